This design comes from an exercise in tuning for small area on the open sky130 flow, not from production work. The RTL was checked by simulation tests, not by an equivalence proof against the original design. Runs are listed by start time; runs that overlapped did not see each other's results, and the first one shown may already differ from the original design. Some runs may be left out. An edit can pass the tests and still lose a function that they never use. In runs 9 to 12 the design's own scripts or RTL, not TritonCTS, make the clock network. No driver is modelled on the clock port, so clock power and skew are understated where the tree is cut down; a real chip needs a root buffer or a tree.

### run.sh
#!/bin/bash
# synth_recipe.tcl (not shown) runs the flow's synth.tcl, then flattens the netlist and writes it again
# the make line also repeats each setting of config.mk as NAME=value (left out here)
make -C /OpenROAD-flow-scripts/flow DESIGN_CONFIG=/design/flow/config.mk WORK_HOME=/design/flow/orfs CLKGATE_MAP_FILE= SYNTH_SCRIPT=/design/flow/synth_recipe.tcl finish
### config.mk
export PLATFORM = sky130hd
export DESIGN_NAME = Oven
export DESIGN_NICKNAME = Oven
export VERILOG_FILES = /design/flow/design.v
export SDC_FILE = /design/flow/constraint.sdc
export NUM_CORES = 4
export LEC_CHECK = 0
export CAP_MARGIN = 20
export CORE_MARGIN = 2
export CORE_UTILIZATION = 40
export SLEW_MARGIN = 20
### constraint.sdc
create_clock -name core_clock -period 150.0 [get_ports {clk}]
set_input_delay 30.0000 -clock core_clock [delete_from_list [all_inputs] [get_ports {clk}]]
set_output_delay 30.0000 -clock core_clock [all_outputs]
set_load 0.01 [all_outputs]
### design.v
module Oven (input ON_OFF_INPUT,
			 input UP,
			 input DOWN,
			 input SW9,
			 input SW8,
			 input clk, 
			 input rst,					 
			 output reg ON_OFF_OUTPUT,	 
			 output reg READY,			 
			 output reg DONE,				 
			 output reg [7:0] HEX0,
			 output reg [7:0] HEX1,
			 output reg [7:0] HEX2,
			 output reg [7:0] HEX3
			);
	reg [11:0] kitchen_clock;			 
	reg [11:0] kitchen_timer;			 
	parameter ROOM_TEMP = 65;
	parameter DEFAULT_TEMP = 300;
	parameter MAX_TEMP = 500;
	reg [8:0] oven_temp;			 
	reg [8:0] preheat_temp;	 
	reg decrease_temp;
	reg one_sec_clk;
	parameter ONE_SEC = 48;
	reg [$clog2(ONE_SEC+2)-1:0] one_sec_count;
	wire one_sec_tick = (one_sec_count > ONE_SEC) && (one_sec_clk == 0);
	always @ (posedge clk) begin
		if (rst) begin
			one_sec_count <= 0;
			one_sec_clk <= 0;
		end
		else if (one_sec_count <= ONE_SEC) one_sec_count <= one_sec_count + 1;
		else begin
			one_sec_count <= 0;
			one_sec_clk <= ~one_sec_clk;
		end
	end
	reg new_clk;
	parameter MAX_COUNT = 10;
	reg [$clog2(MAX_COUNT+2)-1:0] count;
	wire new_tick = (count > MAX_COUNT) && (new_clk == 0);
	always @ (posedge clk) begin
		if (rst) begin
			count <= 0;
			new_clk <= 0;
		end
		else if (count <= MAX_COUNT) count <= count + 1;
		else begin
			count <= 0;
			new_clk <= ~new_clk;
		end
	end
	localparam OFF = 0, PREHEAT = 1, MAINTAIN = 2;
	reg [1:0] current_oven_state, next_oven_state;
	localparam SHOW_CLOCK = 0, SHOW_TEMP = 1, SET_TIMER = 2, SET_TEMP = 3;
	reg [1:0] current_display_state, next_display_state;
	localparam NONE = 0, INCREASE_TIMER = 1, DECREASE_TIMER = 2, INCREASE_TEMP = 3, DECREASE_TEMP = 4;
	reg [2:0] current_increase_decrease_state, next_increase_decrease_state;
	always @ (*) begin
		next_display_state = current_display_state;
		next_increase_decrease_state = NONE;
		next_oven_state = current_oven_state;
		case (current_oven_state)
			OFF: if (ON_OFF_INPUT == 1) next_oven_state = PREHEAT;
			PREHEAT: begin
				if (ON_OFF_INPUT == 0) next_oven_state = OFF;
				else if (oven_temp < preheat_temp + 1 && oven_temp > preheat_temp - 1) next_oven_state = MAINTAIN;
			end
			MAINTAIN: begin
				if (ON_OFF_INPUT == 0) next_oven_state = OFF;
				else if (oven_temp > preheat_temp + 1 || oven_temp < preheat_temp - 1) next_oven_state = PREHEAT;
			end
		endcase
		if (SW9 == 0 && SW8 == 0) next_display_state = SHOW_CLOCK;
		if (SW9 == 0 && SW8 == 1) next_display_state = SHOW_TEMP;
		if (SW9 == 1 && SW8 == 0) next_display_state = SET_TIMER;
		if (SW9 == 1 && SW8 == 1) next_display_state = SET_TEMP;
		if (SW9 == 1 && SW8 == 0) begin
			if (~UP) next_increase_decrease_state = INCREASE_TIMER;
			else if (~DOWN) next_increase_decrease_state = DECREASE_TIMER;
			else next_increase_decrease_state = NONE;
		end
		if (SW9 == 1 && SW8 == 1) begin
			if (~UP) next_increase_decrease_state = INCREASE_TEMP;
			else if (~DOWN) next_increase_decrease_state = DECREASE_TEMP;
			else next_increase_decrease_state = NONE;
		end
		if (SW9 == 0) next_increase_decrease_state = NONE;
	end
	always @ (posedge clk) begin
		if (rst) begin
			current_oven_state <= OFF;
			current_display_state <= SHOW_CLOCK;
			current_increase_decrease_state <= NONE;
		end
		else if (new_tick) begin
			current_oven_state <= next_oven_state;
			current_display_state <= next_display_state;
			current_increase_decrease_state <= next_increase_decrease_state;
		end
	end
	always @ (posedge clk) begin
		if (rst) begin
			kitchen_clock <= 0;
			kitchen_timer <= 0;
			oven_temp <= ROOM_TEMP;
			preheat_temp <= DEFAULT_TEMP;
			decrease_temp <= 0;
			ON_OFF_OUTPUT <= 0;
			READY <= 0;
			DONE <= 0;
		end
		else if (one_sec_tick) begin
		kitchen_clock <= kitchen_clock + 1;
		if (kitchen_timer > 0 && READY == 1) kitchen_timer <= kitchen_timer - 1;
		case (current_increase_decrease_state)
			INCREASE_TIMER: if (kitchen_timer <= 3570) kitchen_timer <= kitchen_timer + 30;
			DECREASE_TIMER: if (kitchen_timer >= 30) kitchen_timer <= kitchen_timer - 30;
			INCREASE_TEMP: if (preheat_temp <= 450) preheat_temp <= preheat_temp + 50;
			DECREASE_TEMP: if (preheat_temp >= 150) preheat_temp <= preheat_temp - 50;
		endcase
		case (current_oven_state)
			PREHEAT: begin
				ON_OFF_OUTPUT <= 1;
				READY <= 0;
				if (oven_temp < preheat_temp - 1) oven_temp <= oven_temp + 2;
				else begin
					if (decrease_temp == 0) decrease_temp <= 1;
					else begin
						oven_temp <= oven_temp - 1;
						decrease_temp <= 0;
					end
				end
			end
			MAINTAIN: begin
				ON_OFF_OUTPUT <= 1;
				READY <= 1;
				if (kitchen_timer == 0) DONE <= 1;
				else DONE <= 0;
				if (oven_temp == preheat_temp - 1) oven_temp <= oven_temp + 2;
				else begin
					if (decrease_temp == 0) decrease_temp <= 1;
					else begin
						oven_temp <= oven_temp - 1;
						decrease_temp <= 0;
					end
				end
			end
			OFF: begin
				ON_OFF_OUTPUT <= 0;
				READY <= 0;
				if (oven_temp > ROOM_TEMP) begin
					if (decrease_temp == 0) decrease_temp <= 1;
					else begin
						oven_temp <= oven_temp - 1;
						decrease_temp <= 0;
					end
				end
			end
		endcase			
		end
	end
	reg [1:0] display_setting;
	reg [3:0] H3;
	reg [3:0] H2;
	reg [3:0] H1;
	reg [3:0] H0;
	always @ (*) begin
		case (current_display_state)
			SHOW_CLOCK: display_setting = 0;
			SHOW_TEMP: display_setting = 1;
			SET_TIMER: display_setting = 2;
			SET_TEMP: display_setting = 3;
		endcase
	end
	always @ (*) begin
		H3 = 0;
		H2 = 0;
		H1 = 0;
		H0 = 0;
		HEX3 = 0;
		HEX2 = 0;
		HEX1 = 0;
		HEX0 = 0;
		if (display_setting == 0 || display_setting == 2) begin
			if (display_setting  == 0) begin
				H3 = (kitchen_clock / 60) / 10;
				H2 = (kitchen_clock / 60) - (H3 * 10);
				H1 = (kitchen_clock % 60) / 10;
				H0 = (kitchen_clock % 60) - (H1 * 10);
			end
			if (display_setting == 2) begin
				H3 = (kitchen_timer / 60) / 10;
				H2 = (kitchen_timer / 60) - (H3 * 10);
				H1 = (kitchen_timer % 60) / 10;
				H0 = (kitchen_timer % 60) - (H1 * 10);
			end
			case (H3)
				0: HEX3 = 8'b11000000;			 
				1: HEX3 = 8'b11111001;			 
				2: HEX3 = 8'b10100100;			 
				3: HEX3 = 8'b10110000;			 
				4: HEX3 = 8'b10011001;			 
				5: HEX3 = 8'b10010010;			 
				6: HEX3 = 8'b10000010;			 
				7: HEX3 = 8'b11111000;			 
				8: HEX3 = 8'b10000000;			 
				9: HEX3 = 8'b10010000;			 
				default: HEX3 = 8'b10111111;	 
			endcase
			case (H2)
				0: HEX2 = 8'b01000000;			 
				1: HEX2 = 8'b01111001;			 
				2: HEX2 = 8'b00100100;			 
				3: HEX2 = 8'b00110000;			 
				4: HEX2 = 8'b00011001;			 
				5: HEX2 = 8'b00010010;			 
				6: HEX2 = 8'b00000010;			 
				7: HEX2 = 8'b01111000;			 
				8: HEX2 = 8'b00000000;			 
				9: HEX2 = 8'b00010000;			 
				default: HEX2 = 8'b00111111;	 
			endcase
			case (H1)
				0: HEX1 = 8'b11000000;			 
				1: HEX1 = 8'b11111001;			 
				2: HEX1 = 8'b10100100;			 
				3: HEX1 = 8'b10110000;			 
				4: HEX1 = 8'b10011001;			 
				5: HEX1 = 8'b10010010;			 
				6: HEX1 = 8'b10000010;			 
				7: HEX1 = 8'b11111000;			 
				8: HEX1 = 8'b10000000;			 
				9: HEX1 = 8'b10010000;			 
				default: HEX1 = 8'b10111111;	 
			endcase
			case (H0)
				0: HEX0 = 8'b11000000;			 
				1: HEX0 = 8'b11111001;			 
				2: HEX0 = 8'b10100100;			 
				3: HEX0 = 8'b10110000;			 
				4: HEX0 = 8'b10011001;			 
				5: HEX0 = 8'b10010010;			 
				6: HEX0 = 8'b10000010;			 
				7: HEX0 = 8'b11111000;			 
				8: HEX0 = 8'b10000000;			 
				9: HEX0 = 8'b10010000;			 
				default: HEX0 = 8'b10111111;	 
			endcase
		end
		if (display_setting == 1 || display_setting == 3) begin
			if (display_setting == 1) begin
				H1 = oven_temp % 10;
				H2 = ((oven_temp - H1) % 100) / 10;
				H3 = ((oven_temp - H1) - H2 * 10) / 100;
			end
			if (display_setting == 3) begin
				H1 = preheat_temp % 10;
				H2 = ((preheat_temp - H1) % 100) / 10;
				H3 = ((preheat_temp - H1) - H2 * 10) / 100;
			end
			case (H3)
				0: HEX3 = 8'b11000000;			 
				1: HEX3 = 8'b11111001;			 
				2: HEX3 = 8'b10100100;			 
				3: HEX3 = 8'b10110000;			 
				4: HEX3 = 8'b10011001;			 
				5: HEX3 = 8'b10010010;			 
				6: HEX3 = 8'b10000010;			 
				7: HEX3 = 8'b11111000;			 
				8: HEX3 = 8'b10000000;			 
				9: HEX3 = 8'b10010000;			 
				default: HEX3 = 8'b10111111;	 
			endcase
			case (H2)
				0: HEX2 = 8'b11000000;			 
				1: HEX2 = 8'b11111001;			 
				2: HEX2 = 8'b10100100;			 
				3: HEX2 = 8'b10110000;			 
				4: HEX2 = 8'b10011001;			 
				5: HEX2 = 8'b10010010;			 
				6: HEX2 = 8'b10000010;			 
				7: HEX2 = 8'b11111000;			 
				8: HEX2 = 8'b10000000;			 
				9: HEX2 = 8'b10010000;			 
				default: HEX2 = 8'b10111111;	 
			endcase
			case (H1)
				0: HEX1 = 8'b11000000;			 
				1: HEX1 = 8'b11111001;			 
				2: HEX1 = 8'b10100100;			 
				3: HEX1 = 8'b10110000;			 
				4: HEX1 = 8'b10011001;			 
				5: HEX1 = 8'b10010010;			 
				6: HEX1 = 8'b10000010;			 
				7: HEX1 = 8'b11111000;			 
				8: HEX1 = 8'b10000000;			 
				9: HEX1 = 8'b10010000;			 
				default: HEX1 = 8'b10111111;	 
			endcase
			HEX0 = 8'b10001110;
		end
	end
endmodule
==> results of run 1 <==
[routing by layer]
layer / vias to the layer above / share of wire (%)
met1: 9188 / 45
met3: 84 / 5.2
met5: - / 0
met2: 656 / 48
met4: 0 / 2.1
li1: 9393 / -
[logic make-up (layout without fill, tap and decap cells)]
group / count (synthesis) / count (layout)
AO/OA/AOI/OAI: 881 / 881
XOR/XNOR: 125 / 125
adder cells (fa/ha/maj): 158 / 158
buffers and inverters: 283 / 219
flip-flops: 64 / 64
multiplexers: 57 / 57
other: 1 / 3
AND/OR/NAND/NOR: 986 / 986
[worst reg2reg max path: stages, from the launching register on]
cell and delay, ns:
dfxtp_1 0.56, inv_1 0.31, ha_1 0.37, nand2_1 0.10, xnor2_1 0.12, ha_1 0.27
a21o_1 0.18, a21o_1 0.17, a21oi_1 0.13, o21ai_0 0.10, a21o_1 0.21, nand2_1 0.13
nand2b_1 0.09, a21oi_1 0.63, inv_1 0.17, o2bb2ai_1 0.17, a221o_1 0.31
[state kept, by name, indices dropped and copies added (netlist names)]
signal / cells
DONE: 1
ON_OFF_OUTPUT: 1
READY: 1
count: 4
current_display_state: 2
current_increase_decrease_state: 3
current_oven_state: 2
decrease_temp: 1
kitchen_clock: 12
kitchen_timer: 12
new_clk: 1
one_sec_clk: 1
one_sec_count: 6
oven_temp: 9
preheat_temp: 8
[area by class of cell]
type / instances / area, um2 / area share [%]
clock inverter: 7 / 104 / 0.565
multi-input combinational: 2210 / 15000 / 81.5
tap: 585 / 732 / 3.98
sequential: 64 / 1280 / 6.98
inverter: 149 / 562 / 3.06
clock buffer: 9 / 225 / 1.23
timing repair buffer: 54 / 498 / 2.71
[worst paths after layout]
| kind | startpoint | endpoint | slack [ns] |
|---|---|---|---|
| max | oven_temp[2] | HEX3[4] | 101.38 |
| min | new_clk | new_clk | 0.45 |
| max reg2reg | preheat_temp[1] | oven_temp[6] | 145.86 |
| min reg2reg | new_clk | new_clk | 0.45 |
[cells in the mapped netlist (49+ instances only)]
master,instances,area (um2)
nor2_1,270,1010
nand2_1,231,867
a21oi_1,195,976
o21ai_0,165,826
ha_1,143,1790
inv_1,136,510
xnor2_1,99,867
clkbuf_1,87,327
nand3_1,76,380
nor3_1,73,365
dfxtp_1,64,1280
a211oi_1,49,368
[cells in the final DEF (no fill, tap or decap), types with 49 or more instances in the layout]
cell type / n
dfxtp_1: 62
xnor2_1: 99
a21oi_1: 195
a211oi_1: 49
nor3_1: 73
nand2_1: 231
ha_1: 143
o21ai_0: 165
nor2_1: 270
nand3_1: 76
inv_1: 136
[through the flow]
stage                     util (%)  worst slack (ns)
after floorplan                  -            105.71
after global placement        42.0            102.85
after detailed placement      42.0            102.19
after CTS                     42.7            101.74
after global routing          42.8             99.59
final                         42.8            101.38
==> results.py, run 1 <==
metrics = {
    "outcome": {
        "outcome": "timing/DRC/antenna clean",
    },
    "synth": {
        "syn_inst": 2555,
        "synth_compound_area_share_pct": 36.0,
        "synth_seq_area_share_pct": 7.37,
        "synth_area_um2": 17400,
        "synth_edf_count": 0,
        "synth.distinct_cells": 128,
        "synth_simple_gate_area_share_pct": 28.4,
        "async_reset_ff_share_pct": 0,
        "ys_ff_latch": 64,
        "synth_top_family_by_area": "compound AO/OA/AOI/OAI gates",
        "synth_area_per_cell_um2": 6.81,
        "synthAdderAreaFrac_pct": 11.7,
        "synth_mux_area_share_pct": 3.54,
        "synth_flop_cell": "dfxtp_1",
        "synth-warning-count": 1,
        "synth_xor_area_share_pct": 6.34,
    },
    "timing": {
        "final_hold_viol_count": 0,
        "min_period_over_period_pct": 32.4,
        "max_slew_margin_pct": 21.5,
        "skew_ns": 0.00676,
        "finalSetupViolations": 0,
        "rsz0062_at_grt": "no",
        "maxSlewViolCount": 0,
        "worst_pin_slew_ns": 1.17,
        "period_minus_slack_ns": 48.62,
        "worst_hold_slack_ns": 0.454,
        "tns_ns": 0,
        "fmax_mhz": 20.6,
    },
    "route": {
        "drt_iter0_markers": 1925,
        "wire_per_inst_um": 17.4,
        "via_per_inst": 6.28,
        "route.detailed.drc": 0,
        "routed_wirelength_mm": 53.5,
        "firstDrtPassIters": 6,
        "vias": 19300,
        "detail-route-antenna-nets": 0,
    },
    "clocking": {
        "cts_buffers": 9,
        "ctsResizeCount": 0,
        "clock_latency_ns": 0.35,
        "clkSinkCount": 64,
        "cts.clk_slew.worst_paths_ns": 0.06,
        "clk_path_buf_depth": 2,
        "cts_tree": "built",
        "h-tree-depth": 3,
        "ctsHoldBuffers": 0,
        "cts_setup_buffers": 0,
        "ctsRootBufferMaster": "clkbuf_16",
    },
    "global_routing": {
        "grt_pass1_vias": 17500,
        "gr-usage-met1_pct": 30.9,
        "grt_max_degree": 57,
        "grt-ovfl-total": 0,
        "grt_busiest_layer": "met2",
        "grt_first_pass_wirelength_mm": 88.1,
        "grtUsageMet3_pct": 1.74,
        "grt.total_usage_pct": 23.2,
        "grtUsageMet2_pct": 40.3,
        "antenna_found_initial": 0,
    },
    "floorplan": {
        "placementRows": 76,
        "dieArea_um2": 45200,
        "core-area_um2": 43000,
        "fp.dieH_um": 213,
        "start_util_pct": 40.5,
        "die_x_um": 213,
        "ios": 42,
    },
    "final_layout": {
        "drive_gt1_share_pct": 6.42,
        "final_area_um2": 18400,
        "final_cell_count_no_fill": 3078,
        "antenna_cells": 0,
        "final.fill_count": 4472,
        "syn2layout_area_growth_pct": 5.68,
        "layout.nets": 2647,
    },
    "setup_path": {
        "start_kind": "flop",
        "slowest_delay_ns": 0.79,
        "crit_family": "compound AO/OA/AOI/OAI gates",
        "crit_required_ns": 120.00,
        "crit_top_cell": "ha_1",
        "critPathMaxFanout": 16,
        "crit_buf_inv": 5,
        "cpMaxStageDelayCell": "nor2b_1",
        "critPathKind": "flop to output pin",
        "path_depth": 61,
        "end_kind": "output pin",
        "arrival_ns": 18.62,
        "ff2ff_path_depth": 16,
    },
    "placement": {
        "gp_congestion": 0.936,
        "dpl.hpwl_mm": 40.9,
        "dp_cells": 3062,
        "io_buffers": 38,
        "placed_cell_area_um2": 18000,
    },
    "min_path": {
        "whs_path_depth": 2,
        "hold_path_class": "flop to flop",
    },
    "flow_run": {
        "drv_cap": 0,
    },
}
Power of run 1 is not shown: the default activity estimate is doubtful for this run.
==> inputs of run 2 (changes only) <==
==> design.v (replaced) <==
module Oven (input ON_OFF_INPUT,
			 input UP,
			 input DOWN,
			 input SW9,
			 input SW8,
			 input clk,
			 input rst,					 
			 output reg ON_OFF_OUTPUT,	 
			 output reg READY,			 
			 output reg DONE,				 
			 output reg [7:0] HEX0,
			 output reg [7:0] HEX1,
			 output reg [7:0] HEX2,
			 output reg [7:0] HEX3
			);
	reg [2:0] c8;
	reg [1:0] c3;		 
	reg [4:0] c25;
	wire sec_tick  = ~c8[1] & c8[0] & c25[4] & c25[3];
	wire samp_tick = c8[1] & c8[0] & ~c8[2] & c3[1];
	always @ (posedge clk) begin
		if (rst) begin
			c8 <= 0;
			c3 <= 0;
			c25 <= 0;
		end
		else begin
			c8 <= c8 + 1;
			c3 <= {c3[0], ~(c3[0] | c3[1])};
			c25 <= (c25[4] & c25[3]) ? 5'd0 : c25 + 1;
		end
	end
	reg [2:0] m;
	reg st_on, st_mt;
	reg [3:0] ks0; reg [2:0] ks1; reg [3:0] km0; reg [2:0] km1;
	reg [3:0] ts0; reg [2:0] ts1; reg [3:0] tm0; reg [2:0] tm1;
	reg [2:0] oh; reg [3:0] ot; reg [3:0] ou;
	reg [2:0] ph; reg pf;
	reg decrease_temp;
	wire ot_is_pt = pf ? (ot == 4'd5) : (ot == 4'd0);
	wire eq   = (oh == ph) & ot_is_pt & (ou == 4'd0);
	wire eqp1 = (oh == ph) & ot_is_pt & (ou == 4'd1);
	wire eqm1 = pf ? ((oh == ph) & (ot == 4'd4) & (ou == 4'd9))
	               : ((oh == ph - 3'd1) & (ot == 4'd9) & (ou == 4'd9));
	wire lt_p = (oh < ph) | ((oh == ph) & pf & (ot < 4'd5));
	wire near = eq | eqm1 | eqp1;
	wire above_room = (oh != 0) | (ot > 4'd6) | ((ot == 4'd6) & (ou > 4'd5));
	always @ (posedge clk) begin
		if (rst) begin
			m <= 0;
			st_on <= 0;
			st_mt <= 0;
		end
		else if (samp_tick) begin
			m <= {SW9 & ~(UP & DOWN), SW9 & UP, SW8};
			st_on <= ON_OFF_INPUT;
			st_mt <= ON_OFF_INPUT & st_on & (st_mt ? near : eq);
		end
	end
	wire act_inc = m[2] & ~m[1];
	wire act_dec = m[2] & m[1];
	wire t_zero = (ts0 == 0) & (ts1 == 0) & (tm0 == 0) & (tm1 == 0);
	wire t_le_3570 = ~((tm1 == 3'd6) | ((tm1 == 3'd5) & (tm0 == 4'd9) & ((ts1 > 3'd3) | ((ts1 == 3'd3) & (ts0 != 0)))));
	wire t_ge_30 = (tm1 != 0) | (tm0 != 0) | (ts1 >= 3'd3);
	wire heat = st_on & (st_mt ? eqm1 : (lt_p & ~eqm1));
	wire cool = ~heat & (st_on | above_room);
	always @ (posedge clk) begin
		if (rst) begin
			ks0 <= 0; ks1 <= 0; km0 <= 0; km1 <= 0;
			ts0 <= 0; ts1 <= 0; tm0 <= 0; tm1 <= 0;
			oh <= 3'd0; ot <= 4'd6; ou <= 4'd5;
			ph <= 3'd3; pf <= 0;
			decrease_temp <= 0;
			ON_OFF_OUTPUT <= 0;
			READY <= 0;
			DONE <= 0;
		end
		else if (sec_tick) begin
			if (km1 == 3'd6 && km0 == 4'd8 && ks1 == 3'd1 && ks0 == 4'd5) begin
				ks0 <= 0; ks1 <= 0; km0 <= 0; km1 <= 0;
			end
			else if (ks0 != 4'd9) ks0 <= ks0 + 1;
			else begin
				ks0 <= 0;
				if (ks1 != 3'd5) ks1 <= ks1 + 1;
				else begin
					ks1 <= 0;
					if (km0 != 4'd9) km0 <= km0 + 1;
					else begin
						km0 <= 0;
						km1 <= km1 + 1;
					end
				end
			end
			if (~m[0] & act_inc & t_le_3570) begin
				if (ts1 < 3'd3) ts1 <= ts1 + 3'd3;
				else begin
					ts1 <= ts1 - 3'd3;
					if (tm0 != 4'd9) tm0 <= tm0 + 1;
					else begin
						tm0 <= 0;
						tm1 <= tm1 + 1;
					end
				end
			end
			else if (~m[0] & act_dec & t_ge_30) begin
				if (ts1 >= 3'd3) ts1 <= ts1 - 3'd3;
				else begin
					ts1 <= ts1 + 3'd3;
					if (tm0 != 0) tm0 <= tm0 - 1;
					else begin
						tm0 <= 4'd9;
						tm1 <= tm1 - 1;
					end
				end
			end
			else if (READY & ~t_zero) begin
				if (ts0 != 0) ts0 <= ts0 - 1;
				else begin
					ts0 <= 4'd9;
					if (ts1 != 0) ts1 <= ts1 - 1;
					else begin
						ts1 <= 3'd5;
						if (tm0 != 0) tm0 <= tm0 - 1;
						else begin
							tm0 <= 4'd9;
							tm1 <= tm1 - 1;
						end
					end
				end
			end
			if (m[0] & act_inc & ~(ph == 3'd5)) begin
				if (pf) begin ph <= ph + 1; pf <= 0; end
				else pf <= 1;
			end
			else if (m[0] & act_dec & ~(ph == 3'd1 & ~pf)) begin
				if (pf) pf <= 0;
				else begin ph <= ph - 1; pf <= 1; end
			end
			if (heat) begin
				if (ou < 4'd8) ou <= ou + 4'd2;
				else begin
					ou <= ou - 4'd8;
					if (ot != 4'd9) ot <= ot + 1;
					else begin
						ot <= 0;
						oh <= oh + 1;
					end
				end
			end
			else if (cool) begin
				decrease_temp <= ~decrease_temp;
				if (decrease_temp) begin
					if (ou != 0) ou <= ou - 1;
					else begin
						ou <= 4'd9;
						if (ot != 0) ot <= ot - 1;
						else begin
							ot <= 4'd9;
							oh <= oh - 1;
						end
					end
				end
			end
			ON_OFF_OUTPUT <= st_on;
			READY <= st_mt;
			if (st_mt) DONE <= t_zero;
		end
	end
	function [6:0] seg;
		input [3:0] d;
		case (d)
			4'd0: seg = 7'b1000000;
			4'd1: seg = 7'b1111001;
			4'd2: seg = 7'b0100100;
			4'd3: seg = 7'b0110000;
			4'd4: seg = 7'b0011001;
			4'd5: seg = 7'b0010010;
			4'd6: seg = 7'b0000010;
			4'd7: seg = 7'b1111000;
			4'd8: seg = 7'b0000000;
			4'd9: seg = 7'b0010000;
			default: seg = 7'b0111111;
		endcase
	endfunction
	wire is_temp = m[0];
	wire is_set = m[1] | m[2];
	reg [3:0] d3, d2, d1, d0;
	always @ (*) begin
		case ({is_temp, is_set})
			2'b00: begin d3 = {1'b0, km1}; d2 = km0; d1 = {1'b0, ks1}; d0 = ks0; end
			2'b01: begin d3 = {1'b0, tm1}; d2 = tm0; d1 = {1'b0, ts1}; d0 = ts0; end
			2'b10: begin d3 = {1'b0, oh}; d2 = ot; d1 = ou; d0 = 4'd0; end
			default: begin d3 = {1'b0, ph}; d2 = pf ? 4'd5 : 4'd0; d1 = 4'd0; d0 = 4'd0; end
		endcase
		HEX3 = {1'b1, seg(d3)};
		HEX2 = {is_temp, seg(d2)};
		HEX1 = {1'b1, seg(d1)};
		HEX0 = is_temp ? 8'b10001110 : {1'b1, seg(d0)};
	end
endmodule
--- a/config.mk
+++ b/config.mk
@@ -5,6 +5,7 @@
 export SDC_FILE = /design/flow/constraint.sdc
 export NUM_CORES = 4
 export LEC_CHECK = 0
+export ABC_AREA = 1
 export CAP_MARGIN = 20
 export CORE_MARGIN = 2
 export CORE_UTILIZATION = 40
==> results.py, run 2 <==
metrics = {
    "outcome": {
        "outcome": "timing/DRC/antenna clean",
    },
    "route": {
        "firstDrtPassIters": 5,
        "via_per_inst": 5.18,
        "vias": 4691,
        "route.detailed.drc": 0,
        "detail-route-antenna-nets": 0,
        "drt_iter0_markers": 265,
        "routed_wirelength_mm": 12.6,
        "wire_per_inst_um": 13.9,
    },
    "setup_path": {
        "arrival_ns": 3.16,
        "slowest_delay_ns": 0.56,
        "cpMaxStageDelayCell": "clkdlybuf4s50_1",
        "crit_start": "m[0]",
        "crit_family": "buffers and inverters",
        "critPathKind": "flop to output pin",
        "start_kind": "flop",
        "path_depth": 11,
        "crit_buf_inv": 3,
        "ff2ff_path_depth": 17,
        "critPathMaxFanout": 11,
        "path_cells": "inv_1, nor2_2, nand2_1, o221ai_1, o21bai_1, inv_1, ha_1, o21ai_0, nand2_1, o21ai_0, clkdlybuf4s50_1",
        "end_kind": "output pin",
        "rr_startpoint": "ph[2]",
        "crit_required_ns": 120.00,
    },
    "timing": {
        "skew_ns": 0.00617,
        "min_period_over_period_pct": 22.1,
        "fmax_mhz": 30.2,
        "worst_pin_slew_ns": 0.646,
        "max_slew_margin_pct": 56.5,
        "final_hold_viol_count": 0,
        "tns_ns": 0,
        "finalSetupViolations": 0,
        "maxSlewViolCount": 0,
        "period_minus_slack_ns": 33.16,
        "rsz0062_at_grt": "no",
    },
    "clocking": {
        "cts_tree": "built",
        "ctsResizeCount": 0,
        "clock_latency_ns": 0.33,
        "ctsHoldBuffers": 0,
        "clkSinkCount": 62,
        "cts_setup_buffers": 0,
        "h-tree-depth": 3,
        "cts_buffers": 9,
        "ctsRootBufferMaster": "clkbuf_16",
        "cts.clk_slew.worst_paths_ns": 0.06,
        "clk_path_buf_depth": 2,
    },
    "final_layout": {
        "layout.nets": 805,
        "regMostFlops": "c25",
        "layout_common_cells": "133 x nand2_1, 104 x inv_1, 71 x nor2_1, 62 x dfxtp_1, 61 x o21ai_0",
        "drive_gt1_share_pct": 10.2,
        "antenna_cells": 0,
        "final_common_cell": "nand2_1",
        "largest_register_ff_count": 5,
        "syn2layout_area_growth_pct": 17.5,
    },
    "placement": {
        "io_buffers": 38,
        "gp_congestion": 0.899,
        "dpl.hpwl_mm": 9.73,
    },
    "synth": {
        "synth_edf_count": 0,
        "synth_seq_area_share_pct": 25.7,
        "synthTopCellsByArea": "dfxtp_1 26%, ha_1 11%, nand2_1 10%, inv_1 8.1%, o21ai_0 6.3%",
        "synth_common_cells": "133 x nand2_1, 104 x inv_1, 71 x nor2_1, 62 x dfxtp_1, 61 x o21ai_0",
        "synth.distinct_cells": 57,
        "synth-warning-count": 1,
        "yosysTopAreaCell": "dfxtp_1",
        "synth_area_per_cell_um2": 6.76,
        "ys_ff_latch": 62,
        "synth_flop_cell": "dfxtp_1",
        "synth_area_um2": 4830,
        "synth_top_area_share_pct": 25.7,
        "synth.most_common_cell": "nand2_1",
        "syn_inst": 715,
        "async_reset_ff_share_pct": 0,
    },
    "floorplan": {
        "core-area_um2": 11900,
        "dieArea_um2": 13000,
        "ios": 42,
        "start_util_pct": 40.6,
        "placementRows": 40,
        "fp.dieH_um": 114,
        "die_x_um": 114,
    },
    "global_routing": {
        "grt_max_degree": 30,
        "grt_pass1_vias": 4391,
        "antenna_found_initial": 0,
        "grt-ovfl-total": 0,
        "grt.total_usage_pct": 20.0,
        "grt_first_pass_wirelength_mm": 20.8,
    },
    "min_path": {
        "whs_path_depth": 1,
        "hold_path_class": "flop to flop",
        "holdCritStartpoint": "c3[1]",
    },
    "flow_run": {
        "drv_cap": 0,
    },
}
run 2: kinds of logic after synthesis:
logic type	synth area share (%)
AOI/OAI and AO/OA	19.3
xor gates and xnor gates	2.64
adders and majority gates	12.0
buffers and inverters	11.0
DFF	25.7
other	0.0776
and+or+nand+nor	29.4
run 2: worst reg2reg max path: stages (launching register included):
cell and delay, ns:
dfxtp_1 0.47, inv_2 0.13, ha_1 0.33, nand3_1 0.12, nor2_1 0.14, nand2_1 0.08
nand2_2 0.09, nand2_1 0.05, nand2_1 0.08, nand2_2 0.07, nand2_4 0.18, inv_4 0.11
fa_1 0.38, xor2_1 0.16, xor2_1 0.17, inv_1 0.06, nand2_1 0.05, a21oi_1 0.13
run 2: final timing paths:
path	to	slack, ns
max	HEX2[4]	116.84
max reg2reg	oh[2]	147.15
min	c3[0]	0.42
min reg2reg	c3[0]	0.42
run 2: routing by layer:
metal  vias to the layer above  global-route usage, %  share of wire, %
met2                        92                   31.8                45
met1                      2160                   26.2                48
met5                         -                      0                 0
met4                         0                   8.62               2.8
met3                        28                   4.41               3.8
li1                       2411                      -                 -
run 2: layout make-up:
cell class	count	area (um2)
clock buffers	10	239
clock inverters	6	115
fillers	1222	6230
inverters	118	445
multi-input cells	523	3070
flip-flops and latches	62	1240
well taps	147	184
repair buffers	39	388
run 2: stage by stage:
| step | hold slack, ns | cells | instance area [um2] | setup slack (ns) | utilization [%] |
|---|---|---|---|---|---|
| 2_1_floorplan | 0.391 | 717 | 4840 | 117.90 | - |
| 3_3_place_gp | 0.403 | 889 | 5330 | 117.28 | 44.7 |
| 3_5_place_dp | 0.413 | 889 | 5330 | 117.20 | 44.7 |
| 4_1_cts | 0.426 | 905 | 5680 | 116.83 | 47.7 |
| 5_1_grt | 0.453 | 905 | 5680 | 116.56 | 47.7 |
| 6_report | 0.419 | 905 | 5680 | 116.84 | 47.7 |
Power of run 2 is not shown: the default activity estimate is doubtful for this run.
==> inputs of run 3 (changes only) <==
==> design.v (replaced) <==
module Oven (input ON_OFF_INPUT,
			 input UP,
			 input DOWN,
			 input SW9,
			 input SW8,
			 input clk,
			 input rst,					 
			 output reg ON_OFF_OUTPUT,	 
			 output reg READY,			 
			 output reg DONE,				 
			 output reg [7:0] HEX0,
			 output reg [7:0] HEX1,
			 output reg [7:0] HEX2,
			 output reg [7:0] HEX3
			);
	function [3:0] inc10;
		input [3:0] d;
		inc10 = {d[3] ? ~d[0] : (d[2] & d[1] & d[0]), d[2] ^ (d[1] & d[0]), ~d[3] & (d[1] ^ d[0]), ~d[0]};
	endfunction
	function [3:0] dec10;
		input [3:0] d;
		dec10 = {(d[3] & d[0]) | ~(d[3] | d[2] | d[1] | d[0]),
		         d[2] ? (d[1] | d[0]) : (d[3] & ~d[0]),
		         d[1] ? d[0] : (~d[0] & (d[3] | d[2])),
		         ~d[0]};
	endfunction
	function [2:0] inc6;
		input [2:0] d;
		inc6 = {(d[2] & ~d[0]) | (d[1] & d[0]), ~d[2] & (d[1] ^ d[0]), ~d[0]};
	endfunction
	function [2:0] dec6;
		input [2:0] d;
		dec6 = {(d[2] & d[0]) | ~(d[2] | d[1] | d[0]), (d[1] & d[0]) | (d[2] & ~d[0]), ~d[0]};
	endfunction
	function [2:0] add3;
		input [2:0] d;
		add3 = {~d[2] & (d[1] ^ d[0]), d[0] ? d[2] : ~(d[2] | d[1]), ~d[0]};
	endfunction
	function [2:0] inc8;
		input [2:0] d;
		inc8 = {d[2] ^ (d[1] & d[0]), d[1] ^ d[0], ~d[0]};
	endfunction
	function [2:0] dec8;
		input [2:0] d;
		dec8 = {d[2] ^ ~(d[1] | d[0]), d[1] ^ ~d[0], ~d[0]};
	endfunction
	function [6:0] seg;
		input [3:0] d;
		seg = ~{d[3] | (d[2] & ~d[1]) | (~d[2] & d[1]) | (d[1] & ~d[0]),
		        d[3] | (~d[1] & ~d[0]) | (d[2] & ~d[1]) | (d[2] & ~d[0]),
		        (~d[2] & ~d[0]) | (d[1] & ~d[0]),
		        d[3] | (~d[2] & ~d[0]) | (d[1] & ~d[0]) | (~d[2] & d[1]) | (d[2] & ~d[1] & d[0]),
		        d[2] | ~d[1] | d[0],
		        ~d[2] | (~d[1] & ~d[0]) | (d[1] & d[0]),
		        d[3] | d[1] | (d[2] & d[0]) | (~d[2] & ~d[0])};
	endfunction
	reg [2:0] c8;
	reg [1:0] c3;		 
	reg [4:0] c25;
	wire c25_end = c25[4] & c25[3];
	wire sec_tick  = ~c8[1] & c8[0] & c25_end;
	wire samp_tick = c8[1] & c8[0] & ~c8[2] & c3[1];
	always @ (posedge clk) begin
		if (rst) begin
			c8 <= 0;
			c3 <= 0;
			c25 <= 0;
		end
		else begin
			c8 <= inc8(c8);
			c3 <= {c3[0], ~(c3[0] | c3[1])};
			c25 <= c25_end ? 5'd0 : {c25[4] ^ (c25[3] & c25[2] & c25[1] & c25[0]),
			                         c25[3] ^ (c25[2] & c25[1] & c25[0]),
			                         c25[2] ^ (c25[1] & c25[0]),
			                         c25[1] ^ c25[0], ~c25[0]};
		end
	end
	reg [2:0] m;
	reg st_on, st_mt;
	reg [3:0] ks0; reg [1:0] kb; reg kh; reg [3:0] km0; reg [2:0] km1;
	reg [3:0] ts0; reg [1:0] tb; reg th; reg [3:0] tm0; reg [2:0] tm1;
	reg [2:0] oh; reg [3:0] ot; reg [3:0] ou;
	reg [2:0] ph; reg pf;
	reg decrease_temp;
	wire h_eq  = (oh == ph);
	wire t_pt  = pf ? (~ot[3] & ot[2] & ~ot[1] & ot[0]) : (ot == 4'd0);
	wire u0    = (ou == 4'd0);
	wire eq    = h_eq & t_pt & u0;											 
	wire eqp1  = h_eq & t_pt & ~ou[3] & ~ou[2] & ~ou[1] & ou[0];			 
	wire u9    = ou[3] & ou[0];
	wire eqm1  = u9 & (pf ? (h_eq & ~ot[3] & ot[2] & ~ot[1] & ~ot[0])		 
	                      : ((oh == dec8(ph)) & ot[3] & ot[0]));
	wire h_lt  = (oh[2] < ph[2]) | ((oh[2] == ph[2]) & ((oh[1] < ph[1]) | ((oh[1] == ph[1]) & (oh[0] < ph[0]))));
	wire lt_p  = h_lt | (h_eq & pf & ~ot[3] & ~(ot[2] & (ot[1] | ot[0])));	 
	wire near  = eq | eqm1 | eqp1;
	wire above_room = (oh != 3'd0) | ot[3] | (ot[2] & ot[1] & (ot[0] | (ou[3] | (ou[2] & ou[1]))));
	always @ (posedge clk) begin
		if (rst) begin
			m <= 0;
			st_on <= 0;
			st_mt <= 0;
		end
		else if (samp_tick) begin
			m <= {SW9 & ~(UP & DOWN), SW9 & UP, SW8};
			st_on <= ON_OFF_INPUT;
			st_mt <= ON_OFF_INPUT & st_on & (st_mt ? near : eq);
		end
	end
	wire ts0_0     = (ts0 == 4'd0);
	wire tb_0      = ~tb[1] & ~tb[0];
	wire tm0_0     = (tm0 == 4'd0);
	wire tm0_9     = tm0[3] & tm0[0];
	wire t_zero    = ts0_0 & tb_0 & ~th & tm0_0 & (tm1 == 3'd0);
	wire t_le_3570 = ~((tm1[2] & tm1[1]) | (tm1[2] & tm1[0] & tm0_9 & th & ~(ts0_0 & tb_0)));
	wire t_ge_30   = (tm1 != 3'd0) | ~tm0_0 | th;
	wire t_inc     = ~m[0] & m[2] & ~m[1] & t_le_3570;
	wire t_dec     = ~m[0] & m[2] & m[1] & t_ge_30;
	wire t_cd      = ~t_inc & ~t_dec & READY & ~t_zero;
	wire t_cd_b    = t_cd & ts0_0;				 
	wire t_half    = t_inc | t_dec | (t_cd_b & tb_0);	 
	wire t_up      = t_inc & th;					 
	wire t_down    = (t_dec | (t_cd_b & tb_0)) & ~th;	 
	wire ks0_9  = ks0[3] & ks0[0];
	wire kb_2   = kb[1];
	wire km0_9  = km0[3] & km0[0];
	wire k_wrap = km1[2] & km1[1] & km0[3] & ~km0[0] & ~kh & ~kb[1] & kb[0] & ~ks0[3] & ks0[2] & ~ks0[1] & ks0[0];
	wire heat = st_on & (st_mt ? eqm1 : (lt_p & ~eqm1));
	wire cool = ~heat & (st_on | above_room);
	wire drop = cool & decrease_temp;
	always @ (posedge clk) begin
		if (rst) begin
			ks0 <= 0; kb <= 0; kh <= 0; km0 <= 0; km1 <= 0;
			ts0 <= 0; tb <= 0; th <= 0; tm0 <= 0; tm1 <= 0;
			oh <= 3'd0; ot <= 4'd6; ou <= 4'd5;
			ph <= 3'd3; pf <= 0;
			decrease_temp <= 0;
			ON_OFF_OUTPUT <= 0;
			READY <= 0;
			DONE <= 0;
		end
		else if (sec_tick) begin
			if (k_wrap) begin
				ks0 <= 0; kb <= 0; kh <= 0; km0 <= 0; km1 <= 0;
			end
			else begin
				ks0 <= inc10(ks0);
				if (ks0_9) kb <= {kb[0], ~(kb[0] | kb[1])};
				if (ks0_9 & kb_2) kh <= ~kh;
				if (ks0_9 & kb_2 & kh) km0 <= inc10(km0);
				if (ks0_9 & kb_2 & kh & km0_9) km1 <= inc8(km1);
			end
			if (t_cd) ts0 <= dec10(ts0);
			if (t_cd_b) tb <= {tb_0, tb[1]};
			if (t_half) th <= ~th;
			if (t_up) begin
				tm0 <= inc10(tm0);
				if (tm0_9) tm1 <= inc8(tm1);
			end
			else if (t_down) begin
				tm0 <= dec10(tm0);
				if (tm0_0) tm1 <= dec8(tm1);
			end
			if (m[0] & m[2] & ~m[1] & ~(ph[2] & ph[0])) begin
				if (pf) ph <= inc8(ph);
				pf <= ~pf;
			end
			else if (m[0] & m[2] & m[1] & ~(~ph[2] & ~ph[1] & ~pf)) begin
				if (~pf) ph <= dec8(ph);
				pf <= ~pf;
			end
			if (heat) begin
				ou <= {~ou[3] & (ou[2] & ou[1]), ou[2] ^ ou[1], ~ou[1] & ~ou[3], ou[0]};
				if (ou[3]) begin
					ot <= inc10(ot);
					if (ot[3] & ot[0]) oh <= inc8(oh);
				end
			end
			else if (cool) begin
				decrease_temp <= ~decrease_temp;
				if (decrease_temp) begin
					ou <= dec10(ou);
					if (u0) begin
						ot <= dec10(ot);
						if (ot == 4'd0) oh <= dec8(oh);
					end
				end
			end
			ON_OFF_OUTPUT <= st_on;
			READY <= st_mt;
			if (st_mt) DONE <= t_zero;
		end
	end
	wire is_temp = m[0];
	wire is_set  = m[1] | m[2];
	reg [3:0] d3, d2, d1, d0;
	function [3:0] tens;
		input h;
		input [1:0] b;
		tens = {1'b0, h & (b[1] | b[0]), h ? ~(b[1] | b[0]) : b[1], b[0] ^ h};
	endfunction
	always @ (*) begin
		case ({is_temp, is_set})
			2'b00:   begin d3 = {1'b0, km1}; d2 = km0; d1 = tens(kh, kb); d0 = ks0; end
			2'b01:   begin d3 = {1'b0, tm1}; d2 = tm0; d1 = tens(th, tb); d0 = ts0; end
			2'b10:   begin d3 = {1'b0, oh};  d2 = ot;  d1 = ou;          d0 = 4'd0; end
			default: begin d3 = {1'b0, ph};  d2 = {1'b0, pf, 1'b0, pf}; d1 = 4'd0; d0 = 4'd0; end
		endcase
		HEX3 = {1'b1, seg(d3)};
		HEX2 = {is_temp, seg(d2)};
		HEX1 = {1'b1, seg(d1)};
		HEX0 = is_temp ? 8'b10001110 : {1'b1, seg(d0)};
	end
endmodule
==> flow/run.sh (new file) <==
#!/bin/bash
# Own layout flow: the standard flow with three changes.
#  1. After the standard synthesis (standard.sh synth, unchanged), the combinational logic
#     is re-mapped by Yosys/ABC with an area-oriented script (flow/abc.script). The
#     flip-flops of the standard synthesis are kept as they are (names, cells, nets).
#  2. Ports are buffered with buf_1 instead of the larger default buffer.
#  3. CTS uses clkbuf_4 and no dummy loads.
# Each step's full output goes to a log file of its own in the work folder.
set -euo pipefail
W=$PWD
F=$W/flow
RES=$W/orfs/results/$FLOW_PLATFORM/Oven/base
bash standard.sh synth > $W/synth.log 2>&1
cp $RES/1_2_yosys.v $W/standard_synth.v
# registers: every cell type that holds state is kept as a black box
KEEP=$(grep -o "sky130_fd_sc_hd__d[a-z]*_[0-9]*" $W/standard_synth.v | sort -u | tr '\n' ' ' | sed 's/ $//')
echo "kept cells: $KEEP" > $W/resyn.log
OWN_LIB=$(ls $FLOW_HOME/platforms/$FLOW_PLATFORM/lib/sky130_fd_sc_hd__tt_025C_1v80.lib) \
OWN_IN=$W/standard_synth.v OWN_OUT=$W/resyn.v OWN_KEEP="$KEEP" OWN_ABC_SCRIPT=$F/abc.script \
  yosys -c $F/resyn.tcl >> $W/resyn.log 2>&1
OWN_LIB=$(ls $FLOW_HOME/platforms/$FLOW_PLATFORM/lib/sky130_fd_sc_hd__tt_025C_1v80.lib) \
OWN_IN=$W/standard_synth.v OWN_OUT=$W/resyn.v OWN_KEEP="$KEEP" \
  yosys -c $F/check.tcl > $W/resyn_check.log 2>&1
cp $W/resyn.v $RES/1_2_yosys.v
bash standard.sh finish \
  "BUFFER_PORTS_ARGS=-buffer_cell sky130_fd_sc_hd__buf_1" \
  "CTS_ARGS=-sink_clustering_enable -repair_clock_nets -dont_use_dummy_load -buf_list sky130_fd_sc_hd__clkbuf_4" \
  > $W/layout.log 2>&1
==> flow/abc.script (new file) <==
strash
 &get -n
 &deepsyn -T 20
 &put
 &get -n
 &dch -f
 &nf -R 1000
 &put
==> flow/check.tcl (new file) <==
# Checks of the re-mapped netlist: it is well formed, and its logic is equivalent to the
# standard synthesis netlist (the flip-flops, kept as they are, cut the design into
# combinational parts that are proven equal net by net).
yosys -import
set lib $::env(OWN_LIB)
read_liberty -lib $lib
read_verilog $::env(OWN_OUT)
hierarchy -top $::env(FLOW_TOP)
check -assert
design -reset
read_liberty -overwrite -ignore_miss_func $lib
read_verilog $::env(OWN_IN)
yosys rename $::env(FLOW_TOP) gold
read_verilog $::env(OWN_OUT)
yosys rename $::env(FLOW_TOP) gate
foreach m [split $::env(OWN_KEEP) " "] { blackbox $m }
flatten
opt_clean
equiv_make gold gate equiv
hierarchy -top equiv
equiv_simple -seq 0
equiv_status -assert
==> flow/resyn.tcl (new file) <==
# Re-map the combinational logic of the standard synthesis netlist with a stronger,
# area-oriented ABC script. Flip-flop instances (names, cell types, Q nets) are kept.
yosys -import
set lib $::env(OWN_LIB)
read_liberty -overwrite -ignore_miss_func -setattr liberty_cell $lib
read_verilog $::env(OWN_IN)
hierarchy -top $::env(FLOW_TOP)
foreach m [split $::env(OWN_KEEP) " "] { blackbox $m }
flatten
yosys rename -hide w:*.*
opt_clean
techmap
opt -fast
# the platform's don't-use cells (DONT_USE_CELLS: probe and lpflow cells)
set fh [open $lib r]; set txt [read $fh]; close $fh
set dont_use {}
foreach {all name} [regexp -all -inline {cell \("?(sky130_fd_sc_hd__[a-z0-9_]+)"?\)} $txt] {
  if {[string match *lpflow* $name] || [string match *probe* $name]} { lappend dont_use -dont_use $name }
}
abc -script $::env(OWN_ABC_SCRIPT) -liberty $lib {*}$dont_use
opt_clean -purge
hilomap -singleton -hicell sky130_fd_sc_hd__conb_1 HI -locell sky130_fd_sc_hd__conb_1 LO
insbuf -buf sky130_fd_sc_hd__buf_4 A X
splitnets
opt_clean
tee -o $::env(OWN_OUT).stat stat -liberty $lib
write_verilog -noattr -noexpr -nohex -nodec $::env(OWN_OUT)
==> standard.sh (new file) <==
#!/bin/bash
# synth_recipe.tcl (not shown) runs the flow's synth.tcl, then flattens the netlist and writes it again
# the make line also repeats each setting of config.mk as NAME=value (left out here)
make -C /OpenROAD-flow-scripts/flow DESIGN_CONFIG=/design/flow/config.mk WORK_HOME=/design/flow/orfs CLKGATE_MAP_FILE= SYNTH_SCRIPT=/design/flow/synth_recipe.tcl "${@:-finish}"
--- a/config.mk
+++ b/config.mk
@@ -5,7 +5,6 @@
 export SDC_FILE = /design/flow/constraint.sdc
 export NUM_CORES = 4
 export LEC_CHECK = 0
-export ABC_AREA = 1
 export CAP_MARGIN = 20
 export CORE_MARGIN = 2
 export CORE_UTILIZATION = 40
removed: run.sh
==> results.py, run 3 <==
metrics = {
    "timing": {
        "maxSlewViolCount": 0,
        "min_period_over_period_pct": 22.2,
        "finalSetupViolations": 0,
        "fmax_mhz": 30.0,
        "max_slew_margin_pct": 42.7,
        "final_hold_viol_count": 0,
        "rsz0062_at_grt": "no",
        "skew_ns": 0.0441,
        "period_minus_slack_ns": 33.31,
        "tns_ns": 0,
        "fin_ws_ns": 116.69,
        "worst_pin_slew_ns": 0.853,
    },
    "final_layout": {
        "layout_common_cells": "64 x nand2_1, 63 x nor2_1, 62 x dfxtp_1, 38 x buf_1, 33 x a21oi_1",
        "largest_register_ff_count": 5,
        "regMostFlops": "c25",
        "drive_gt1_share_pct": 2.26,
        "layout.nets": 496,
        "final_area_um2": 3660,
        "final.fill_count": 841,
        "final_common_cell": "nand2_1",
        "syn2layout_area_growth_pct": 10.0,
        "antenna_cells": 0,
        "postLayoutCoreUtil_pct": 45.0,
    },
    "route": {
        "drt_iter0_markers": 175,
        "firstDrtPassIters": 4,
        "routed_wirelength_mm": 8.50,
        "detail-route-antenna-nets": 0,
        "via_per_inst": 5.51,
        "wire_per_inst_um": 14.4,
        "route.detailed.drc": 0,
        "vias": 3260,
    },
    "clocking": {
        "ctsRootBufferMaster": "clkbuf_4",
        "cts_tree": "built",
        "h-tree-depth": 3,
        "ctsHoldBuffers": 0,
        "clk_path_buf_depth": 2,
        "cts.clk_slew.worst_paths_ns": 0.12,
        "cts_buffers": 9,
        "ctsResizeCount": 0,
        "cts_setup_buffers": 0,
        "clkSinkCount": 62,
        "clock_latency_ns": 0.42,
    },
    "placement": {
        "gp_congestion": 0.880,
        "placed_cell_area_um2": 3600,
        "io_buffers": 38,
        "pre_cts_ws_ns": 117.15,
        "dpl.hpwl_mm": 6.45,
    },
    "global_routing": {
        "grt-ovfl-total": 0,
        "gr-usage-met1_pct": 25.8,
        "grtUsageMet3_pct": 5.14,
        "grt_pass1_vias": 2947,
        "grt_max_degree": 38,
        "grt.total_usage_pct": 20.1,
        "grt_first_pass_wirelength_mm": 14.0,
        "grt_busiest_layer": "met2",
        "antenna_found_initial": 0,
        "grtUsageMet2_pct": 32.2,
    },
    "synth": {
        "synth_area_um2": 3330,
        "syn_inst": 440,
        "synth_area_per_cell_um2": 7.57,
        "synth-warning-count": 1,
    },
    "min_path": {
        "whs_path_depth": 1,
        "hold_path_class": "flop to flop",
    },
    "setup_path": {
        "critPathMaxFanout": 11,
        "end_kind": "output pin",
        "arrival_ns": 3.31,
        "crit_required_ns": 120.00,
        "start_kind": "flop",
        "critPathKind": "flop to output pin",
        "ff2ff_setup_slack_ns": 144.77,
        "ff2ff_path_depth": 22,
    },
    "floorplan": {
        "core-area_um2": 8130,
        "start_util_pct": 40.9,
        "die_x_um": 95.2,
        "ios": 42,
        "dieArea_um2": 9070,
        "placementRows": 33,
        "fp.dieH_um": 95.2,
    },
    "flow_run": {
        "drv_cap": 0,
    },
    "outcome": {
        "outcome": "timing/DRC/antenna clean",
    },
}
## run 3: changes by cell type in the layout (fill, tap and decap cells not counted), sizes merged, moves of 17 or more
cell,previous run,this run
nand3,37,8
inv,119,0
ha,43,0
o21ai,78,25
buf,1,40
a21oi,50,33
nand2,144,64
nor2,85,63
clkdlybuf4s50,38,0
## run 3: critical path, cell delays in order (launching register included)
cell and delay, ns:
dfxtp_1 0.54, clkinv_1 0.30, nor3_1 0.76, nand2_1 0.18, o21ai_0 0.11, a21oi_1 0.09
or2_0 0.25, and2_0 0.16, nor3b_1 0.22, nor2b_1 0.15, buf_1 0.15
## run 3: cell type report
type / instances / area [um2] / share of cell area, %
timing repair buffer: 40 / 158 / 4.30
sequential: 62 / 1240 / 33.9
tap: 105 / 131 / 3.59
inverter: 16 / 60.1 / 1.64
clock buffer: 9 / 67.6 / 1.84
multi-input combinational: 360 / 2010 / 54.7
## run 3: worst paths after layout
check             startpoint      end
setup / recovery        m[0]  HEX1[0]
hold / removal         c3[1]    c3[0]
setup reg to reg       oh[2]    oh[2]
hold reg to reg        c3[1]    c3[0]
## run 3: layer usage
metal / vias up / wire [um]
li1: 1681 / -
met1: 1474 / 4080
met2: 92 / 3770
met3: 13 / 468
met4: 0 / 179
met5: - / 0
## run 3: per-stage QoR
step / cells / hold WS, ns
2_1_floorplan: 442 / 0.383
3_3_place_gp: 583 / 0.390
3_5_place_dp: 583 / 0.397
4_1_cts: 592 / 0.398
5_1_grt: 592 / 0.420
6_report: 592 / 0.403
Power of run 3 is not shown: the default activity estimate is doubtful for this run.
==> inputs of run 4 (changes only) <==
--- a/design.v
+++ b/design.v
@@ -57,22 +57,20 @@
 	reg [2:0] c8;
 	reg [1:0] c3;		 
 	reg [4:0] c25;
-	wire c25_end = c25[4] & c25[3];
+	wire c25_end = ~c25[2] & ~c25[3] & ~c25[4];
+	wire [15:0] c25_fb = 16'b0010001010001000;
 	wire sec_tick  = ~c8[1] & c8[0] & c25_end;
 	wire samp_tick = c8[1] & c8[0] & ~c8[2] & c3[1];
 	always @ (posedge clk) begin
 		if (rst) begin
 			c8 <= 0;
 			c3 <= 0;
-			c25 <= 0;
+			c25 <= 5'd7;
 		end
 		else begin
 			c8 <= inc8(c8);
 			c3 <= {c3[0], ~(c3[0] | c3[1])};
-			c25 <= c25_end ? 5'd0 : {c25[4] ^ (c25[3] & c25[2] & c25[1] & c25[0]),
-			                         c25[3] ^ (c25[2] & c25[1] & c25[0]),
-			                         c25[2] ^ (c25[1] & c25[0]),
-			                         c25[1] ^ c25[0], ~c25[0]};
+			c25 <= {c25[3:0], c25[4] ^ c25_fb[c25[3:0]]};
 		end
 	end
 	reg [2:0] m;
==> flow/run.sh (replaced) <==
#!/bin/bash
# Own layout flow: the standard flow with three changes.
#  1. After the standard synthesis (standard.sh synth, unchanged), the combinational logic
#     is re-mapped by Yosys/ABC with an area-oriented script (flow/abc.script), run with
#     four random seeds; the smallest result is kept. The flip-flops of the standard
#     synthesis are kept as they are (names, cells, nets), and the re-mapped logic is
#     proven equivalent to the standard netlist (flow/check.tcl) before it is used.
#  2. Ports are buffered with buf_1 instead of the larger default buffer.
#  3. CTS uses clkbuf_4 and no dummy loads.
# Each step's full output goes to a log file of its own in the work folder.
set -euo pipefail
W=$PWD
F=$W/flow
RES=$W/orfs/results/$FLOW_PLATFORM/Oven/base
export OWN_LIB=$(ls $FLOW_HOME/platforms/$FLOW_PLATFORM/lib/sky130_fd_sc_hd__tt_025C_1v80.lib)
bash standard.sh synth > $W/synth.log 2>&1
cp $RES/1_2_yosys.v $W/standard_synth.v
export OWN_IN=$W/standard_synth.v
# registers: every cell type that holds state is kept as a black box
export OWN_KEEP=$(grep -o "sky130_fd_sc_hd__d[a-z]*_[0-9]*" $W/standard_synth.v | sort -u | tr '\n' ' ' | sed 's/ $//')
for sd in 0 1 2 3; do
  sed "s/@SEED@/$sd/" $F/abc.script > $W/abc_$sd.script
  OWN_OUT=$W/resyn_$sd.v OWN_ABC_SCRIPT=$W/abc_$sd.script yosys -c $F/resyn.tcl > $W/resyn_$sd.log 2>&1 &
done
wait
best=$(for sd in 0 1 2 3; do echo "$(grep 'Chip area' $W/resyn_$sd.v.stat | awk '{print $NF}') $sd"; done | sort -g | head -1 | cut -d' ' -f2)
echo "kept cells: $OWN_KEEP; areas: $(grep -h 'Chip area' $W/resyn_*.v.stat | awk '{print $NF}' | tr '\n' ' '); best seed $best" > $W/resyn.log
cp $W/resyn_$best.v $W/resyn.v
OWN_OUT=$W/resyn.v yosys -c $F/check.tcl > $W/resyn_check.log 2>&1
cp $W/resyn.v $RES/1_2_yosys.v
bash standard.sh finish \
  "BUFFER_PORTS_ARGS=-buffer_cell sky130_fd_sc_hd__buf_1" \
  "CTS_ARGS=-sink_clustering_enable -repair_clock_nets -dont_use_dummy_load -buf_list sky130_fd_sc_hd__clkbuf_4" \
  > $W/layout.log 2>&1
==> flow/abc.script (replaced) <==
strash
&get -n
&deepsyn -T 40 -S @SEED@
&put
&get -n
&dch -f
&nf -R 1000
&put
--- a/flow/resyn.tcl
+++ b/flow/resyn.tcl
@@ -20,7 +20,7 @@
 abc -script $::env(OWN_ABC_SCRIPT) -liberty $lib {*}$dont_use
 opt_clean -purge
 hilomap -singleton -hicell sky130_fd_sc_hd__conb_1 HI -locell sky130_fd_sc_hd__conb_1 LO
-insbuf -buf sky130_fd_sc_hd__buf_4 A X
+insbuf -buf sky130_fd_sc_hd__buf_1 A X
 splitnets
 opt_clean
 tee -o $::env(OWN_OUT).stat stat -liberty $lib
--- a/config.mk
+++ b/config.mk
@@ -5,6 +5,7 @@
 export SDC_FILE = /design/flow/constraint.sdc
 export NUM_CORES = 4
 export LEC_CHECK = 0
+export ABC_AREA = 1
 export CAP_MARGIN = 20
 export CORE_MARGIN = 2
 export CORE_UTILIZATION = 40
==> results.py, run 4 <==
metrics = {
    "timing": {
        "final_hold_viol_count": 0,
        "max_slew_margin_pct": 47.8,
        "rsz0062_at_grt": "no",
        "tns_ns": 0,
        "maxSlewViolCount": 0,
        "min_period_over_period_pct": 22.1,
        "period_minus_slack_ns": 33.15,
        "worst_pin_slew_ns": 0.777,
        "fmax_mhz": 30.2,
        "skew_ns": 0.0345,
        "finalSetupViolations": 0,
    },
    "final_layout": {
        "largest_register_ff_count": 5,
        "drive_gt1_share_pct": 2.60,
        "postLayoutCoreUtil_pct": 46.1,
        "regMostFlops": "c25",
        "multi_input_area_um2": 1940,
        "final.fill_count": 817,
        "syn2layout_area_growth_pct": 10.9,
        "final_cell_count_no_fill": 564,
        "layout_common_cells": "62 x dfxtp_1, 51 x nor2_1, 44 x nand2_1, 39 x a21oi_1, 38 x buf_1",
        "antenna_cells": 0,
        "final_common_cell": "dfxtp_1",
        "layout.nets": 471,
        "seq_area_um2": 1240,
    },
    "setup_path": {
        "arrival_ns": 3.15,
        "start_kind": "flop",
        "critPathMaxFanout": 10,
        "crit_required_ns": 120.00,
        "ff2ff_setup_slack_ns": 145.49,
        "critPathKind": "flop to output pin",
        "end_kind": "output pin",
    },
    "synth": {
        "synth_area_per_cell_um2": 7.78,
        "syn_inst": 415,
        "synth-warning-count": 1,
        "synth_area_um2": 3230,
    },
    "clocking": {
        "h-tree-depth": 3,
        "ctsResizeCount": 0,
        "cts_buffers": 9,
        "clock_latency_ns": 0.42,
        "cts_tree": "built",
        "ctsHoldBuffers": 0,
        "ctsRootBufferMaster": "clkbuf_4",
        "cts_setup_buffers": 0,
        "clk_path_buf_depth": 2,
        "clkSinkCount": 62,
        "cts.clk_slew.worst_paths_ns": 0.12,
    },
    "global_routing": {
        "grt.total_usage_pct": 20.3,
        "grt_first_pass_wirelength_mm": 14.0,
        "grtUsageMet2_pct": 31.8,
        "grtUsageMet3_pct": 5.22,
        "grt-ovfl-total": 0,
        "grt_pass1_vias": 2904,
        "gr-usage-met1_pct": 27.3,
        "antenna_found_initial": 0,
        "grt_busiest_layer": "met2",
        "grt_max_degree": 36,
    },
    "floorplan": {
        "ios": 42,
        "dieArea_um2": 8810,
        "start_util_pct": 41.6,
        "die_x_um": 93.9,
        "placementRows": 32,
        "core-area_um2": 7770,
        "fp.dieH_um": 93.9,
    },
    "route": {
        "detail-route-antenna-nets": 0,
        "wire_per_inst_um": 15.1,
        "drt_iter0_markers": 178,
        "via_per_inst": 5.77,
        "routed_wirelength_mm": 8.50,
        "vias": 3256,
        "route.detailed.drc": 0,
        "firstDrtPassIters": 5,
    },
    "placement": {
        "dpl.hpwl_mm": 6.19,
        "gp_congestion": 0.841,
        "dp_cells": 555,
        "io_buffers": 38,
    },
    "flow_run": {
        "drv_cap": 0,
    },
    "outcome": {
        "outcome": "timing/DRC/antenna clean",
    },
    "min_path": {
        "hold_path_class": "flop to flop",
    },
}
## run 4: layout make-up
cell class              count  share of cell area (%)
flip-flops and latches     62                    34.6
clock buffers               9                    1.89
multi-input cells         339                    54.2
well taps                 102                    3.56
inverters                  12                    1.26
repair buffers             40                    4.40
## run 4: critical path, cell delays in order (launching register included)
cell and delay [ns]:
dfxtp_1 0.41, nor2_1 0.51, nor2_1 0.22, a222oi_1 0.38, o21ai_0 0.26, a21oi_1 0.25
nor2b_1 0.26, nor3_1 0.10, or2_0 0.22, buf_1 0.13
## run 4: final timing paths
check | from | to | cells after the start
max reg2reg | oh[2] | oh[2] | 19
max | m[1] | HEX3[4] | 9
min | c3[0] | c3[0] | 1
min reg2reg | c3[0] | c3[0] | 1
## run 4: stage by stage
step / worst slack [ns] / hold WS, ns / instance area (um2)
detailed placement: 117.34 / 0.406 / 3510
finish: 116.85 / 0.422 / 3580
global placement: 117.53 / 0.401 / 3510
global route: 116.45 / 0.441 / 3580
floorplan: 117.67 / 0.389 / 3240
CTS: 116.83 / 0.423 / 3580
## run 4: layer usage
| metal | wire [um] | vias up | share of wire (%) |
|---|---|---|---|
| li1 | - | 1629 | - |
| met5 | 0 | - | 0 |
| met1 | 4010 | 1524 | 47 |
| met2 | 3920 | 93 | 46 |
| met3 | 476 | 10 | 5.6 |
| met4 | 91 | 0 | 1.1 |
Power of run 4 is not shown: the default activity estimate is doubtful for this run.
==> inputs of run 5 (changes only) <==
--- a/config.mk
+++ b/config.mk
@@ -8,5 +8,5 @@
 export ABC_AREA = 1
 export CAP_MARGIN = 20
 export CORE_MARGIN = 2
-export CORE_UTILIZATION = 40
+export CORE_UTILIZATION = 65
 export SLEW_MARGIN = 20
==> results.py, run 5 <==
metrics = {
    "floorplan": {
        "dieArea_um2": 5550,
        "fp.dieH_um": 74.5,
        "core-area_um2": 4750,
        "ios": 42,
        "die_x_um": 74.5,
        "start_util_pct": 67.9,
        "placementRows": 25,
    },
    "route": {
        "detail-route-antenna-nets": 0,
        "drt_iter0_markers": 272,
        "routed_wirelength_mm": 8.03,
        "firstDrtPassIters": 6,
        "via_per_inst": 6.23,
        "route.detailed.drc": 0,
        "vias": 3295,
        "wire_per_inst_um": 15.2,
    },
    "clocking": {
        "cts_tree": "built",
        "cts_buffers": 9,
        "ctsRootBufferMaster": "clkbuf_4",
        "clkSinkCount": 62,
        "ctsHoldBuffers": 0,
        "ctsResizeCount": 0,
        "clk_path_buf_depth": 2,
        "clock_latency_ns": 0.40,
        "h-tree-depth": 3,
        "cts.clk_slew.worst_paths_ns": 0.11,
        "cts_setup_buffers": 0,
    },
    "global_routing": {
        "grt-ovfl-total": 0,
        "grt_first_pass_wirelength_mm": 12.8,
        "grt.total_usage_pct": 30.3,
        "grt_pass1_vias": 2835,
        "antenna_found_initial": 0,
        "grt_max_degree": 36,
    },
    "final_layout": {
        "layout_common_cells": "62 x dfxtp_1, 51 x nor2_1, 44 x nand2_1, 39 x a21oi_1, 38 x buf_1",
        "final_area_um2": 3530,
        "largest_register_ff_count": 5,
        "syn2layout_area_growth_pct": 9.33,
        "regMostFlops": "c25",
        "final_common_cell": "dfxtp_1",
        "antenna_cells": 0,
        "layout.nets": 471,
        "drive_gt1_share_pct": 2.38,
    },
    "setup_path": {
        "path_cells": "nor2_1, and2_0, a222oi_1, o21ai_0, clkinv_1, xnor2_1, nand2_1, a21oi_1, nor2b_1, buf_1",
        "arrival_ns": 3.08,
        "critPathKind": "flop to output pin",
        "end_kind": "output pin",
        "path_depth": 10,
        "crit_family": "simple AND/OR/NAND/NOR gates",
        "critPathMaxFanout": 10,
        "start_kind": "flop",
        "crit_required_ns": 120.00,
        "slowest_delay_ns": 0.49,
        "crit_buf_inv": 2,
        "ff2ff_path_depth": 19,
        "cpMaxStageDelayCell": "nor2_1",
    },
    "placement": {
        "gp_congestion": 0.971,
        "placed_cell_area_um2": 3460,
        "dpl.hpwl_mm": 5.87,
        "pre_cts_ws_ns": 117.42,
        "io_buffers": 38,
    },
    "timing": {
        "worst_hold_slack_ns": 0.421,
        "max_slew_margin_pct": 56.2,
        "finalSetupViolations": 0,
        "final_hold_viol_count": 0,
        "skew_ns": 0.0257,
        "tns_ns": 0,
        "maxSlewViolCount": 0,
        "period_minus_slack_ns": 33.08,
        "rsz0062_at_grt": "no",
        "fin_ws_ns": 116.92,
        "min_period_over_period_pct": 22.1,
        "fmax_mhz": 30.2,
        "worst_pin_slew_ns": 0.652,
    },
    "synth": {
        "synth_area_um2": 3230,
        "synth-warning-count": 1,
        "syn_inst": 415,
        "synth_area_per_cell_um2": 7.78,
    },
    "outcome": {
        "outcome": "timing/DRC/antenna clean",
    },
    "min_path": {
        "hold_path_class": "flop to flop",
        "whs_path_depth": 1,
    },
    "flow_run": {
        "drv_cap": 0,
    },
}
-- run 5: metal layers --
| metal | wire (um) | vias to the layer above | track usage (%) |
|---|---|---|---|
| met5 | 0 | - | 0 |
| met2 | 3790 | 121 | 48.5 |
| met1 | 3570 | 1529 | 38.7 |
| li1 | - | 1628 | - |
| met3 | 512 | 17 | 7.72 |
| met4 | 157 | 0 | 13.5 |
-- run 5: worst paths after layout --
check                           endpoint  slack (ns)  start
worst max-delay path             HEX1[0]      116.92   m[1]
worst min-delay path               c3[0]        0.42  c3[0]
worst max register to register     oh[2]      145.51  oh[2]
worst min register to register     c3[0]        0.42  c3[0]
-- run 5: final cells by class --
| cell class | instances | area (um2) |
|---|---|---|
| clock buffers | 9 | 67.6 |
| repair buffers | 40 | 158 |
| flip-flops and latches | 62 | 1240 |
| inverters | 12 | 45.0 |
| well taps | 67 | 83.8 |
| fillers | 392 | 1220 |
| multi-input cells | 339 | 1940 |
-- run 5: per-stage QoR --
stage | utilization (%) | instances
6_report | 74.3 | 529
5_1_grt | 74.3 | 529
4_1_cts | 74.3 | 529
3_5_place_dp | 72.9 | 520
3_3_place_gp | 72.9 | 520
2_1_floorplan | - | 417
Power of run 5 is not shown: the default activity estimate is doubtful for this run.
==> inputs of run 6 (changes only) <==
--- a/flow/run.sh
+++ b/flow/run.sh
@@ -30,5 +30,5 @@
 cp $W/resyn.v $RES/1_2_yosys.v
 bash standard.sh finish \
   "BUFFER_PORTS_ARGS=-buffer_cell sky130_fd_sc_hd__buf_1" \
-  "CTS_ARGS=-sink_clustering_enable -repair_clock_nets -dont_use_dummy_load -buf_list sky130_fd_sc_hd__clkbuf_4" \
+  "CTS_ARGS=-sink_clustering_enable -repair_clock_nets -dont_use_dummy_load -buf_list sky130_fd_sc_hd__clkbuf_2 sky130_fd_sc_hd__clkbuf_4 sky130_fd_sc_hd__clkbuf_8" \
   > $W/layout.log 2>&1
==> results.py, run 6 <==
metrics = {
    "synth": {
        "synth_area_um2": 3230,
        "synth_area_per_cell_um2": 7.78,
        "synth-warning-count": 1,
        "syn_inst": 415,
    },
    "outcome": {
        "flow.stopped_at": "4_1_cts",
        "error": "[ERROR STA-0564] clock_tree_synthesis positional arguments not supported.",
        "outcome": "did not finish",
    },
    "floorplan": {
        "start_util_pct": 67.9,
        "die_x_um": 74.5,
        "ios": 42,
        "fp.dieH_um": 74.5,
        "placementRows": 25,
    },
    "placement": {
        "io_buffers": 38,
        "placed_cell_area_um2": 3460,
        "gp_congestion": 0.971,
        "dpl.hpwl_mm": 5.87,
    },
}
[run 6: stage by stage]
stage | hold WS (ns) | worst slack [ns] | cells
detailed placement | 0.411 | 117.42 | 520
floorplan | 0.389 | 117.67 | 417
global placement | 0.402 | 117.58 | 520
[run 6: worst min-delay path by stage]
stage                        to  slack, ns  depth (start not counted)
after detailed placement  c3[0]       0.41                          1
after global placement    c3[0]       0.40                          1
after floorplan           c3[0]       0.39                          1
==> inputs of run 7 (changes only) <==
--- a/flow/run.sh
+++ b/flow/run.sh
@@ -30,5 +30,5 @@
 cp $W/resyn.v $RES/1_2_yosys.v
 bash standard.sh finish \
   "BUFFER_PORTS_ARGS=-buffer_cell sky130_fd_sc_hd__buf_1" \
-  "CTS_ARGS=-sink_clustering_enable -repair_clock_nets -dont_use_dummy_load -buf_list sky130_fd_sc_hd__clkbuf_2 sky130_fd_sc_hd__clkbuf_4 sky130_fd_sc_hd__clkbuf_8" \
+  "CTS_ARGS=-sink_clustering_enable -repair_clock_nets -dont_use_dummy_load -buf_list sky130_fd_sc_hd__clkbuf_4" \
   > $W/layout.log 2>&1
==> flow/abc.script (replaced) <==
strash
&get -n
&deepsyn -T 40 -S @SEED@
&put
&get -n
&dch -f
&nf -R 1000
&put
mfs2
strash
&get -n
&dch -f
&nf -R 1000
&put
==> results.py, run 7 <==
metrics = {
    "timing": {
        "worst_pin_slew_ns": 0.796,
        "maxSlewViolCount": 0,
        "finalSetupViolations": 0,
        "skew_ns": 0.0307,
        "fmax_mhz": 30.1,
        "fin_ws_ns": 116.81,
        "final_hold_viol_count": 0,
        "max_slew_margin_pct": 46.5,
        "rsz0062_at_grt": "no",
        "min_period_over_period_pct": 22.1,
        "period_minus_slack_ns": 33.19,
        "tns_ns": 0,
    },
    "clocking": {
        "cts.clk_slew.worst_paths_ns": 0.10,
        "clkSinkCount": 62,
        "cts_setup_buffers": 0,
        "cts_buffers": 9,
        "ctsRootBufferMaster": "clkbuf_4",
        "h-tree-depth": 3,
        "clock_latency_ns": 0.42,
        "cts_tree": "built",
        "ctsHoldBuffers": 0,
        "ctsResizeCount": 0,
        "clk_path_buf_depth": 2,
    },
    "global_routing": {
        "grt_first_pass_wirelength_mm": 13.1,
        "antenna_found_initial": 0,
        "grt.total_usage_pct": 30.8,
        "grt-ovfl-total": 0,
        "grt_pass1_vias": 2808,
        "grt_max_degree": 50,
    },
    "route": {
        "detail-route-antenna-nets": 0,
        "via_per_inst": 6.02,
        "drt_iter0_markers": 170,
        "wire_per_inst_um": 14.6,
        "vias": 3238,
        "firstDrtPassIters": 6,
        "routed_wirelength_mm": 7.88,
        "route.detailed.drc": 0,
    },
    "min_path": {
        "hold_path_class": "flop to flop",
    },
    "final_layout": {
        "layout.nets": 480,
        "postLayoutCoreUtil_pct": 74.5,
        "final_common_cell": "nor2_1",
        "drive_gt1_share_pct": 2.34,
        "final.fill_count": 387,
        "antenna_cells": 0,
        "syn2layout_area_growth_pct": 9.09,
        "largest_register_ff_count": 5,
        "layout_common_cells": "68 x nor2_1, 62 x dfxtp_1, 46 x nand2_1, 44 x a21oi_1, 37 x buf_1",
        "regMostFlops": "c25",
    },
    "floorplan": {
        "start_util_pct": 68.3,
        "fp.dieH_um": 74.7,
        "ios": 42,
        "placementRows": 25,
        "die_x_um": 74.7,
        "core-area_um2": 4750,
        "dieArea_um2": 5580,
    },
    "placement": {
        "io_buffers": 38,
        "gp_congestion": 0.934,
        "dpl.hpwl_mm": 5.64,
        "pre_cts_ws_ns": 117.34,
    },
    "setup_path": {
        "slowest_delay_ns": 0.57,
        "arrival_ns": 3.19,
        "critPathKind": "flop to output pin",
        "crit_required_ns": 120.00,
        "path_cells": "nor2_1, nor2_1, a222oi_1, nand2_1, nor2b_1, or2_0, nand2_1, and2_0, nor3_1, buf_1",
        "end_kind": "output pin",
        "critPathMaxFanout": 12,
        "start_kind": "flop",
        "crit_family": "simple AND/OR/NAND/NOR gates",
        "ff2ff_setup_slack_ns": 145.91,
        "cpMaxStageDelayCell": "nor2_1",
        "crit_buf_inv": 1,
    },
    "synth": {
        "synth_area_per_cell_um2": 7.64,
        "syn_inst": 425,
        "synth_area_um2": 3250,
        "synth-warning-count": 1,
    },
    "outcome": {
        "outcome": "timing/DRC/antenna clean",
    },
    "flow_run": {
        "drv_cap": 0,
    },
}
## run 7: area by class of cell
cell class | instances | area [um2] | area share [%]
Timing Repair Buffer | 39 | 151 | 4.27
Inverter | 8 | 30.0 | 0.848
Multi-Input combinational cell | 353 | 1970 | 55.6
Tap cell | 67 | 83.8 | 2.37
Clock buffer | 9 | 67.6 | 1.91
Sequential cell | 62 | 1240 | 35.0
## run 7: path summary, 6_finish.rpt
path                            depth (start not counted)   from      end
worst min register to register                          1  c3[0]    c3[0]
worst max register to register                         17  oh[1]    oh[0]
worst min-delay path                                    1  c3[0]    c3[0]
worst max-delay path                                   10   m[1]  HEX3[6]
## run 7: per-layer routing
metal  up-vias  global-route usage (%)  wire length [um]
met1      1486                    41.0              3600
met2       105                    50.0              3740
li1       1636                       -                 -
met4         0                    8.33               112
met3        11                    7.76               426
met5         -                       0                 0
## run 7: per-stage QoR
| step | instance area [um2] | hold WS (ns) | std cells |
|---|---|---|---|
| 2_1_floorplan | 3250 | 0.389 | 427 |
| 3_3_place_gp | 3470 | 0.400 | 529 |
| 3_5_place_dp | 3470 | 0.415 | 529 |
| 4_1_cts | 3540 | 0.432 | 538 |
| 5_1_grt | 3540 | 0.455 | 538 |
| 6_report | 3540 | 0.432 | 538 |
Power of run 7 is not shown: the default activity estimate is doubtful for this run.
==> inputs of run 8 (changes only) <==
==> flow/run.sh (replaced) <==
#!/bin/bash
# Own layout flow: the standard flow with three changes.
#  1. After the standard synthesis (standard.sh synth, unchanged), the combinational logic
#     is re-mapped by Yosys/ABC with an area-oriented script (flow/abc.script), from eight
#     random seeds; the smallest result is kept. The flip-flops of the standard synthesis
#     are kept as they are (names, cells, nets), and each result is proven equivalent to
#     the standard netlist, flip-flop by flip-flop (flow/check.tcl), before it is used.
#  2. Ports are buffered with buf_1 instead of the larger default buffer.
#  3. CTS uses clkbuf_4 and no dummy loads.
# Each tool's full output goes to a log file of its own in the work folder.
set -euo pipefail
W=$PWD
F=$W/flow
RES=$W/orfs/results/$FLOW_PLATFORM/Oven/base
export OWN_LIB=$(ls $FLOW_HOME/platforms/$FLOW_PLATFORM/lib/sky130_fd_sc_hd__tt_025C_1v80.lib)
bash standard.sh synth > $W/synth.log 2>&1
cp $RES/1_2_yosys.v $W/standard_synth.v
export OWN_IN=$W/standard_synth.v
# registers: every cell type that holds state is kept as a black box
export OWN_KEEP=$(grep -o "sky130_fd_sc_hd__d[a-z]*_[0-9]*" $W/standard_synth.v | sort -u | tr '\n' ' ' | sed 's/ $//')
cand() {
  local c=$W/cand_$1
  sed "s/@SEED@/$1/" $F/abc.script > $c.abc
  OWN_OUT=$c.v OWN_ABC_SCRIPT=$c.abc yosys -c $F/resyn.tcl > $c.resyn.log 2>&1
  OWN_OUT=$c.v yosys -c $F/check.tcl > $c.check.log 2>&1
  grep 'Chip area' $c.v.stat | awk '{print $NF}' > $c.ok
}
for sd in 0 1 2 3; do cand $sd & done; wait
for sd in 4 5 6 7; do cand $sd & done; wait
for f in $W/cand_*.ok; do echo "$f $(cat $f)"; done > $W/candidates.log
best=$(for f in $W/cand_*.ok; do [[ -s $f ]] && echo "$(cat $f) ${f%.ok}"; done | sort -g | head -1 | cut -d' ' -f2)
echo "best: $best" >> $W/candidates.log
cp $best.v $W/final_synth.v
cp $best.v $RES/1_2_yosys.v
bash standard.sh finish \
  "BUFFER_PORTS_ARGS=-buffer_cell sky130_fd_sc_hd__buf_1" \
  "CTS_ARGS=-sink_clustering_enable -repair_clock_nets -dont_use_dummy_load -buf_list sky130_fd_sc_hd__clkbuf_4" \
  > $W/layout.log 2>&1
==> flow/abc.script (replaced) <==
strash
&get -n
&deepsyn -T 30 -S @SEED@
&put
&get -n
&dch -f
&nf -R 1000
&put
mfs2 -a -e -W 4 -M 1000
strash
&get -n
&dch -f
&nf -R 1000
&put
mfs2 -a -e -W 4 -M 1000
strash
&get -n
&dch -f
&nf -R 1000
&put
==> results.py, run 8 <==
metrics = {
    "setup_path": {
        "crit_buf_inv": 1,
        "end_kind": "output pin",
        "critPathKind": "flop to output pin",
        "crit_family": "simple AND/OR/NAND/NOR gates",
        "start_kind": "flop",
        "critPathMaxFanout": 10,
        "crit_required_ns": 120.00,
        "path_cells": "or2_0, nor2_1, a221oi_1, a21oi_1, a221oi_1, nand2_1, nor2_1, and3_1, buf_1",
        "cpMaxStageDelayCell": "a221oi_1",
        "ff2ff_setup_slack_ns": 146.33,
        "arrival_ns": 3.45,
        "slowest_delay_ns": 0.64,
    },
    "clocking": {
        "ctsHoldBuffers": 0,
        "clock_latency_ns": 0.43,
        "clk_path_buf_depth": 2,
        "cts.clk_slew.worst_paths_ns": 0.10,
        "ctsResizeCount": 0,
        "ctsRootBufferMaster": "clkbuf_4",
        "cts_buffers": 9,
        "cts_tree": "built",
        "h-tree-depth": 3,
        "cts_setup_buffers": 0,
        "clkSinkCount": 62,
    },
    "floorplan": {
        "core-area_um2": 4790,
        "placementRows": 25,
        "ios": 42,
        "die_x_um": 74.7,
        "fp.dieH_um": 74.7,
        "dieArea_um2": 5580,
        "start_util_pct": 67.9,
    },
    "global_routing": {
        "grt_pass1_vias": 2845,
        "antenna_found_initial": 0,
        "grt_first_pass_wirelength_mm": 12.9,
        "grt.total_usage_pct": 30.4,
        "grt-ovfl-total": 0,
        "grt_max_degree": 50,
    },
    "outcome": {
        "outcome": "timing/DRC/antenna clean",
    },
    "timing": {
        "rsz0062_at_grt": "no",
        "max_slew_margin_pct": 33.3,
        "period_minus_slack_ns": 33.45,
        "final_hold_viol_count": 0,
        "skew_ns": 0.0415,
        "finalSetupViolations": 0,
        "min_period_over_period_pct": 22.3,
        "fmax_mhz": 29.9,
        "tns_ns": 0,
        "worst_pin_slew_ns": 0.987,
        "maxSlewViolCount": 0,
    },
    "route": {
        "routed_wirelength_mm": 8.03,
        "detail-route-antenna-nets": 0,
        "firstDrtPassIters": 6,
        "route.detailed.drc": 0,
        "via_per_inst": 6.08,
        "wire_per_inst_um": 14.9,
        "vias": 3278,
        "drt_iter0_markers": 276,
    },
    "final_layout": {
        "antenna_cells": 0,
        "layout_common_cells": "62 x dfxtp_1, 57 x nand2_1, 48 x nor2_1, 40 x a21oi_1, 37 x buf_1",
        "final_cell_count_no_fill": 539,
        "syn2layout_area_growth_pct": 9.32,
        "regMostFlops": "c25",
        "final_common_cell": "dfxtp_1",
        "layout.nets": 481,
        "largest_register_ff_count": 5,
        "drive_gt1_share_pct": 2.54,
    },
    "synth": {
        "syn_inst": 425,
        "synth_area_per_cell_um2": 7.64,
        "synth_area_um2": 3250,
        "synth-warning-count": 1,
    },
    "placement": {
        "dp_cells": 530,
        "io_buffers": 38,
        "gp_congestion": 0.907,
        "dpl.hpwl_mm": 5.84,
    },
    "flow_run": {
        "drv_cap": 0,
    },
    "min_path": {
        "hold_path_class": "flop to flop",
    },
}
-- run 8: layout make-up --
class / instances / area, um2
repair buffers: 40 / 159
flip-flops and latches: 62 / 1240
fillers: 395 / 1230
multi-input cells: 351 / 1960
well taps: 67 / 83.8
clock buffers: 9 / 67.6
inverters: 10 / 37.5
-- run 8: layer usage --
metal / part of all wire [%] / wire, um / GRT usage, %
met1: 46 / 3650 / 40.6
met2: 45 / 3640 / 48.1
met3: 6.9 / 553 / 8.70
met4: 2.2 / 179 / 9.33
met5: 0 / 0 / 0
-- run 8: worst reg2reg max path, stage by stage, from the launching register on --
cell	delay [ns]
dfxtp_1	0.41
clkinv_1	0.18
a21oi_1	0.21
o21ai_0	0.19
nor3_1	0.37
nand4_1	0.13
o21ai_0	0.09
and3_1	0.21
nor3_1	0.06
a21oi_1	0.18
clkinv_1	0.09
a221oi_1	0.42
and3_1	0.38
nand3_1	0.17
nor3_1	0.18
a31oi_1	0.07
xor2_1	0.16
nor2_1	0.05
-- run 8: through the flow --
stage	worst slack, ns	hold WS [ns]	utilization [%]	cell area (um2)
floorplan	117.39	0.383	-	3260
detailed placement	117.10	0.395	72.8	3480
global route	116.24	0.429	74.2	3550
CTS	116.62	0.413	74.2	3550
global placement	117.21	0.398	72.8	3480
finish	116.55	0.411	74.2	3550
-- run 8: path summary, 6_finish.rpt --
path / from / cells after the start / to
worst max register to register: oh[1] / 17 / oh[2]
worst max-delay path: m[1] / 9 / HEX2[0]
worst min register to register: c3[1] / 1 / c3[0]
worst min-delay path: c3[1] / 1 / c3[0]
Power of run 8 is not shown: the default activity estimate is doubtful for this run.
==> inputs of run 9 (changes only) <==
--- a/flow/run.sh
+++ b/flow/run.sh
@@ -1,12 +1,13 @@
 #!/bin/bash
 # Own layout flow: the standard flow with three changes.
 #  1. After the standard synthesis (standard.sh synth, unchanged), the combinational logic
-#     is re-mapped by Yosys/ABC with an area-oriented script (flow/abc.script), from eight
+#     is re-mapped by Yosys/ABC with an area-oriented script (flow/abc.script), from twelve
 #     random seeds; the smallest result is kept. The flip-flops of the standard synthesis
 #     are kept as they are (names, cells, nets), and each result is proven equivalent to
 #     the standard netlist, flip-flop by flip-flop (flow/check.tcl), before it is used.
 #  2. Ports are buffered with buf_1 instead of the larger default buffer.
-#  3. CTS uses clkbuf_4 and no dummy loads.
+#  3. The clock tree is built by flow/own_cts.tcl (a root buffer and one leaf buffer per
+#     cluster of about 7 flip-flops) instead of TritonCTS.
 # Each tool's full output goes to a log file of its own in the work folder.
 set -euo pipefail
 W=$PWD
@@ -25,8 +26,9 @@
   OWN_OUT=$c.v yosys -c $F/check.tcl > $c.check.log 2>&1
   grep 'Chip area' $c.v.stat | awk '{print $NF}' > $c.ok
 }
-for sd in 0 1 2 3; do cand $sd & done; wait
-for sd in 4 5 6 7; do cand $sd & done; wait
+for r in 0 1 2; do
+  for i in 0 1 2 3; do cand $((4 * r + i)) & done; wait
+done
 for f in $W/cand_*.ok; do echo "$f $(cat $f)"; done > $W/candidates.log
 best=$(for f in $W/cand_*.ok; do [[ -s $f ]] && echo "$(cat $f) ${f%.ok}"; done | sort -g | head -1 | cut -d' ' -f2)
 echo "best: $best" >> $W/candidates.log
@@ -34,5 +36,5 @@
 cp $best.v $RES/1_2_yosys.v
 bash standard.sh finish \
   "BUFFER_PORTS_ARGS=-buffer_cell sky130_fd_sc_hd__buf_1" \
-  "CTS_ARGS=-sink_clustering_enable -repair_clock_nets -dont_use_dummy_load -buf_list sky130_fd_sc_hd__clkbuf_4" \
+  "PRE_CTS_TCL=$F/own_cts.tcl" \
   > $W/layout.log 2>&1
==> flow/own_cts.tcl (new file) <==
set block [ord::get_db_block]
set db [ord::get_db]
set clknet [$block findNet [get_full_name [lindex [get_property [lindex [all_clocks] 0] sources] 0]]]
set root_name sky130_fd_sc_hd__clkbuf_2
set leaf_name sky130_fd_sc_hd__buf_4
set root_m [$db findMaster $root_name]
set leaf_m [$db findMaster $leaf_name]
set sinks {}
foreach it [$clknet getITerms] {
  set b [[$it getInst] getBBox]
  lappend sinks [list $it [expr ([$b xMin] + [$b xMax]) / 2] [expr ([$b yMin] + [$b yMax]) / 2]]
}
set n [llength $sinks]
set k [expr {($n + 6) / 7}]
# k-means on the sink positions, seeded with sinks spread along the sorted order
set sorted [lsort -real -index 1 $sinks]
set cent {}
for {set i 0} {$i < $k} {incr i} {
  set s [lindex $sorted [expr int(($i + 0.5) * $n / $k)]]
  lappend cent [list [lindex $s 1] [lindex $s 2]]
}
for {set iter 0} {$iter < 50} {incr iter} {
  set assign {}
  foreach s $sinks {
    set best 0; set bd 1e30
    for {set i 0} {$i < $k} {incr i} {
      set c [lindex $cent $i]
      set d [expr abs([lindex $s 1] - [lindex $c 0]) + abs([lindex $s 2] - [lindex $c 1])]
      if {$d < $bd} { set bd $d; set best $i }
    }
    lappend assign $best
  }
  set newc {}
  for {set i 0} {$i < $k} {incr i} {
    set sx 0; set sy 0; set m 0
    foreach s $sinks a $assign { if {$a == $i} { set sx [expr $sx + [lindex $s 1]]; set sy [expr $sy + [lindex $s 2]]; incr m } }
    if {$m > 0} { lappend newc [list [expr $sx / $m] [expr $sy / $m]] } else { lappend newc [lindex $cent $i] }
  }
  set cent $newc
}
# root buffer
set rx 0; set ry 0
foreach c $cent { set rx [expr $rx + [lindex $c 0]]; set ry [expr $ry + [lindex $c 1]] }
set rx [expr int($rx / $k)]; set ry [expr int($ry / $k)]
set root [odb::dbInst_create $block $root_m clkbuf_own_root]
set rnet [odb::dbNet_create $block clknet_own_root]
$rnet setSigType CLOCK
for {set i 0} {$i < $k} {incr i} {
  set leaf [odb::dbInst_create $block $leaf_m clkbuf_own_leaf_$i]
  set lnet [odb::dbNet_create $block clknet_own_leaf_$i]
  $lnet setSigType CLOCK
  [$leaf findITerm A] connect $rnet
  [$leaf findITerm X] connect $lnet
  set c [lindex $cent $i]
  $leaf setLocation [expr int([lindex $c 0])] [expr int([lindex $c 1])]
  $leaf setPlacementStatus PLACED
  foreach s $sinks a $assign {
    if {$a == $i} { set it [lindex $s 0]; $it disconnect; $it connect $lnet }
  }
}
[$root findITerm A] connect $clknet
[$root findITerm X] connect $rnet
$root setLocation $rx $ry
$root setPlacementStatus PLACED
set_propagated_clock [all_clocks]
puts "own clock tree: $n sinks, $k leaves ($leaf_name), root $root_name"
proc clock_tree_synthesis {args} { puts "clock_tree_synthesis skipped: the clock tree was built by PRE_CTS_TCL" }
==> results.py, run 9 <==
metrics = {
    "clocking": {
        "ctsHoldBuffers": 0,
        "cts_setup_buffers": 0,
        "clock_latency_ns": 0.51,
        "cts.clk_slew.worst_paths_ns": 0.09,
        "ctsResizeCount": 0,
    },
    "final_layout": {
        "final_common_cell": "nor2_1",
        "drive_gt1_share_pct": 2.97,
        "seq_area_um2": 1240,
        "multi_input_area_um2": 1960,
        "layout.nets": 481,
        "largest_register_ff_count": 5,
        "final_area_um2": 3550,
        "final.fill_count": 396,
        "regMostFlops": "c25",
        "antenna_cells": 0,
        "syn2layout_area_growth_pct": 9.70,
        "postLayoutCoreUtil_pct": 74.7,
        "layout_common_cells": "67 x nor2_1, 62 x dfxtp_1, 42 x a21oi_1, 41 x nand2_1, 37 x buf_1",
    },
    "floorplan": {
        "placementRows": 25,
        "die_x_um": 74.6,
        "dieArea_um2": 5560,
        "core-area_um2": 4750,
        "fp.dieH_um": 74.6,
        "ios": 42,
        "start_util_pct": 68.1,
    },
    "setup_path": {
        "crit_required_ns": 120.00,
        "crit_family": "compound AO/OA/AOI/OAI gates",
        "start_kind": "flop",
        "r2r-end": "oh[2]",
        "ff2ff_path_depth": 19,
        "arrival_ns": 3.21,
        "ff2ff_setup_slack_ns": 146.36,
        "slowest_delay_ns": 0.65,
        "crit_buf_inv": 2,
        "rr_startpoint": "oh[1]",
        "critPathMaxFanout": 15,
        "path_cells": "clkinv_1, o21ai_0, o22ai_1, nor2_1, a21boi_0, nor2b_1, nor3_1, or2_0, buf_1",
        "critPathKind": "flop to output pin",
        "end_kind": "output pin",
        "cpMaxStageDelayCell": "dfxtp_1",
    },
    "route": {
        "firstDrtPassIters": 5,
        "drt_iter0_markers": 219,
        "detail-route-antenna-nets": 0,
        "vias": 3269,
        "via_per_inst": 6.06,
        "route.detailed.drc": 0,
        "wire_per_inst_um": 14.5,
        "routed_wirelength_mm": 7.79,
    },
    "timing": {
        "period_minus_slack_ns": 33.21,
        "maxSlewViolCount": 0,
        "tns_ns": 0,
        "worst_pin_slew_ns": 0.966,
        "skew_ns": 0.0261,
        "final_hold_viol_count": 0,
        "min_period_over_period_pct": 22.1,
        "max_slew_margin_pct": 34.7,
        "rsz0062_at_grt": "no",
        "finalSetupViolations": 0,
        "fmax_mhz": 30.1,
    },
    "global_routing": {
        "grt-ovfl-total": 0,
        "grt_first_pass_wirelength_mm": 12.5,
        "grt_max_degree": 48,
        "antenna_found_initial": 0,
        "grt.total_usage_pct": 27.6,
        "grt_pass1_vias": 2856,
    },
    "placement": {
        "dpl.hpwl_mm": 5.78,
        "io_buffers": 38,
        "gp_congestion": 0.908,
        "placed_cell_area_um2": 3480,
    },
    "min_path": {
        "whs_path_depth": 1,
        "holdCritStartpoint": "c3[1]",
        "worst_hold_path.endpoint": "c3[0]",
        "hold_path_class": "flop to flop",
    },
    "synth": {
        "syn_inst": 424,
        "synth_area_um2": 3240,
        "synth-warning-count": 1,
        "synth_area_per_cell_um2": 7.63,
    },
    "outcome": {
        "outcome": "timing/DRC/antenna clean",
    },
    "flow_run": {
        "drv_cap": 0,
    },
}
==> run 9: worst register-to-register path, stage by stage, from the launching register on <==
cell	delay, ns
dfxtp_1	0.49
clkinv_1	0.11
a21oi_1	0.19
o21ai_0	0.17
nor3_1	0.20
nand3_1	0.10
nor2_1	0.14
a22oi_1	0.11
nor2_1	0.18
o21ai_0	0.16
a21oi_1	0.22
a21oi_1	0.06
nor2_1	0.22
nand2_1	0.08
nor2_1	0.17
and2_0	0.34
nand3_1	0.12
o21ai_0	0.19
a21oi_1	0.15
nor3_1	0.17
==> run 9: through the flow <==
| stage | setup WS, ns | cells | hold WS (ns) |
|---|---|---|---|
| global route | 116.56 | 539 | 0.447 |
| CTS | 116.84 | 539 | 0.418 |
| detailed placement | 117.39 | 529 | 0.403 |
| global placement | 117.51 | 529 | 0.398 |
| floorplan | 117.72 | 426 | 0.383 |
| finish | 116.79 | 539 | 0.416 |
==> run 9: routing by layer <==
metal	GRT usage [%]	vias to the layer above	wire length, um
met1	34.6	1522	3390
met2	49.2	87	3820
met4	7.94	0	149
met5	0	-	0
li1	-	1642	-
met3	3.93	18	434
==> run 9: cell type report <==
cell class              count  share of cell area, %
repair buffers             40                   4.47
well taps                  67                   2.36
inverters                   8                  0.846
plain buffers              10                   2.04
multi-input cells         352                   55.3
flip-flops and latches     62                   35.0
==> run 9: worst max path at each step <==
| stage | start | end | cells after the start |
|---|---|---|---|
| after floorplan | m[0] | HEX3[4] | 8 |
| after global placement | m[0] | HEX1[6] | 8 |
| after detailed placement | m[0] | HEX3[4] | 9 |
| after CTS | m[0] | HEX3[4] | 9 |
| after global routing | m[0] | HEX3[4] | 9 |
| final | m[0] | HEX3[4] | 9 |
Power of run 9 is not shown: the default activity estimate is doubtful for this run.
==> inputs of run 10 (changes only) <==
--- a/flow/run.sh
+++ b/flow/run.sh
@@ -1,7 +1,7 @@
 #!/bin/bash
 # Own layout flow: the standard flow with three changes.
 #  1. After the standard synthesis (standard.sh synth, unchanged), the combinational logic
-#     is re-mapped by Yosys/ABC with an area-oriented script (flow/abc.script), from twelve
+#     is re-mapped by Yosys/ABC with an area-oriented script (flow/abc.script), from twenty
 #     random seeds; the smallest result is kept. The flip-flops of the standard synthesis
 #     are kept as they are (names, cells, nets), and each result is proven equivalent to
 #     the standard netlist, flip-flop by flip-flop (flow/check.tcl), before it is used.
@@ -26,7 +26,7 @@
   OWN_OUT=$c.v yosys -c $F/check.tcl > $c.check.log 2>&1
   grep 'Chip area' $c.v.stat | awk '{print $NF}' > $c.ok
 }
-for r in 0 1 2; do
+for r in 0 1 2 3 4; do
   for i in 0 1 2 3; do cand $((4 * r + i)) & done; wait
 done
 for f in $W/cand_*.ok; do echo "$f $(cat $f)"; done > $W/candidates.log
==> results.py, run 10 <==
metrics = {
    "global_routing": {
        "grt_pass1_vias": 2856,
        "grt_max_degree": 48,
        "grt_first_pass_wirelength_mm": 12.5,
        "grt-ovfl-total": 0,
        "grt.total_usage_pct": 27.6,
        "antenna_found_initial": 0,
    },
    "final_layout": {
        "seq_area_um2": 1240,
        "drive_gt1_share_pct": 2.97,
        "largest_register_ff_count": 5,
        "layout.nets": 481,
        "final.fill_count": 396,
        "final_common_cell": "nor2_1",
        "layout_common_cells": "67 x nor2_1, 62 x dfxtp_1, 42 x a21oi_1, 41 x nand2_1, 37 x buf_1",
        "regMostFlops": "c25",
        "antenna_cells": 0,
        "syn2layout_area_growth_pct": 9.70,
        "multi_input_area_um2": 1960,
    },
    "setup_path": {
        "path_cells": "clkinv_1, o21ai_0, o22ai_1, nor2_1, a21boi_0, nor2b_1, nor3_1, or2_0, buf_1",
        "arrival_ns": 3.21,
        "start_kind": "flop",
        "end_kind": "output pin",
        "crit_family": "compound AO/OA/AOI/OAI gates",
        "crit_required_ns": 120.00,
        "critPathKind": "flop to output pin",
        "crit_buf_inv": 2,
        "critPathMaxFanout": 15,
        "cpMaxStageDelayCell": "dfxtp_1",
        "slowest_delay_ns": 0.65,
    },
    "route": {
        "routed_wirelength_mm": 7.79,
        "drt_iter0_markers": 219,
        "firstDrtPassIters": 5,
        "vias": 3269,
        "wire_per_inst_um": 14.5,
        "detail-route-antenna-nets": 0,
        "route.detailed.drc": 0,
        "via_per_inst": 6.06,
    },
    "timing": {
        "max_slew_margin_pct": 34.7,
        "final_hold_viol_count": 0,
        "worst_pin_slew_ns": 0.966,
        "tns_ns": 0,
        "fmax_mhz": 30.1,
        "rsz0062_at_grt": "no",
        "maxSlewViolCount": 0,
        "finalSetupViolations": 0,
        "period_minus_slack_ns": 33.21,
        "min_period_over_period_pct": 22.1,
        "skew_ns": 0.0261,
    },
    "placement": {
        "gp_congestion": 0.908,
        "io_buffers": 38,
        "dpl.hpwl_mm": 5.78,
    },
    "clocking": {
        "clock_latency_ns": 0.51,
        "cts.clk_slew.worst_paths_ns": 0.09,
        "ctsHoldBuffers": 0,
        "ctsResizeCount": 0,
        "cts_setup_buffers": 0,
    },
    "floorplan": {
        "core-area_um2": 4750,
        "ios": 42,
        "dieArea_um2": 5560,
        "fp.dieH_um": 74.6,
        "placementRows": 25,
        "start_util_pct": 68.1,
        "die_x_um": 74.6,
    },
    "min_path": {
        "hold_path_class": "flop to flop",
    },
    "synth": {
        "synth_area_per_cell_um2": 7.63,
        "syn_inst": 424,
        "synth_area_um2": 3240,
        "synth-warning-count": 1,
    },
    "flow_run": {
        "drv_cap": 0,
    },
    "outcome": {
        "outcome": "timing/DRC/antenna clean",
    },
}
==> run 10: per-stage QoR <==
stage	cells	setup slack, ns	hold slack, ns	instance area (um2)	utilization [%]
detailed placement	529	117.39	0.403	3480	73.2
global placement	529	117.51	0.398	3480	73.2
global route	539	116.56	0.447	3550	74.7
CTS	539	116.84	0.418	3550	74.7
finish	539	116.79	0.416	3550	74.7
floorplan	426	117.72	0.383	3240	-
==> run 10: path summary, 6_finish.rpt <==
path                             from  endpoint  cells past startpoint  slack [ns]
worst max-delay path             m[0]   HEX3[4]                      9      116.79
worst min-delay path            c3[1]     c3[0]                      1        0.42
worst max register to register  oh[1]     oh[2]                     19      146.36
worst min register to register  c3[1]     c3[0]                      1        0.42
==> run 10: worst reg2reg max path: cells and delay by family (launching register included) <==
kind	cells	cell delay, ns
AOI/OAI and AO/OA	8	1.25
buffers and inverters	1	0.11
DFF	1	0.49
and+or+nand+nor	10	1.72
==> run 10: cell type report <==
class                      instances  share of cell area [%]
buffer                            10                    2.04
sequential                        62                    35.0
tap                               67                    2.36
timing repair buffer              40                    4.47
multi-input combinational        352                    55.3
inverter                           8                   0.846
==> run 10: metal layers <==
layer	up-vias	GRT usage [%]	wire (um)
met5	-	0	0
met4	0	7.94	149
met3	18	3.93	434
met2	87	49.2	3820
met1	1522	34.6	3390
li1	1642	-	-
Power of run 10 is not shown: the default activity estimate is doubtful for this run.
==> inputs of run 11 (changes only) <==
--- a/flow/run.sh
+++ b/flow/run.sh
@@ -1,7 +1,7 @@
 #!/bin/bash
 # Own layout flow: the standard flow with three changes.
 #  1. After the standard synthesis (standard.sh synth, unchanged), the combinational logic
-#     is re-mapped by Yosys/ABC with an area-oriented script (flow/abc.script), from twenty
+#     is re-mapped by Yosys/ABC with an area-oriented script (flow/abc.script), from 32
 #     random seeds; the smallest result is kept. The flip-flops of the standard synthesis
 #     are kept as they are (names, cells, nets), and each result is proven equivalent to
 #     the standard netlist, flip-flop by flip-flop (flow/check.tcl), before it is used.
@@ -26,7 +26,7 @@
   OWN_OUT=$c.v yosys -c $F/check.tcl > $c.check.log 2>&1
   grep 'Chip area' $c.v.stat | awk '{print $NF}' > $c.ok
 }
-for r in 0 1 2 3 4; do
+for r in 0 1 2 3 4 5 6 7; do
   for i in 0 1 2 3; do cand $((4 * r + i)) & done; wait
 done
 for f in $W/cand_*.ok; do echo "$f $(cat $f)"; done > $W/candidates.log
==> results.py, run 11 <==
metrics = {
    "setup_path": {
        "rr_startpoint": "ph[2]",
        "path_cells": "nor3_1, a32oi_1, o21ai_0, a31o_1, nor2_1, a211oi_1, nand3_1, a21oi_1, buf_1",
        "arrival_ns": 3.17,
        "critPathKind": "flop to output pin",
        "critPathMaxFanout": 21,
        "r2r-end": "ot[2]",
        "ff2ff_path_depth": 15,
        "start_kind": "flop",
        "cp-endpoint": "HEX1[6]",
        "cpMaxStageDelayCell": "nor3_1",
        "slowest_delay_ns": 0.68,
        "ff2ff_setup_slack_ns": 146.32,
        "end_kind": "output pin",
        "crit_start": "m[0]",
        "crit_required_ns": 120.00,
    },
    "flow_run": {
        "drv_cap": 0,
    },
    "final_layout": {
        "antenna_cells": 0,
        "final.fill_count": 391,
        "seq_area_um2": 1240,
        "drive_gt1_share_pct": 3.00,
        "multi_input_area_um2": 1950,
        "regMostFlops": "c25",
        "largest_register_ff_count": 5,
        "layout.nets": 475,
        "final_common_cell": "nor2_1",
        "syn2layout_area_growth_pct": 9.72,
        "layout_common_cells": "64 x nor2_1, 62 x dfxtp_1, 44 x nand2_1, 37 x a21oi_1, 37 x buf_1",
    },
    "floorplan": {
        "fp.dieH_um": 74.5,
        "core-area_um2": 4750,
        "die_x_um": 74.5,
        "placementRows": 25,
        "ios": 42,
        "start_util_pct": 68.0,
        "dieArea_um2": 5550,
    },
    "route": {
        "route.detailed.drc": 0,
        "drt_iter0_markers": 304,
        "wire_per_inst_um": 14.8,
        "via_per_inst": 6.08,
        "routed_wirelength_mm": 7.89,
        "detail-route-antenna-nets": 0,
        "firstDrtPassIters": 5,
        "vias": 3240,
    },
    "placement": {
        "dpl.hpwl_mm": 5.79,
        "gp_congestion": 0.831,
        "io_buffers": 38,
    },
    "timing": {
        "period_minus_slack_ns": 33.17,
        "rsz0062_at_grt": "no",
        "worst_hold_slack_ns": 0.414,
        "tns_ns": 0,
        "skew_ns": 0.0318,
        "worst_pin_slew_ns": 0.715,
        "fmax_mhz": 30.1,
        "max_slew_margin_pct": 52.0,
        "maxSlewViolCount": 0,
        "final_hold_viol_count": 0,
        "finalSetupViolations": 0,
        "min_period_over_period_pct": 22.1,
    },
    "global_routing": {
        "grt_max_degree": 51,
        "grt.total_usage_pct": 28.2,
        "antenna_found_initial": 0,
        "grt_pass1_vias": 2769,
        "grt-ovfl-total": 0,
        "grt_first_pass_wirelength_mm": 12.6,
    },
    "clocking": {
        "cts.clk_slew.worst_paths_ns": 0.10,
        "ctsHoldBuffers": 0,
        "cts_setup_buffers": 0,
        "clock_latency_ns": 0.51,
        "ctsResizeCount": 0,
    },
    "synth": {
        "synth_area_per_cell_um2": 7.73,
        "synth_area_um2": 3230,
        "synth-warning-count": 1,
        "syn_inst": 418,
    },
    "outcome": {
        "outcome": "timing/DRC/antenna clean",
    },
    "min_path": {
        "hold_path_class": "flop to flop",
    },
}
## run 11: worst min path at each step
| stage | start | to | cells past startpoint |
|---|---|---|---|
| after detailed placement | c3[0] | c3[0] | 1 |
| after floorplan | c3[0] | c3[0] | 1 |
| final | c3[0] | c3[0] | 1 |
| after global routing | c3[0] | c3[0] | 1 |
| after CTS | c3[0] | c3[0] | 1 |
| after global placement | c3[0] | c3[0] | 1 |
## run 11: layout make-up
type                       instances  share of cell area, %
multi-input combinational        343                   54.9
sequential                        62                   35.0
timing repair buffer              40                   4.48
tap                               67                   2.36
buffer                            10                   2.05
inverter                          11                   1.16
## run 11: per-stage QoR
step           instances  utilization, %  instance area [um2]  worst slack [ns]
2_1_floorplan        420               -                 3240            117.72
3_3_place_gp         523            73.1                 3470            117.61
3_5_place_dp         523            73.1                 3470            117.45
4_1_cts              533            74.6                 3550            116.87
5_1_grt              533            74.6                 3550            116.59
6_report             533            74.6                 3550            116.83
## run 11: worst max-delay path: cells and delay by family (launching register included)
kind | cells | cell delay (ns)
AO/OA/AOI/OAI | 5 | 1.04
buffers and inverters | 1 | 0.18
AND/OR/NAND/NOR | 3 | 0.91
flip-flops | 1 | 0.51
## run 11: routing by layer
layer	vias to the layer above	GRT usage (%)	wire length, um	part of all wire, %
met5	-	0	0	0
met4	0	7.94	161	2.0
met3	16	3.52	571	7.2
met2	128	47.9	3680	47
met1	1465	37.8	3480	44
li1	1631	-	-	-
Power of run 11 is not shown: the default activity estimate is doubtful for this run.
==> inputs of run 12 (changes only) <==
--- a/config.mk
+++ b/config.mk
@@ -6,7 +6,7 @@
 export NUM_CORES = 4
 export LEC_CHECK = 0
 export ABC_AREA = 1
-export CAP_MARGIN = 20
+export CAP_MARGIN = 0
 export CORE_MARGIN = 2
 export CORE_UTILIZATION = 65
-export SLEW_MARGIN = 20
+export SLEW_MARGIN = 0
==> results.py, run 12 <==
metrics = {
    "timing": {
        "finalSetupViolations": 0,
        "fmax_mhz": 30.1,
        "skew_ns": 0.0318,
        "max_slew_margin_pct": 52.0,
        "worst_pin_slew_ns": 0.715,
        "maxSlewViolCount": 0,
        "period_minus_slack_ns": 33.17,
        "rsz0062_at_grt": "no",
        "tns_ns": 0,
        "final_hold_viol_count": 0,
        "min_period_over_period_pct": 22.1,
    },
    "clocking": {
        "clock_latency_ns": 0.51,
        "ctsResizeCount": 0,
        "cts.clk_slew.worst_paths_ns": 0.10,
        "cts_setup_buffers": 0,
        "ctsHoldBuffers": 0,
    },
    "setup_path": {
        "crit_required_ns": 120.00,
        "end_kind": "output pin",
        "arrival_ns": 3.17,
        "critPathMaxFanout": 21,
        "critPathKind": "flop to output pin",
        "rr_startpoint": "ph[2]",
        "crit_start": "m[0]",
        "start_kind": "flop",
    },
    "synth": {
        "synth-warning-count": 1,
        "syn_inst": 418,
        "synth_area_um2": 3230,
        "synth_area_per_cell_um2": 7.73,
    },
    "floorplan": {
        "core-area_um2": 4750,
        "dieArea_um2": 5550,
        "die_x_um": 74.5,
        "fp.dieH_um": 74.5,
        "ios": 42,
        "placementRows": 25,
        "start_util_pct": 68.0,
    },
    "final_layout": {
        "layout.nets": 475,
        "final_area_um2": 3550,
        "drive_gt1_share_pct": 3.00,
        "final_cell_count_no_fill": 533,
        "final.fill_count": 391,
        "syn2layout_area_growth_pct": 9.72,
        "postLayoutCoreUtil_pct": 74.6,
        "layout_common_cells": "64 x nor2_1, 62 x dfxtp_1, 44 x nand2_1, 37 x a21oi_1, 37 x buf_1",
        "regMostFlops": "c25",
        "largest_register_ff_count": 5,
        "antenna_cells": 0,
        "final_common_cell": "nor2_1",
    },
    "placement": {
        "placed_cell_area_um2": 3470,
        "gp_congestion": 0.831,
        "dpl.hpwl_mm": 5.79,
        "dp_cells": 523,
        "io_buffers": 38,
    },
    "flow_run": {
        "drv_cap": 0,
    },
    "global_routing": {
        "grt_max_degree": 51,
        "antenna_found_initial": 0,
        "grt_pass1_vias": 2769,
        "grt_first_pass_wirelength_mm": 12.6,
        "grt.total_usage_pct": 28.2,
        "grt-ovfl-total": 0,
    },
    "route": {
        "route.detailed.drc": 0,
        "firstDrtPassIters": 5,
        "routed_wirelength_mm": 7.89,
        "via_per_inst": 6.08,
        "drt_iter0_markers": 304,
        "vias": 3240,
        "wire_per_inst_um": 14.8,
        "detail-route-antenna-nets": 0,
    },
    "min_path": {
        "hold_path_class": "flop to flop",
        "holdCritStartpoint": "c3[0]",
    },
    "outcome": {
        "outcome": "timing/DRC/antenna clean",
    },
}
## run 12: final cells by class
type                       count  area, um2  share of cell area (%)
timing repair buffer          40        159                    4.48
inverter                      11       41.3                    1.16
sequential                    62       1240                    35.0
buffer                        10       72.6                    2.05
multi-input combinational    343       1950                    54.9
tap                           67       83.8                    2.36
## run 12: per-layer routing
layer	up-vias	routed length [um]	GRT usage (%)	share of wire (%)
met5	-	0	0	0
met4	0	161	7.94	2.0
met3	16	571	3.52	7.2
met2	128	3680	47.9	47
met1	1465	3480	37.8	44
li1	1631	-	-	-
## run 12: per-stage QoR
| step | worst slack [ns] | hold WS [ns] |
|---|---|---|
| floorplan | 117.72 | 0.389 |
| global placement | 117.61 | 0.399 |
| detailed placement | 117.45 | 0.404 |
| CTS | 116.87 | 0.412 |
| global route | 116.59 | 0.430 |
| finish | 116.83 | 0.414 |
## run 12: path summary, 6_finish.rpt
check | depth (start not counted) | slack [ns] | to
max | 9 | 116.83 | HEX1[6]
min | 1 | 0.41 | c3[0]
max reg2reg | 15 | 146.32 | ot[2]
min reg2reg | 1 | 0.41 | c3[0]
## run 12: critical path, stage by stage (launching register included)
cell	delay, ns
dfxtp_1	0.51
nor3_1	0.68
a32oi_1	0.21
o21ai_0	0.14
a31o_1	0.17
nor2_1	0.09
a211oi_1	0.32
nand3_1	0.14
a21oi_1	0.20
buf_1	0.18
Power of run 12 is not shown: the default activity estimate is doubtful for this run.

[re-timing with driven ports]
The results above use ideal ports. As a check the final layouts listed here were re-extracted and re-timed, cells and wires unchanged.
Step 1 sets driving cells, clkbuf_16 on the clock port and buf_2 on the other inputs (assumed; they add their load-dependent delay and slew).
Step 2 times the ports against the registers' clock, not the clock port: input delays grow and output delays shrink by t, the midpoint of the rising clock arrivals with the driver on.
a / b / c = ideal / step 1 / step 2; a / b = the first two.
run | t (ns) | setup slack, ns | worst hold slack (ns)
run 1 | 0.396 | 101.381 / 101.332 / 101.728 | 0.454 / 0.454 / 0.454
run 2 | 0.372 | 116.836 / 116.796 / 117.168 | 0.419 / 0.419 / 0.419
run 3 | 0.424 | 116.692 / 116.664 / 117.088 | 0.403 / 0.403 / 0.403
run 4 | 0.431 | 116.852 / 116.822 / 117.253 | 0.422 / 0.422 / 0.422
run 5 | 0.419 | 116.922 / 116.894 / 117.313 | 0.421 / 0.421 / 0.421
run 7 | 0.431 | 116.812 / 116.784 / 117.215 | 0.432 / 0.432 / 0.432
run 8 | 0.432 | 116.549 / 116.523 / 116.955 | 0.411 / 0.411 / 0.411
run 9 | 0.526 | 116.789 / 116.763 / 117.288 | 0.416 / 0.416 / 0.416
run 10 | 0.526 | 116.789 / 116.763 / 117.288 | 0.416 / 0.416 / 0.416
run 11 | 0.523 | 116.832 / 116.806 / 117.329 | 0.414 / 0.414 / 0.414
run 12 | 0.523 | 116.832 / 116.806 / 117.329 | 0.414 / 0.414 / 0.414
After both steps setup and hold are still met in every run listed.
